This design comes from an exercise in tuning for small area on the open sky130 flow, not from production work.
At most, simulation tests tie the RTL to the original design; equivalence was not proved.
The runs stand in the order in which they began. Some may have run side by side, so a run need not build on the results above it, and the first need not be the original design.
Some runs may be left out. An edit can pass the tests and still lose a function that they never use.
The RTL of runs 2 and 10 was laid out without a check of its function.

==> design.v <==
`timescale 1ns / 1ps
module reset_synchronization (
    input wire clk,
    input wire rst_n,
    output reg rst_n_sync
);
reg upsample_data_in;
reg upsample_data_mid;
always @(posedge clk or negedge rst_n) begin
    if (!rst_n) begin
        rst_n_sync <= 0;
        upsample_data_mid <= 0;
        upsample_data_in <= 0;
    end else begin
        rst_n_sync <= upsample_data_mid;
        upsample_data_mid <= upsample_data_in;
        upsample_data_in <= 1'b1;
    end
end
endmodule
`timescale 1ns / 1ps
module upsampler(
		 input wire	  clk,
		 input wire	  rst_n,
		 input wire       new_symbol,
		 input wire [3:0] input_data,
		 input wire [3:0] sample_rate,
		 output reg [3:0] output_data
		 );
   reg [3:0] output_data_next;
   reg [3:0] sample_count_next;
   reg	     state_next;
   reg [3:0] sample_count_current;
   reg	     state_current;
   reg [3:0] sample_rate_q;
   parameter S0_IDLE = 1'b0;
   parameter S1_SAMPLING = 1'b1;
   parameter ZERO_PAD = 4'b0000;
   always @(posedge clk or negedge rst_n)
     begin
	if(rst_n == 1'b0)begin
	   output_data <= 4'd0;
	   sample_count_current <= 4'd0;
	   state_current <= S0_IDLE;
	end else begin
	   sample_rate_q <= sample_rate;
	   output_data <= output_data_next;
	   sample_count_current <= sample_count_next;
	   state_current <= state_next;
	end
     end
   always @(*)
     begin
	output_data_next = output_data;
	state_next = state_current;
	sample_count_next = sample_count_current;
	case(state_current)
	  S0_IDLE: begin
	     if(new_symbol == 1'b1)begin
		state_next = S1_SAMPLING;
	     end
	  end
	  S1_SAMPLING: begin
	     sample_count_next = sample_count_current + 1'b1;
	     if(sample_count_current == sample_rate_q-1)begin
		state_next = S0_IDLE;
		sample_count_next = 4'd0;		
	     end else if(sample_count_current == 4'd0)begin
		output_data_next = input_data;
	     end else begin
		output_data_next = ZERO_PAD;
	     end
	  end  
	endcase  
     end  
endmodule  
`timescale 1ns /1ps
module dsp_slice(
		 input wire clk,
		 input wire signed [3:0] sample_in,
		 input wire signed [11:0] accum_in,
		 input wire signed [7:0] coeff_in,
		 output wire signed [3:0] sample_out,
		 output wire signed [11:0] accum_out
		 );
   reg signed [3:0] 			   sample_delay0;
   reg signed [3:0] 			   sample_delay1;
   reg signed [11:0] 			   mult_out;
   reg signed [11:0]                       accum;
   assign sample_out = sample_delay1;
   assign accum_out  = accum;
    always @(posedge clk)
      begin
	 sample_delay0 <= sample_in;
	 sample_delay1 <= sample_delay0;
	 mult_out      <= sample_delay1 * coeff_in;
	 accum         <= accum_in + mult_out;         
    end
endmodule
`timescale 1ns /1ps
module coeff_memory(
		 input wire 		  clk,
		 input wire signed [7:0]  coeff_in,
		 input wire [6:0] 	  coeff_addr,
		 input wire 		  coeff_write,
		 output wire signed [7:0] coeff_out0,
		 output wire signed [7:0] coeff_out1,
		 output wire signed [7:0] coeff_out2,
		 output wire signed [7:0] coeff_out3,
		 output wire signed [7:0] coeff_out4,
		 output wire signed [7:0] coeff_out5,
		 output wire signed [7:0] coeff_out6,
		 output wire signed [7:0] coeff_out7,
		 output wire signed [7:0] coeff_out8,
		 output wire signed [7:0] coeff_out9,
		 output wire signed [7:0] coeff_out10,
		 output wire signed [7:0] coeff_out11,
		 output wire signed [7:0] coeff_out12,
		 output wire signed [7:0] coeff_out13,
		 output wire signed [7:0] coeff_out14,
		 output wire signed [7:0] coeff_out15,
		 output wire signed [7:0] coeff_out16,
		 output wire signed [7:0] coeff_out17,
		 output wire signed [7:0] coeff_out18,
		 output wire signed [7:0] coeff_out19,
		 output wire signed [7:0] coeff_out20,
		 output wire signed [7:0] coeff_out21,
		 output wire signed [7:0] coeff_out22,
		 output wire signed [7:0] coeff_out23,
		 output wire signed [7:0] coeff_out24,
		 output wire signed [7:0] coeff_out25,
		 output wire signed [7:0] coeff_out26,
		 output wire signed [7:0] coeff_out27,
		 output wire signed [7:0] coeff_out28,
		 output wire signed [7:0] coeff_out29,
                 output wire signed [7:0] coeff_out30,
		 output wire signed [7:0] coeff_out31,
		 output wire signed [7:0] coeff_out32,
		 output wire signed [7:0] coeff_out33,
		 output wire signed [7:0] coeff_out34,
		 output wire signed [7:0] coeff_out35,
		 output wire signed [7:0] coeff_out36,
		 output wire signed [7:0] coeff_out37,
		 output wire signed [7:0] coeff_out38,
		 output wire signed [7:0] coeff_out39,
		 output wire signed [7:0] coeff_out40,
		 output wire signed [7:0] coeff_out41,
		 output wire signed [7:0] coeff_out42,
		 output wire signed [7:0] coeff_out43,
		 output wire signed [7:0] coeff_out44,
		 output wire signed [7:0] coeff_out45,
		 output wire signed [7:0] coeff_out46,
		 output wire signed [7:0] coeff_out47,
		 output wire signed [7:0] coeff_out48,
		 output wire signed [7:0] coeff_out49,
		 output wire signed [7:0] coeff_out50,
		 output wire signed [7:0] coeff_out51,
		 output wire signed [7:0] coeff_out52,
		 output wire signed [7:0] coeff_out53,
		 output wire signed [7:0] coeff_out54,
		 output wire signed [7:0] coeff_out55,
		 output wire signed [7:0] coeff_out56,
		 output wire signed [7:0] coeff_out57,
		 output wire signed [7:0] coeff_out58,
		 output wire signed [7:0] coeff_out59,
		 output wire signed [7:0] coeff_out60,
		 output wire signed [7:0] coeff_out61,
		 output wire signed [7:0] coeff_out62,
		 output wire signed [7:0] coeff_out63,
		 output wire signed [7:0] coeff_out64,
		 output wire signed [7:0] coeff_out65,
		 output wire signed [7:0] coeff_out66,
		 output wire signed [7:0] coeff_out67,
		 output wire signed [7:0] coeff_out68,
		 output wire signed [7:0] coeff_out69,
		 output wire signed [7:0] coeff_out70
		 );
   reg signed [7:0] coeff_internal[0:70];
   always @(posedge clk)
     begin
	if (coeff_write == 1'b1) begin
	   coeff_internal[coeff_addr] <= coeff_in;
	end
     end
   assign coeff_out0 = coeff_internal[0];
   assign coeff_out1 = coeff_internal[1];
   assign coeff_out2 = coeff_internal[2];
   assign coeff_out3 = coeff_internal[3];
   assign coeff_out4 = coeff_internal[4];
   assign coeff_out5 = coeff_internal[5];
   assign coeff_out6 = coeff_internal[6];
   assign coeff_out7 = coeff_internal[7];
   assign coeff_out8 = coeff_internal[8];
   assign coeff_out9 = coeff_internal[9];
   assign coeff_out10 = coeff_internal[10];
   assign coeff_out11 = coeff_internal[11];
   assign coeff_out12 = coeff_internal[12];
   assign coeff_out13 = coeff_internal[13];
   assign coeff_out14 = coeff_internal[14];
   assign coeff_out15 = coeff_internal[15];
   assign coeff_out16 = coeff_internal[16];
   assign coeff_out17 = coeff_internal[17];
   assign coeff_out18 = coeff_internal[18];
   assign coeff_out19 = coeff_internal[19];
   assign coeff_out20 = coeff_internal[20];
   assign coeff_out21 = coeff_internal[21];
   assign coeff_out22 = coeff_internal[22];
   assign coeff_out23 = coeff_internal[23];
   assign coeff_out24 = coeff_internal[24];
   assign coeff_out25 = coeff_internal[25];
   assign coeff_out26 = coeff_internal[26];
   assign coeff_out27 = coeff_internal[27];
   assign coeff_out28 = coeff_internal[28];
   assign coeff_out29 = coeff_internal[29];
   assign coeff_out30 = coeff_internal[30];
   assign coeff_out31 = coeff_internal[31];
   assign coeff_out32 = coeff_internal[32];
   assign coeff_out33 = coeff_internal[33];
   assign coeff_out34 = coeff_internal[34];
   assign coeff_out35 = coeff_internal[35];
   assign coeff_out36 = coeff_internal[36];
   assign coeff_out37 = coeff_internal[37];
   assign coeff_out38 = coeff_internal[38];
   assign coeff_out39 = coeff_internal[39];
   assign coeff_out40 = coeff_internal[40];
   assign coeff_out41 = coeff_internal[41];
   assign coeff_out42 = coeff_internal[42];
   assign coeff_out43 = coeff_internal[43];
   assign coeff_out44 = coeff_internal[44];
   assign coeff_out45 = coeff_internal[45];
   assign coeff_out46 = coeff_internal[46];
   assign coeff_out47 = coeff_internal[47];
   assign coeff_out48 = coeff_internal[48];
   assign coeff_out49 = coeff_internal[49];
   assign coeff_out50 = coeff_internal[50];
   assign coeff_out51 = coeff_internal[51];
   assign coeff_out52 = coeff_internal[52];
   assign coeff_out53 = coeff_internal[53];
   assign coeff_out54 = coeff_internal[54];
   assign coeff_out55 = coeff_internal[55];
   assign coeff_out56 = coeff_internal[56];
   assign coeff_out57 = coeff_internal[57];
   assign coeff_out58 = coeff_internal[58];
   assign coeff_out59 = coeff_internal[59];
   assign coeff_out60 = coeff_internal[60];
   assign coeff_out61 = coeff_internal[61];
   assign coeff_out62 = coeff_internal[62];
   assign coeff_out63 = coeff_internal[63];
   assign coeff_out64 = coeff_internal[64];
   assign coeff_out65 = coeff_internal[65];
   assign coeff_out66 = coeff_internal[66];
   assign coeff_out67 = coeff_internal[67];
   assign coeff_out68 = coeff_internal[68];
   assign coeff_out69 = coeff_internal[69];
   assign coeff_out70 = coeff_internal[70];
endmodule
`timescale 1ns /1ps
module fir_filter(
		  input wire 		    clk,
		  input wire signed [3:0]   sample_in,
		  input wire 		    coeff_write,
		  input wire signed [7:0]   coeff_in,
		  input wire [6:0] 	    coeff_addr,
		  output wire signed [11:0] fir_out
		  );
   wire signed [3:0] 				    sample_internal [0:71];
   wire signed [11:0] 				    accum_internal [0:71];
   wire signed [7:0] 				    coeff [0:70];
   genvar 				    i;
   assign sample_internal[0] = sample_in;
   assign accum_internal[0] = 12'h000;
   assign fir_out = accum_internal[71];
   generate for (i = 0; i < 71; i = i + 1)
     begin: GEN_SLICE
	dsp_slice u_fir_slice(
			      .clk(clk),
			      .sample_in(sample_internal[i]),
			      .accum_in(accum_internal[i]),
			      .coeff_in(coeff[i]),
			      .sample_out(sample_internal[i+1]),
			      .accum_out(accum_internal[i+1])
			      );
     end
   endgenerate
   coeff_memory u_coeff_memory(
			       .clk(clk),
			       .coeff_in(coeff_in),
			       .coeff_addr(coeff_addr),
			       .coeff_write(coeff_write),
			       .coeff_out0(coeff[0]),
			       .coeff_out1(coeff[1]),
			       .coeff_out2(coeff[2]),
			       .coeff_out3(coeff[3]),
			       .coeff_out4(coeff[4]),
			       .coeff_out5(coeff[5]),
			       .coeff_out6(coeff[6]),
			       .coeff_out7(coeff[7]),
			       .coeff_out8(coeff[8]),
			       .coeff_out9(coeff[9]),
			       .coeff_out10(coeff[10]),
			       .coeff_out11(coeff[11]),
			       .coeff_out12(coeff[12]),
			       .coeff_out13(coeff[13]),
			       .coeff_out14(coeff[14]),
			       .coeff_out15(coeff[15]),
			       .coeff_out16(coeff[16]),
			       .coeff_out17(coeff[17]),
			       .coeff_out18(coeff[18]),
			       .coeff_out19(coeff[19]),
			       .coeff_out20(coeff[20]),
			       .coeff_out21(coeff[21]),
			       .coeff_out22(coeff[22]),
			       .coeff_out23(coeff[23]),
			       .coeff_out24(coeff[24]),
			       .coeff_out25(coeff[25]),
			       .coeff_out26(coeff[26]),
			       .coeff_out27(coeff[27]),
			       .coeff_out28(coeff[28]),
			       .coeff_out29(coeff[29]),
			       .coeff_out30(coeff[30]),
			       .coeff_out31(coeff[31]),
			       .coeff_out32(coeff[32]),
			       .coeff_out33(coeff[33]),
			       .coeff_out34(coeff[34]),
			       .coeff_out35(coeff[35]),
			       .coeff_out36(coeff[36]),
			       .coeff_out37(coeff[37]),
			       .coeff_out38(coeff[38]),
			       .coeff_out39(coeff[39]),
			       .coeff_out40(coeff[40]),
			       .coeff_out41(coeff[41]),
			       .coeff_out42(coeff[42]),
			       .coeff_out43(coeff[43]),
			       .coeff_out44(coeff[44]),
			       .coeff_out45(coeff[45]),
			       .coeff_out46(coeff[46]),
			       .coeff_out47(coeff[47]),
			       .coeff_out48(coeff[48]),
			       .coeff_out49(coeff[49]),
			       .coeff_out50(coeff[50]),
			       .coeff_out51(coeff[51]),
			       .coeff_out52(coeff[52]),
			       .coeff_out53(coeff[53]),
			       .coeff_out54(coeff[54]),
			       .coeff_out55(coeff[55]),
			       .coeff_out56(coeff[56]),
			       .coeff_out57(coeff[57]),
			       .coeff_out58(coeff[58]),
			       .coeff_out59(coeff[59]),
			       .coeff_out60(coeff[60]),
			       .coeff_out61(coeff[61]),
			       .coeff_out62(coeff[62]),
			       .coeff_out63(coeff[63]),
			       .coeff_out64(coeff[64]),
			       .coeff_out65(coeff[65]),
			       .coeff_out66(coeff[66]),
			       .coeff_out67(coeff[67]),
			       .coeff_out68(coeff[68]),
			       .coeff_out69(coeff[69]),
			       .coeff_out70(coeff[70])
			       );
endmodule			       
`timescale 1ns / 1ps
module TopModule(
    input clk,
    input rst_n,				
    input wire [3:0] sample_rate,
    input [3:0] data_in,     	 
    input coeff_write,
    input [7:0] coeff_in, 		 
    input [6:0] coeff_addr,
    input wire new_symbol, 		
    output wire [11:0] data_out,   
    output reg data_out_valid     
);
    wire [3:0] upsampler_out;
	wire [11:0] filter_out;
    wire rst_n_sync_wire;
    parameter LATENCY = 144;
    reg [7:0] counter;
    reg [7:0] counter_next;
    reg data_out_valid_next;
    reset_synchronization rst(.clk(clk),
                            .rst_n(rst_n),
                            .rst_n_sync(rst_n_sync_wire)
    );
	upsampler u_upsampler(
		.clk(clk),
		.rst_n(rst_n_sync_wire),
		.sample_rate(sample_rate),
		.new_symbol(new_symbol),
		.input_data(data_in),
		.output_data(upsampler_out)
	);
    fir_filter u_fir_filter(
        .clk(clk),
		.sample_in(upsampler_out),
        .coeff_write(coeff_write),
        .coeff_in(coeff_in),
        .coeff_addr(coeff_addr),
        .fir_out(filter_out)
    );
  always @(posedge clk or negedge rst_n_sync_wire) begin
    if (!rst_n_sync_wire) begin
        counter <= 0;
        data_out_valid <= 0;
    end else begin
        counter <= counter_next;
        data_out_valid <= data_out_valid_next;
    end
end
	always @(*) begin
		data_out_valid_next = data_out_valid;
		counter_next = counter;
		if(data_in) begin
			counter_next = counter + 1'b1;
		end
		if (counter < LATENCY) begin
			data_out_valid_next = 0;
		end
		else begin
			data_out_valid_next = 1'b1;
		end
	end
    assign data_out = filter_out;
endmodule
==> run.sh <==
#!/bin/bash
# synth_recipe.tcl (not shown) runs the flow's synth.tcl, then flattens the netlist and writes it again
# the make line also repeats each setting of config.mk as NAME=value (left out here)
make -C /OpenROAD-flow-scripts/flow DESIGN_CONFIG=/design/flow/config.mk WORK_HOME=/design/flow/orfs CLKGATE_MAP_FILE= SYNTH_SCRIPT=/design/flow/synth_recipe.tcl finish
==> config.mk <==
export PLATFORM = sky130hd
export DESIGN_NAME = TopModule
export DESIGN_NICKNAME = TopModule
export VERILOG_FILES = /design/flow/design.v
export SDC_FILE = /design/flow/constraint.sdc
export NUM_CORES = 4
export LEC_CHECK = 0
export CAP_MARGIN = 20
export CORE_MARGIN = 2
export CORE_UTILIZATION = 40
export SLEW_MARGIN = 20
==> constraint.sdc <==
create_clock -name core_clock -period 6.0 [get_ports {clk}]
set_input_delay 1.2000 -clock core_clock [delete_from_list [all_inputs] [get_ports {clk}]]
set_output_delay 1.2000 -clock core_clock [all_outputs]
set_load 0.01 [all_outputs]
==> results of run 1 <==
-- path summary, 6_finish.rpt --
kind | end | slack, ns | depth (start not counted)
min | register | 0.31 | 0
min reg2reg | register | 0.31 | 0
max reg2reg | u_fir_filter.GEN_SLICE[4].u_fir_slice.mult_out[11] | 2.16 | 11
max in group asynchronous | counter[1] | 5.09 | 0
max | u_fir_filter.GEN_SLICE[4].u_fir_slice.mult_out[11] | 2.16 | 11
min in group asynchronous | u_upsampler.sample_count_current[3] | 0.37 | 0
-- final cells by class --
class	instances	area, um^2
Antenna cell	5	12.51
Multi-Input combinational cell	11480	105900
Clock buffer	432	9264
Clock inverter	164	1843
Fill cell	40110	239100
Timing Repair Buffer	64	588.1
Inverter	1178	4422
Sequential cell	2865	63190
Tap cell	5710	7144
-- per-layer routing --
| metal | part of all wire (%) | track usage [%] | routed length (um) |
|---|---|---|---|
| met2 | 46 | 25.65 | 155300 |
| met1 | 49 | 21.48 | 165300 |
| met4 | 2.5 | 3.924 | 8548 |
| met3 | 3.0 | 1.592 | 10320 |
| met5 | 0 | 0 | 0 |
-- flip-flops by register name, indices dropped and copies added, names as in the netlist --
register	cells
u_upsampler.output_data	4
data_out_valid	1
counter	8
u_fir_filter.u_coeff_memory.coeff_internal	568
u_fir_filter.GEN_SLICE.u_fir_slice.sample_delay1	284
u_upsampler.sample_rate_q	4
u_fir_filter.GEN_SLICE.u_fir_slice.sample_delay0	284
rst.upsample_data_mid	1
rst.upsample_data_in	1
u_upsampler.sample_count_current	4
rst.rst_n_sync	1
u_fir_filter.GEN_SLICE.u_fir_slice.accum	852
u_upsampler.state_current	1
u_fir_filter.GEN_SLICE.u_fir_slice.mult_out	852
-- worst max-delay path, stage by stage, from the launching register on --
cell and delay [ns]:
dfxtp_1 0.55, nand2b_1 0.14, fa_1 0.48, fa_1 0.50, inv_1 0.05, fa_1 0.44, ha_1 0.25, fa_1 0.48
a211oi_1 0.32, o21ai_0 0.16, a31oi_1 0.24, xnor2_1 0.10
-- per-stage QoR --
| stage | hold slack [ns] | util [%] | cell area (um^2) | std cells |
|---|---|---|---|---|
| 2_1_floorplan | 0.2770 | - | 173500 | 15530 |
| 3_3_place_gp | 0.3098 | 42.00 | 181200 | 21290 |
| 3_5_place_dp | 0.3121 | 42.00 | 181200 | 21290 |
| 4_1_cts | 0.3162 | 44.58 | 192300 | 21890 |
| 5_1_grt | 0.3206 | 44.58 | 192400 | 21890 |
| 6_report | 0.3128 | 44.58 | 192400 | 21890 |
-- cells in the final DEF (no fill, tap or decap), types with 130 or more instances in the layout --
cell type and instances:
dfxtp_1 2272, ha_1 2194, and2_1 1352, fa_1 1277, inv_1 1174, xnor2_1 950
edfxtp_1 572, nand2_1 547, a21oi_1 509, nor2b_1 477, nor2_1 454, o21ai_0 432
xor2_1 402, clkbuf_16 348, nor3_1 319, a21o_1 301, nand2b_1 280, a211oi_1 226
a31oi_1 159, o211ai_1 137, o21bai_1 133, o21a_1 130
-- logic make-up (layout without fill, tap and decap cells) --
group,count (synthesis),count (layout),synth area share [%]
and+or+nand+nor,3938,3938,12.54
muxes,113,113,0.6930
adders and majority gates,3471,3471,30.55
AOI/OAI and AO/OA,2601,2601,10.41
other,1,6,0.002161
xor gates and xnor gates,1352,1352,6.824
DFF,2865,2865,36.41
buffers and inverters,1188,1838,2.570
==> summary.txt, run 1 <==
- Clock Skew: 0.03188 ns
- CTS tree: built
- Synth Cell Area: 173500 um^2
- Slew @ Worst Pin: 1.080 ns
- Wire per inst: 15.50 um
- First-pass GRT wire length: 566400 um
- Post-synth EDFFs: 572
- Drt pass-1 iters: 5
- FMAX: 260.4 MHz
- Rel. slew slack: 27.75%
- Final worst-path cycle share: 64.00%
- Synth warn: 6
- Maximum root-to-sink buffer count: 4
- Area share of the largest cell type after synthesis: 26.21%
- Most common cell in the netlist: dfxtp_1
- Remaining Overflow, GRT: 0
- Port buffer count: 39
- Synth area leaders: dfxtp_1, ha_1, fa_1, edfxtp_1, and2_1
- Pins Over Slew Limit: 0
- Cell taking the most area after synthesis: dfxtp_1
- Worst setup SP type: register
- Clock transition at path regs: 0.06 ns
- Async SR Flop Fraction: 0.7330%
- Setup TNS: 0 ns
- Clock root buffer: clkbuf_16
- Vias per inst: 4.908
- Via count: 107400
- CP Capture Type: register
- Initial antenna violation count: 25
- Core Rows: 241
- RSZ-0062 raised after global routing: no
- Unique masters post-synth: 73
- Critical path type: register to register
- Arr. time, crit path: 4.64 ns
- Post CTS Setup Buffer Count: 0
- Post-Synthesis Cells: 15530
- Syn-to-layout area delta: 10.87%
- Final WL: 339400 um
- Endpoints failing setup: 0
- WP data required: 6.80 ns
- Iteration-0 DRC Markers: 4878
- Routed Antenna Nets: 0
- Post-synth top cells: dfxtp_1, ha_1, and2_1
- Synthesized flop and latch total: 2865
- Die ar.: 439100 um^2
- Clock Sinks: 2865
- Starting Density: 40.21%
- Worst Hold Class: register to register
- Layout cells sized above 1: 4.722%
- Largest net degree at the start of global routing: 45
- Worst-path maximum fanout: 10
- Core area: 431500 um^2
- Worst skew pair latency: 0.92 ns
- Register area share after synthesis: 36.41%
- H-tree levels: 5
- Post-DP HPWL: 254500 um
- Worst setup margin: 2.160 ns
- Post-CTS sizing: 0
- Status: timing/DRC/antenna clean
- Inserted Clock Buffers: 321
- Mean Syn Cell Area: 11.17 um^2
- DRC: 0
- Fin. Hold Viols: 0
- Hold Buf Count CTS: 0
- Max Cap Violations: 0
- Die height: 662.6 um
- Post-Syn Nets: 19030
- Post-layout nets: 19400
- Die width: 662.6 um
- Total GRT Usage: 15.43%
- RePlAce Congestion: 0.7981
- Pre-CTS WS: 1.733 ns
- Number of global-route vias before repair: 109600
- Crit path time final: 3.840 ns
- Top_reg_cell synth: dfxtp_1
- IO Pins: 40
Power of run 1 is not shown: the default activity estimate is doubtful for this run.
--- run 2: outline of the changes from run 1 ---
design.v: 426 -> 6754 lines; modules unchanged: 1
  upsampler: edited, 55 -> 31 lines
  csa_fa: new, 10 lines
  coeff_memory: edited, 156 -> 15 lines
  fir_filter: edited, 105 -> 6629 lines, shown in part
  TopModule: edited, 63 -> 44 lines
  removed: dsp_slice
==> module upsampler as of run 2 <==
module upsampler(
		 input wire	  clk,
		 input wire	  rst_n,
		 input wire       new_symbol,
		 input wire [3:0] input_data,
		 input wire [3:0] sample_rate,
		 output reg [3:0] output_data
		 );
   reg [3:0] sample_count;
   reg	     sampling;
   reg [3:0] sample_rate_q;
   wire last = (sample_rate_q != 4'd0) && (sample_count == sample_rate_q - 4'd1);
   always @(posedge clk)
     sample_rate_q <= sample_rate;
   always @(posedge clk or negedge rst_n)
     begin
	if (!rst_n) begin
	   output_data <= 4'd0;
	   sample_count <= 4'd0;
	   sampling <= 1'b0;
	end else if (!sampling) begin
	   sampling <= new_symbol;
	end else if (last) begin
	   sampling <= 1'b0;
	   sample_count <= 4'd0;
	end else begin
	   sample_count <= sample_count + 4'd1;
	   output_data <= (sample_count == 4'd0) ? input_data : 4'd0;
	end
     end
endmodule
==> module csa_fa as of run 2 <==
module csa_fa(
	      input wire  a,
	      input wire  b,
	      input wire  c,
	      output wire s,
	      output wire co
	      );
   assign s  = a ^ b ^ c;
   assign co = (a & b) | (a & c) | (b & c);
endmodule
==> module coeff_memory as of run 2 <==
module coeff_memory(
		    input wire 	       clk,
		    input wire [7:0]   coeff_in,
		    input wire [6:0]   coeff_addr,
		    input wire 	       coeff_write,
		    output reg [567:0] coeff_out
		    );
   genvar i;
   generate for (i = 0; i < 71; i = i + 1) begin: GEN_COEFF
      always @(posedge clk)
	if (coeff_write && coeff_addr == i)
	  coeff_out[8*i +: 8] <= coeff_in;
   end
   endgenerate
endmodule
==> module fir_filter, changes in run 2, first 53 of 6719 lines <==
@@ -4,102 +4,6626 @@
 		  input wire 		    coeff_write,
 		  input wire signed [7:0]   coeff_in,
 		  input wire [6:0] 	    coeff_addr,
-		  output wire signed [11:0] fir_out
+		  output reg signed [11:0]  fir_out
 		  );
-   wire signed [3:0] 				    sample_internal [0:71];
-   wire signed [11:0] 				    accum_internal [0:71];
-   wire signed [7:0] 				    coeff [0:70];
-   genvar 				    i;
-   assign sample_internal[0] = sample_in;
-   assign accum_internal[0] = 12'h000;
-   assign fir_out = accum_internal[71];
-   generate for (i = 0; i < 71; i = i + 1)
-     begin: GEN_SLICE
-	dsp_slice u_fir_slice(
-			      .clk(clk),
-			      .sample_in(sample_internal[i]),
-			      .accum_in(accum_internal[i]),
-			      .coeff_in(coeff[i]),
-			      .sample_out(sample_internal[i+1]),
-			      .accum_out(accum_internal[i+1])
-			      );
-     end
-   endgenerate
+   reg [567:0] dl;
+   always @(posedge clk)
+     dl <= {dl[563:0], sample_in};
+   wire [567:0] coef;
    coeff_memory u_coeff_memory(
 			       .clk(clk),
 			       .coeff_in(coeff_in),
 			       .coeff_addr(coeff_addr),
 			       .coeff_write(coeff_write),
-			       .coeff_out0(coeff[0]),
-			       .coeff_out1(coeff[1]),
-			       .coeff_out2(coeff[2]),
-			       .coeff_out3(coeff[3]),
-			       .coeff_out4(coeff[4]),
-			       .coeff_out5(coeff[5]),
-			       .coeff_out6(coeff[6]),
-			       .coeff_out7(coeff[7]),
-			       .coeff_out8(coeff[8]),
-			       .coeff_out9(coeff[9]),
-			       .coeff_out10(coeff[10]),
-			       .coeff_out11(coeff[11]),
-			       .coeff_out12(coeff[12]),
-			       .coeff_out13(coeff[13]),
-			       .coeff_out14(coeff[14]),
-			       .coeff_out15(coeff[15]),
-			       .coeff_out16(coeff[16]),
-			       .coeff_out17(coeff[17]),
==> module TopModule as of run 2 <==
module TopModule(
    input clk,
    input rst_n,
    input wire [3:0] sample_rate,
    input [3:0] data_in,
    input coeff_write,
    input [7:0] coeff_in,
    input [6:0] coeff_addr,
    input wire new_symbol,
    output wire [11:0] data_out,
    output reg data_out_valid
);
    parameter LATENCY = 144;
    wire [3:0] upsampler_out;
    wire rst_n_sync_wire;
    reg [7:0] counter;
    reset_synchronization rst(.clk(clk),
                              .rst_n(rst_n),
                              .rst_n_sync(rst_n_sync_wire));
    upsampler u_upsampler(
        .clk(clk),
        .rst_n(rst_n_sync_wire),
        .sample_rate(sample_rate),
        .new_symbol(new_symbol),
        .input_data(data_in),
        .output_data(upsampler_out));
    fir_filter u_fir_filter(
        .clk(clk),
        .sample_in(upsampler_out),
        .coeff_write(coeff_write),
        .coeff_in(coeff_in),
        .coeff_addr(coeff_addr),
        .fir_out(data_out));
    always @(posedge clk or negedge rst_n_sync_wire) begin
        if (!rst_n_sync_wire) begin
            counter <= 0;
            data_out_valid <= 0;
        end else begin
            if (data_in != 4'd0)
                counter <= counter + 8'd1;
            data_out_valid <= (counter >= LATENCY);
        end
    end
endmodule
--- a/config.mk
+++ b/config.mk
@@ -9,3 +9,4 @@
 export CORE_MARGIN = 2
 export CORE_UTILIZATION = 40
 export SLEW_MARGIN = 20
+export SYNTH_HIERARCHICAL = 1
==> run 2 against run 1 <==
  * Now fails the layout checks on negative setup slack
  * Synthesized area decreased by 51%
  * Sequential share of layout area down 0.50 points
  * Core utilization grew 0.42 points
  * Critical path depth up 3
  * Synthesized cell count shrank 59%
  * First-iteration DRC count rose by 60%
  * Cell count shrank 57%
  * Hold slack lost 0.017 ns
  * Fmax shrank 36%
  * Via count decreased by 50%
  * Design area down 50%
  * Critical endpoint is now u_fir_filter.st[24]
==> summary.txt, run 2 <==
- Die height: 467.0 um
- Iteration-0 DRC Markers: 7812
- Most frequent cells in the layout: nand2_1, fa_1, dfxtp_1, edfxtp_1, buf_4
- RSZ-0062 raised after global routing: no
- Clock Sinks: 1256
- CP Capture Type: register
- H-tree levels: 4
- Synth Cell Area: 85740 um^2
- Port buffer count: 39
- Cell taking the most area after synthesis: fa_1
- Worst skew pair latency: 0.87 ns
- Synth warn: 11
- Worst Hold Class: register to async pin
- Endpoints failing setup: 1
- Placed insts: 9092
- Post CTS Setup Buffer Count: 0
- Drt pass-1 iters: 5
- Pins Over Slew Limit: 0
- CTS tree: built
- Wire per inst: 43.70 um
- Worst setup SP type: register
- Rel. slew slack: 18.96%
- Die width: 467.0 um
- Arr. time, crit path: 6.75 ns
- Failed Checks: negative setup slack
- Vias per inst: 5.757
- Die ar.: 218100 um^2
- WP data required: 6.72 ns
- Clock root buffer: clkbuf_16
- Final WL: 409400 um
- Clock transition at path regs: 0.07 ns
- Routed Antenna Nets: 0
- Post-DP HPWL: 356200 um
- Number of global-route vias before repair: 56750
- Synthesized flop and latch total: 1256
- Biggest regs: u_fir_filter.dl: 568 flops, u_fir_filter.u_coeff_memory.coeff_out: 568 flops, u_fir_filter.st: 83 flops
- IO Pins: 40
- Initial antenna violation count: 20
- Post-Syn Nets: 8477
- Total GRT Usage: 38.30%
- Crit path time final: 6.034 ns
- Most common cell in the netlist: nand2_1
- First-pass GRT wire length: 538800 um
- Slew @ Worst Pin: 1.216 ns
- Mean Syn Cell Area: 13.59 um^2
- Post-synth top cells: nand2_1, fa_1, dfxtp_1
- Post-layout nets: 8588
- Worst-path maximum fanout: 8
- Starting Density: 40.35%
- Top_reg_cell synth: dfxtp_1
- Register area share after synthesis: 36.08%
- Post-Synthesis Cells: 6308
- Post-CTS sizing: 0
- Unique masters post-synth: 40
- Worst setup margin: -0.03402 ns
- Async SR Flop Fraction: 1.672%
- RePlAce Congestion: 1.108
- Remaining Overflow, GRT: 0
- Synth area leaders: fa_1, edfxtp_1, dfxtp_1, nand2_1, clkbuf_1
- Maximum root-to-sink buffer count: 3
- Commonest non-fill, non-tap cell in the layout: nand2_1
- FMAX: 165.7 MHz
- Final worst-path cycle share: 100.6%
- Fin. Hold Viols: 0
- Area share of the largest cell type after synthesis: 49.64%
- Inserted Clock Buffers: 146
- Critical path type: register to register
- Core area: 212500 um^2
- Syn-to-layout area delta: 11.55%
- Fill count: 19080
- Final Non-Filler Cells: 9369
- Via count: 53940
- Largest net degree at the start of global routing: 42
- Core Rows: 169
- Layout cells sized above 1: 7.656%
- Post-synth EDFFs: 568
- DRC: 0
- Max Cap Violations: 0
- Clock Skew: 0.06097 ns
- Hold Buf Count CTS: 0
- Status: finished with violations
-- run 2: modules after synthesis, one instance, submodules excluded --
module	cell area (um^2)	copies in the design	cells inside	flops+latches
TopModule	406.6	1	36	9
coeff_memory	17670	1	678	568
csa_fa	20.02	2125	1	0
fir_filter	24410	1	3410	663
reset_synchronization	78.83	1	4	3
upsampler	636.9	1	55	13
-- run 2: cells by family (layout without fill, tap and decap cells) --
family          after synthesis  after routing  synth area share [%]
compound gates               23             23                0.2072
simple gates               2393           2393                 10.77
fa+ha+maj                  2142           2142                 49.87
mux                           1              1               0.01167
other cells                   1              5              0.004374
flops                      1256           1256                 36.08
xor+xnor                    150            150                 1.550
buf+inv                     342            578                 1.510
-- run 2: final cells by class --
type                       count  area [um^2]  share of cell area (%)
tap                         2821         3530                   3.690
clock buffer                 186         4049                   4.233
timing repair buffer         264         2230                   2.331
sequential                  1256        30930                   32.34
inverter                      41        153.9                  0.1609
antenna                        4        10.01                 0.01047
multi-input combinational   4710        53570                   56.02
clock inverter                87         1161                   1.214
-- run 2: path summary, 6_finish.rpt --
kind,cells after the start,from,slack [ns],to
min reg2reg,0,rst.rst_n_sync,0.30,u_upsampler.sample_count[3]
min,0,rst.rst_n_sync,0.30,u_upsampler.sample_count[3]
max reg2reg,14,u_fir_filter.dl[287],-0.03,u_fir_filter.st[24]
min in group core_clock,0,u_fir_filter.dl[254],0.32,u_fir_filter.dl[258]
max in group asynchronous,0,rst.rst_n_sync,5.24,counter[1]
max,14,u_fir_filter.dl[287],-0.03,u_fir_filter.st[24]
-- run 2: layer usage --
layer  track usage (%)  share of wire [%]  wire, um
met2             55.26                 43    175600
met5                 0              0.042       170
met4             22.18                7.3     30020
met3             11.09                 11     43500
met1             51.69                 39    160100
-- run 2: metrics by stage --
| stage | setup TNS (ns) | hold slack [ns] | cell area (um^2) | util [%] | setup WS, ns |
|---|---|---|---|---|---|
| 2_1_floorplan | 0 | 0.2266 | 85740 | - | 0.9842 |
| 3_3_place_gp | 0 | 0.3107 | 90420 | 42.55 | 0.1296 |
| 3_5_place_dp | 0 | 0.3121 | 90420 | 42.55 | 0.1368 |
| 4_1_cts | 0 | 0.3157 | 95630 | 45.00 | 0.1220 |
| 5_1_grt | 0 | 0.3249 | 95630 | 45.00 | 0.01530 |
| 6_report | -0.03402 | 0.2963 | 95640 | 45.01 | -0.03402 |
-- run 2: critical path, cell delays in order, from the launching register on --
cell and delay, ns:
dfxtp_1 0.34, buf_4 0.31, nand2_1 0.32, fa_1 0.58, fa_1 0.59, fa_1 0.65
fa_1 0.53, fa_1 0.54, fa_1 0.42, fa_1 0.42, xnor2_1 0.15, xnor2_1 0.40
xnor2_1 0.17, xnor2_1 0.36, xnor2_1 0.11
Power of run 2 is not shown: the default activity estimate is doubtful for this run.
--- run 3: outline of the changes from run 2 ---
design.v: 6754 -> 6757 lines; modules unchanged: 5
  fir_filter: edited, 6629 -> 6632 lines, shown in part
==> module fir_filter as of run 3, first 54 of 6632 lines <==
module fir_filter(
		  input wire 		    clk,
		  input wire signed [3:0]   sample_in,
		  input wire 		    coeff_write,
		  input wire signed [7:0]   coeff_in,
		  input wire [6:0] 	    coeff_addr,
		  output reg signed [11:0]  fir_out
		  );
   reg [563:0] dl;
   always @(posedge clk)
     dl <= {dl[559:0], sample_in};
   wire [567:0] coef;
   coeff_memory u_coeff_memory(
			       .clk(clk),
			       .coeff_in(coeff_in),
			       .coeff_addr(coeff_addr),
			       .coeff_write(coeff_write),
			       .coeff_out(coef)
			       );
   wire p1 = ~(coef[0] & dl[280]);
   wire p2 = ~(coef[0] & dl[281]);
   wire p3 = ~(coef[0] & dl[282]);
   wire p4 = ~(coef[0] & dl[283]);
   wire p5 = ~(coef[1] & dl[280]);
   wire p6 = ~(coef[1] & dl[281]);
   wire p7 = ~(coef[1] & dl[282]);
   wire p8 = ~(coef[1] & dl[283]);
   wire p9 = ~(coef[2] & dl[280]);
   wire p10 = ~(coef[2] & dl[281]);
   wire p11 = ~(coef[2] & dl[282]);
   wire p12 = ~(coef[2] & dl[283]);
   wire p13 = ~(coef[3] & dl[280]);
   wire p14 = ~(coef[3] & dl[281]);
   wire p15 = ~(coef[3] & dl[282]);
   wire p16 = ~(coef[3] & dl[283]);
   wire p17 = ~(coef[4] & dl[280]);
   wire p18 = ~(coef[4] & dl[281]);
   wire p19 = ~(coef[4] & dl[282]);
   wire p20 = ~(coef[4] & dl[283]);
   wire p21 = ~(coef[5] & dl[280]);
   wire p22 = ~(coef[5] & dl[281]);
   wire p23 = ~(coef[5] & dl[282]);
   wire p24 = ~(coef[5] & dl[283]);
   wire p25 = ~(coef[6] & dl[280]);
   wire p26 = ~(coef[6] & dl[281]);
   wire p27 = ~(coef[6] & dl[282]);
   wire p28 = ~(coef[6] & dl[283]);
   wire p29 = ~(coef[7] & dl[280]);
   wire p30 = ~(coef[7] & dl[281]);
   wire p31 = ~(coef[7] & dl[282]);
   wire p32 = ~(coef[7] & dl[283]);
   wire p33 = ~(coef[8] & dl[284]);
   wire p34 = ~(coef[8] & dl[285]);
   wire p35 = ~(coef[8] & dl[286]);
==> run 3 against run 2 <==
  * Core utilization down 0.14 points
  * Largest cell class unchanged
  * Critical endpoint is now u_fir_filter.st0[100]
  * Register-to-register slack better by 0.23 ns
  * Now clean on timing, DRC and antenna
  * Cell count up 0.85%
  * Synthesized area up 0.86%
  * Global-route usage up 0.25 points
  * Hold slack worse by 0.018 ns
  * First-iteration DRC count down 1.9%
  * Sequential share of layout area up 0.50 points
  * Non-clock buffer count down 8
  * Synthesized cell count up 0.63%
  * Highest routed layer unchanged
  * Fmax up 4.1%
  * Die area up 0.85%
==> summary.txt, run 3 <==
- WP data required: 6.74 ns
- Post-synth top cells: nand2_1, fa_1, dfxtp_1
- Final worst-path cycle share: 96.65%
- First-pass GRT wire length: 542100 um
- Largest net degree at the start of global routing: 52
- Register area share after synthesis: 36.61%
- IO Pins: 40
- Iteration-0 DRC Markers: 7667
- Via count: 53860
- Post-DP HPWL: 359900 um
- Layout cells sized above 1: 7.455%
- Max reg flops: 568
- Cell taking the most area after synthesis: fa_1
- Total GRT Usage: 38.55%
- Synth Cell Area: 86480 um^2
- Post-synth EDFFs: 568
- Most common cell in the netlist: nand2_1
- Number of global-route vias before repair: 57020
- CP Capture Type: register
- Critical path type: register to register
- Core Rows: 170
- Async SR Flop Fraction: 1.625%
- Synthesized flop and latch total: 1292
- Die ar.: 219900 um^2
- Clock transition at path regs: 0.06 ns
- Post-layout nets: 8625
- Drt pass-1 iters: 9
- Fin. Hold Viols: 0
- Arr. time, crit path: 6.54 ns
- Hold Buf Count CTS: 0
- Remaining Overflow, GRT: 0
- Pins Over Slew Limit: 0
- H-tree levels: 4
- Main combinational cell family by area after synthesis: adder cells
- Die height: 469.0 um
- Commonest non-fill, non-tap cell in the layout: nand2_1
- Mux cell area share after synthesis: 0.01157%
- Top_reg_cell synth: dfxtp_1
- Clock Skew: 0.08846 ns
- Area share of the largest cell type after synthesis: 49.22%
- Final Non-Filler Cells: 9449
- Setup TNS: 0 ns
- Unique masters post-synth: 40
- Initial antenna violation count: 34
- Post CTS Setup Buffer Count: 0
- Starting Density: 40.25%
- Placed insts: 9141
- Vias per inst: 5.700
- Slew @ Worst Pin: 1.395 ns
- Routed Antenna Nets: 0
- Wire per inst: 43.79 um
- Worst Hold Class: register to async pin
- Mean Syn Cell Area: 13.62 um^2
- Biggest regs: u_fir_filter.u_coeff_memory.coeff_out: 568 flops, u_fir_filter.dl: 564 flops, u_fir_filter.st0: 102 flops
- RePlAce Congestion: 1.125
- R2R setup slack: 0.20 ns
- Synth area leaders: fa_1, edfxtp_1, dfxtp_1, nand2_1, clkbuf_1
- RSZ-0062 raised after global routing: no
- Worst setup SP type: register
- R2R Path End: u_fir_filter.st0[100]
- Most frequent cells in the layout: nand2_1, fa_1, dfxtp_1, edfxtp_1, buf_4
- Post-Synthesis Cells: 6348
- Max Cap Violations: 0
- Syn-to-layout area delta: 11.46%
- Simple-Gate Fraction of Synth Area: 10.67%
- Worst-path maximum fanout: 9
- Fin area: 96380 um^2
- Largest Register: u_fir_filter.u_coeff_memory.coeff_out
- Worst skew pair latency: 0.90 ns
- Synth warn: 11
- R2r startpoint: u_fir_filter.dl[288]
- Worst R2R Path Depth: 14
- DRC: 0
- Clock Sinks: 1292
- Final WL: 413800 um
- Core area: 214800 um^2
- Placed Area: 91030 um^2
- Inserted Clock Buffers: 151
- Endpoints failing setup: 0
- Xor and xnor area share after synthesis: 1.537%
- Post-CTS sizing: 0
- Status: timing/DRC/antenna clean
- Maximum root-to-sink buffer count: 3
- CTS tree: built
- Clock root buffer: clkbuf_16
- Post-Synth Adder-Cell Area: 49.45%
- Port buffer count: 39
- Compound-cell area share of the yosys netlist: 0.2055%
- Post-Syn Nets: 8517
- FMAX: 172.4 MHz
- Die width: 469.0 um
- Rel. slew slack: 6.353%
- Crit path time final: 5.799 ns
-- run 3: stage by stage --
stage               hold WS, ns  util, %  worst slack (ns)
floorplan                0.2266        -             1.208
global placement         0.3096    42.37            0.2017
global route             0.3025    44.84            0.1066
finish                   0.2783    44.87            0.2010
detailed placement       0.3121    42.37            0.2661
CTS                      0.3022    44.84            0.1876
-- run 3: how the worst max path moves through the flow --
| stage | from | endpoint | slack, ns | cells past startpoint |
|---|---|---|---|---|
| floorplan | u_fir_filter.dl[492] | u_fir_filter.st0[100] | 1.21 | 15 |
| global placement | u_fir_filter.u_coeff_memory.coeff_out[3] | u_fir_filter.st0[100] | 0.20 | 14 |
| detailed placement | u_fir_filter.u_coeff_memory.coeff_out[3] | u_fir_filter.st0[100] | 0.27 | 14 |
| global route | u_fir_filter.dl[288] | u_fir_filter.st0[100] | 0.11 | 14 |
| CTS | u_fir_filter.u_coeff_memory.coeff_out[3] | u_fir_filter.st0[100] | 0.19 | 14 |
| finish | u_fir_filter.dl[288] | u_fir_filter.st0[100] | 0.20 | 14 |
-- run 3: kinds of logic (layout without fill, tap and decap cells) --
kind of cell,count (synthesis),count (layout)
simple gates,2393,2393
compound gates,23,23
mux,1,1
fa+ha+maj,2142,2142
xor+xnor,150,150
buf+inv,346,584
other cells,1,26
flops,1292,1292
-- run 3: metal layers --
| metal | vias to the layer above | wire, um | track usage (%) |
|---|---|---|---|
| li1 | 19860 | - | - |
| met2 | 3718 | 177500 | 55.41 |
| met4 | 30 | 29310 | 21.71 |
| met3 | 769 | 47270 | 13.27 |
| met5 | - | 219 | 0.1948 |
| met1 | 29490 | 159500 | 51.06 |
-- run 3: critical path, cell delays in order (launching register included) --
cell and delay (ns):
dfxtp_1 0.82, nand2_1 0.15, fa_1 0.53, fa_1 0.44
fa_1 0.64, fa_1 0.58, fa_1 0.43, fa_1 0.44
fa_1 0.42, xnor2_1 0.30, xnor2_1 0.14, xnor2_1 0.19
xnor2_1 0.27, xnor2_1 0.12, xnor2_1 0.20
-- run 3: layout make-up --
type                       count  area (um^2)
fill                       19460       118400
inverter                      45        168.9
multi-input combinational   4710        53590
clock buffer                 198         4159
tap                         2838         3551
antenna                       25        62.56
sequential                  1292        31660
clock inverter                85         1127
timing repair buffer         256         2067
-- run 3: modules after synthesis (local to each module, per instance) --
module / flops+latches / cell area (um^2) / times used
TopModule: 9 / 406.6 / 1
coeff_memory: 568 / 17670 / 1
fir_filter: 699 / 25140 / 1
upsampler: 13 / 636.9 / 1
reset_synchronization: 3 / 78.83 / 1
csa_fa: 0 / 20.02 / 2125
Power of run 3 is not shown: the default activity estimate is doubtful for this run.
==> run 4: changes to the inputs <==
--- a/config.mk
+++ b/config.mk
@@ -7,6 +7,9 @@
 export LEC_CHECK = 0
 export CAP_MARGIN = 20
 export CORE_MARGIN = 2
-export CORE_UTILIZATION = 40
+export CORE_UTILIZATION = 65
+export CTS_BUF_LIST = sky130_fd_sc_hd__clkbuf_8 sky130_fd_sc_hd__clkbuf_16
+export CTS_CLUSTER_DIAMETER = 60
+export CTS_CLUSTER_SIZE = 20
 export SLEW_MARGIN = 20
 export SYNTH_HIERARCHICAL = 1
==> run 4 against run 3 <==
  * Register-to-register slack better by 0.09 ns
  * Sequential cell count is the same
  * Worst setup slack improved by 0.087 ns
  * Synthesized area did not move
  * Clock-buffer cell count fell by 84
  * Wire length is 13% lower
  * Cell count shrank 14%
  * Critical path type unchanged
  * First-iteration DRC count increased by 32%
  * Fmax up 1.5%
  * Hold slack better by 0.0075 ns
  * Non-clock buffer count decreased by 116
==> summary.txt, run 4 <==
- Status: timing/DRC/antenna clean
- Routed Antenna Nets: 0
- Crit path time final: 5.712 ns
- Clock Sinks: 1292
- Endpoints failing setup: 0
- Fill count: 8905
- WP data required: 6.66 ns
- Port buffer count: 39
- Worst setup SP type: register
- IO Pins: 40
- Post-layout nets: 8468
- Final WL: 359400 um
- DRC: 0
- Post-synth EDFFs: 568
- Starting Density: 65.61%
- Initial antenna violation count: 23
- Top_reg_cell synth: dfxtp_1
- R2R Path End: u_fir_filter.st0[100]
- Crit path from: u_fir_filter.u_coeff_memory.coeff_out[3]
- Core area: 131800 um^2
- Slowest CP cell: fa_1
- GRT Max-Usage Layer: met2
- Mux cell area share after synthesis: 0.01157%
- Synth warn: 11
- RePlAce Congestion: 1.251
- Die ar.: 136000 um^2
- Pins Over Slew Limit: 0
- R2r startpoint: u_fir_filter.u_coeff_memory.coeff_out[3]
- Largest stage delay on the critical path: 0.72 ns
- Clock transition at path regs: 0.08 ns
- Fin. Hold Viols: 0
- Post-DP HPWL: 303900 um
- Inserted Clock Buffers: 110
- Worst-path maximum fanout: 4
- Die height: 368.7 um
- Critical path type: register to register
- Post-Syn Nets: 8517
- Post-CTS sizing: 0
- GR Util met1: 66.88%
- Vias per inst: 6.887
- Mean Syn Cell Area: 13.62 um^2
- Synth area leaders: fa_1, edfxtp_1, dfxtp_1, nand2_1, clkbuf_1
- Storage cell area: 31660 um^2
- Setup TNS: 0 ns
- Commonest non-fill, non-tap cell in the layout: nand2_1
- Synthesized flop and latch total: 1292
- Via count: 56260
- FMAX: 175.1 MHz
- R2R setup slack: 0.29 ns
- Cell taking the most area after synthesis: fa_1
- Remaining Overflow, GRT: 0
- Unique masters post-synth: 40
- Met2 Track Usage GR: 71.68%
- CP Capture Type: register
- Post-Synth Adder-Cell Area: 49.45%
- Slew @ Worst Pin: 1.250 ns
- Max reg flops: 568
- Die width: 368.7 um
- Arr. time, crit path: 6.37 ns
- Largest net degree at the start of global routing: 40
- Hold Buf Count CTS: 0
- Worst Setup EP: u_fir_filter.st0[100]
- Compound-cell area share of the yosys netlist: 0.2055%
- Max Cap Violations: 0
- Clock Skew: 0.05994 ns
- Drt pass-1 iters: 8
- CTS tree: built
- Synth Cell Area: 86480 um^2
- Worst R2R Path Depth: 14
- Simple-Gate Fraction of Synth Area: 10.67%
- Area of the multi-input gates: 53560 um^2
- Most common cell in the netlist: nand2_1
- Xor and xnor area share after synthesis: 1.537%
- Most frequent cells in the layout: nand2_1, fa_1, dfxtp_1, edfxtp_1, xnor2_1
- Post-Synthesis Cells: 6348
- Number of global-route vias before repair: 58200
- Layout cells sized above 1: 4.943%
- Worst skew pair latency: 0.82 ns
- Area share of the largest cell type after synthesis: 49.22%
- Iteration-0 DRC Markers: 10120
- Main combinational cell family by area after synthesis: adder cells
- Async SR Flop Fraction: 1.625%
- Biggest regs: u_fir_filter.u_coeff_memory.coeff_out: 568 flops, u_fir_filter.dl: 564 flops, u_fir_filter.st0: 102 flops
- Largest Register: u_fir_filter.u_coeff_memory.coeff_out
- Post CTS Setup Buffer Count: 0
- Wire per inst: 44.00 um
- Clock root buffer: clkbuf_16
- Core Rows: 133
- Rel. slew slack: 16.04%
- Register area share after synthesis: 36.61%
- First-pass GRT wire length: 483500 um
- H-tree levels: 3
- Final worst-path cycle share: 95.20%
- Post-synth top cells: nand2_1, fa_1, dfxtp_1
- Worst Hold Class: register to async pin
- CP most frequent cell: fa_1
- Syn-to-layout area delta: 7.226%
- Crit-path cells: nand2_1, fa_1, fa_1, fa_1, fa_1, fa_1, fa_1, fa_1, xnor2_1, xnor2_1, xnor2_1, xnor2_1, xnor2_1, xnor2_1
- GR Util met3: 31.82%
- RSZ-0062 raised after global routing: no
- Total GRT Usage: 54.88%
- Maximum root-to-sink buffer count: 3
run 4: cell count changes in the layout (fill, tap and decap cells not counted), moves of 12 or more:
cell / delta
buf_4: -108
clkbuf_1: -30
clkbuf_16: -42
clkbuf_8: -12
clkinv_1: -14
clkinv_2: -24
inv_1: +23
inv_12: +20
run 4: critical path: cells and delay by family, from the launching register on:
kind,cells,cell delay (ns)
XOR/XNOR,6,1.03
adder cells (fa/ha/maj),7,3.71
flip-flops,1,0.60
AND/OR/NAND/NOR,1,0.24
run 4: per-layer routing:
layer,part of all wire [%],vias up
met1,31,28810
met3,19,1605
met4,11,28
met5,0.21,-
li1,-,19500
met2,39,6314
run 4: logic make-up after synthesis:
kind of cell / count (synthesis)
and+or+nand+nor: 2393
xor gates and xnor gates: 150
buffers and inverters: 346
adders and majority gates: 2142
AOI/OAI and AO/OA: 23
DFF: 1292
muxes: 1
other: 1
run 4: how the worst min path moves through the flow:
stage                    startpoint                    to  slack (ns)  cells past startpoint
2_1_floorplan        rst.rst_n_sync            counter[0]        0.23                      0
3_3_place_gp         rst.rst_n_sync            counter[5]        0.31                      0
3_5_place_dp         rst.rst_n_sync            counter[3]        0.31                      0
4_1_cts        u_fir_filter.dl[198]  u_fir_filter.dl[202]        0.31                      0
5_1_grt        u_fir_filter.dl[198]  u_fir_filter.dl[202]        0.31                      0
6_report             rst.rst_n_sync            counter[5]        0.29                      0
run 4: Yosys stat by module (local to each module, per instance):
module,cells,area [um^2],flops+latches,times used
fir_filter,3450,25140,699,1
coeff_memory,678,17670,568,1
upsampler,55,636.9,13,1
TopModule,36,406.6,9,1
reset_synchronization,4,78.83,3,1
csa_fa,1,20.02,0,2125
run 4: layout make-up:
cell class              count  area share [%]
repair buffers            140           1.231
clock buffers             114           3.052
well taps                1755           2.368
clock inverters            92           1.209
inverters                  45          0.1822
flip-flops and latches   1292           34.14
multi-input cells        4710           57.76
diodes                     20         0.05397
run 4: metrics by stage:
step	utilization, %	hold slack, ns	setup slack [ns]	instance area [um^2]	std cells
after floorplan	-	0.2266	1.208	86480	6348
after global placement	67.32	0.3073	0.3288	88720	7942
after detailed placement	67.32	0.3121	0.4751	88720	7942
after CTS	70.32	0.3120	0.4719	92680	8148
after global routing	70.32	0.3137	0.3290	92690	8152
final	70.35	0.2858	0.2880	92730	8168
Power of run 4 is not shown: the default activity estimate is doubtful for this run.
==> run 5: changes to the inputs <==
--- a/config.mk
+++ b/config.mk
@@ -8,8 +8,8 @@
 export CAP_MARGIN = 20
 export CORE_MARGIN = 2
 export CORE_UTILIZATION = 65
-export CTS_BUF_LIST = sky130_fd_sc_hd__clkbuf_8 sky130_fd_sc_hd__clkbuf_16
-export CTS_CLUSTER_DIAMETER = 60
-export CTS_CLUSTER_SIZE = 20
+export CTS_BUF_LIST = sky130_fd_sc_hd__clkbuf_8
+export CTS_CLUSTER_DIAMETER = 50
+export CTS_CLUSTER_SIZE = 16
 export SLEW_MARGIN = 20
 export SYNTH_HIERARCHICAL = 1
==> run 5 against run 4 <==
  * Design area shrank 0.85%
  * Sequential share of layout area is 0.29 points higher
  * Wire length down 1.0%
  * Still clean on timing, DRC and antenna
  * Register-to-register slack barely moved
  * Worst setup slack lost 0.0036 ns
  * Core utilization shrank 0.60 points
  * Via count shrank 0.46%
  * Critical path depth is the same
  * Clock-buffer cell count grew 38
  * Highest routed layer unchanged
  * Critical path type unchanged
==> summary.txt, run 5 <==
- Register area share after synthesis: 36.61%
- Status: timing/DRC/antenna clean
- Commonest non-fill, non-tap cell in the layout: nand2_1
- Die width: 368.7 um
- Top_reg_cell synth: dfxtp_1
- Remaining Overflow, GRT: 0
- Iteration-0 DRC Markers: 10220
- Layout cells sized above 1: 5.643%
- Post-synth EDFFs: 568
- Total GRT Usage: 54.47%
- Routed Antenna Nets: 0
- Port buffer count: 39
- Initial antenna violation count: 19
- Synth warn: 11
- Synthesized flop and latch total: 1292
- Post CTS Setup Buffer Count: 0
- Slew @ Worst Pin: 1.244 ns
- Cell taking the most area after synthesis: fa_1
- First-pass GRT wire length: 479200 um
- H-tree levels: 4
- Arr. time, crit path: 6.48 ns
- Clock Sinks: 1292
- IO Pins: 40
- Placed Area: 88720 um^2
- RSZ-0062 raised after global routing: no
- Biggest regs: u_fir_filter.u_coeff_memory.coeff_out: 568 flops, u_fir_filter.dl: 564 flops, u_fir_filter.st0: 102 flops
- Largest stage delay on the critical path: 0.72 ns
- Wire per inst: 43.29 um
- Via count: 56000
- Critical path type: register to register
- Area share of the largest cell type after synthesis: 49.22%
- DRC: 0
- Post-Synthesis Cells: 6348
- FMAX: 175.0 MHz
- Syn-to-layout area delta: 6.311%
- CP most frequent cell: fa_1
- Rel. slew slack: 16.45%
- Crit path time final: 5.716 ns
- Slowest CP cell: fa_1
- Fin area: 91930 um^2
- Synth area leaders: fa_1, edfxtp_1, dfxtp_1, nand2_1, clkbuf_1
- Most common cell in the netlist: nand2_1
- Final WL: 355800 um
- Crit-path cells: nand2_1, fa_1, fa_1, fa_1, fa_1, fa_1, fa_1, fa_1, xnor2_1, xnor2_1, xnor2_1, xnor2_1, xnor2_1, xnor2_1
- Maximum root-to-sink buffer count: 3
- Core area: 131800 um^2
- Endpoints failing setup: 0
- WP data required: 6.77 ns
- Die height: 368.7 um
- CTS tree: built
- Vias per inst: 6.812
- Clock root buffer: clkbuf_8
- Post-synth top cells: nand2_1, fa_1, dfxtp_1
- Async SR Flop Fraction: 1.625%
- Final worst-path cycle share: 95.26%
- Post-Syn Nets: 8517
- Max reg flops: 568
- Worst skew pair latency: 0.95 ns
- Largest Register: u_fir_filter.u_coeff_memory.coeff_out
- Synth Cell Area: 86480 um^2
- Hold Buf Count CTS: 0
- Post-DP HPWL: 303900 um
- Post-CTS sizing: 0
- Pins Over Slew Limit: 0
- Post-layout nets: 8502
- Number of global-route vias before repair: 57990
- Worst Hold Class: register to async pin
- Worst setup SP type: register
- Setup TNS: 0 ns
- Inserted Clock Buffers: 144
- Starting Density: 65.61%
- Fin. Hold Viols: 0
- Core Rows: 133
- Clock Skew: 0.08750 ns
- Worst hold slack: 0.3019 ns
- RePlAce Congestion: 1.251
- Most frequent cells in the layout: nand2_1, fa_1, dfxtp_1, edfxtp_1, clkbuf_8
- Mean Syn Cell Area: 13.62 um^2
- Unique masters post-synth: 40
- Worst-path maximum fanout: 4
- Largest net degree at the start of global routing: 40
- Max Cap Violations: 0
- Die ar.: 136000 um^2
- Clock transition at path regs: 0.10 ns
- CP Capture Type: register
- Drt pass-1 iters: 7
run 5: worst paths after layout:
path                       slack [ns]                     endpoint                                      from  cells past startpoint
setup / recovery                 0.28        u_fir_filter.st0[100]  u_fir_filter.u_coeff_memory.coeff_out[3]                     14
hold / removal                   0.30  u_upsampler.sample_count[3]                            rst.rst_n_sync                      0
setup reg to reg                 0.28        u_fir_filter.st0[100]  u_fir_filter.u_coeff_memory.coeff_out[3]                     14
hold reg to reg                  0.30  u_upsampler.sample_count[3]                            rst.rst_n_sync                      0
max in group asynchronous        5.24   u_upsampler.output_data[2]                            rst.rst_n_sync                      0
min in group core_clock          0.31          u_fir_filter.dl[83]                       u_fir_filter.dl[79]                      0
run 5: logic make-up after synthesis:
| logic type | count (synthesis) | share of synthesized area (%) |
|---|---|---|
| AOI/OAI and AO/OA | 23 | 0.2054 |
| xor gates and xnor gates | 150 | 1.537 |
| adders and majority gates | 2142 | 49.45 |
| buffers and inverters | 346 | 1.515 |
| DFF | 1292 | 36.61 |
| muxes | 1 | 0.01158 |
| other | 1 | 0.004336 |
| and+or+nand+nor | 2393 | 10.67 |
run 5: stage by stage:
step | setup slack (ns) | utilization (%) | instances
final | 0.2844 | 69.75 | 8220
after CTS | 0.4554 | 69.73 | 8206
after floorplan | 1.208 | - | 6348
after detailed placement | 0.4751 | 67.32 | 7942
after global routing | 0.2674 | 69.73 | 8208
after global placement | 0.3288 | 67.32 | 7942
run 5: worst max-delay path, delay by kind of cell, from the launching register on:
family / cells / cell delay (ns)
xor gates and xnor gates: 6 / 1.02
adders and majority gates: 7 / 3.70
DFF: 1 / 0.59
and+or+nand+nor: 1 / 0.24
run 5: per-module statistics from Yosys (local to each module, per instance):
| module | copies in the design | flip-flops and latches | cells | area (um^2) |
|---|---|---|---|---|
| TopModule | 1 | 9 | 36 | 406.6 |
| reset_synchronization | 1 | 3 | 4 | 78.83 |
| csa_fa | 2125 | 0 | 1 | 20.02 |
| coeff_memory | 1 | 568 | 678 | 17670 |
| fir_filter | 1 | 699 | 3450 | 25140 |
| upsampler | 1 | 13 | 55 | 636.9 |
run 5: area by class of cell:
class	count	area, um^2
Multi-Input combinational cell	4710	53560
Fill cell	9111	39860
Sequential cell	1292	31660
Tap cell	1755	2196
Clock buffer	152	2092
Timing Repair Buffer	140	1141
Clock inverter	112	1084
Inverter	45	168.9
Antenna cell	14	35.03
run 5: metal layers:
layer	wire [um]	share of wire [%]	GRT usage (%)	vias up
li1	-	-	-	19580
met1	111900	31	66.80	28760
met2	140900	40	71.82	6220
met3	66750	19	30.89	1416
met4	35920	10	39.82	18
met5	285	0.080	1.781	-
Power of run 5 is not shown: the default activity estimate is doubtful for this run.
==> run 6: changes to the inputs <==
--- a/config.mk
+++ b/config.mk
@@ -7,9 +7,9 @@
 export LEC_CHECK = 0
 export CAP_MARGIN = 20
 export CORE_MARGIN = 2
-export CORE_UTILIZATION = 65
-export CTS_BUF_LIST = sky130_fd_sc_hd__clkbuf_8
-export CTS_CLUSTER_DIAMETER = 50
-export CTS_CLUSTER_SIZE = 16
+export CORE_UTILIZATION = 60
+export CTS_BUF_LIST = sky130_fd_sc_hd__clkbuf_16
+export CTS_CLUSTER_DIAMETER = 80
+export CTS_CLUSTER_SIZE = 26
 export SLEW_MARGIN = 20
 export SYNTH_HIERARCHICAL = 1
==> run 6 against run 5 <==
  * Hold slack worse by 0.018 ns
  * First-iteration DRC count down 9.1%
  * Non-clock buffer count down 4
  * Worst setup slack better by 0.078 ns
  * Clock skew down 0.028 ns
  * Sequential share of layout area about the same
  * Design area about the same
  * Highest routed layer unchanged
  * Critical path depth unchanged
==> summary.txt, run 6 <==
- Pins Over Slew Limit: 0
- Crit path time final: 5.637 ns
- Die height: 383.6 um
- R2R Path End: u_fir_filter.st0[29]
- IO Pins: 40
- Largest Register: u_fir_filter.u_coeff_memory.coeff_out
- Clock root buffer: clkbuf_16
- Post-synth EDFFs: 568
- Top_reg_cell synth: dfxtp_1
- Clock Skew: 0.05916 ns
- Vias per inst: 6.674
- First-pass GRT wire length: 494900 um
- Wire per inst: 44.81 um
- Clock Sinks: 1292
- Max Cap Violations: 0
- Port buffer count: 39
- Area share of the largest cell type after synthesis: 49.22%
- R2R setup slack: 0.36 ns
- Post-layout nets: 8436
- Rel. slew slack: 16.84%
- Synth Cell Area: 86480 um^2
- Syn-to-layout area delta: 6.384%
- RSZ-0062 raised after global routing: no
- H-tree levels: 3
- Post CTS Setup Buffer Count: 0
- WP data required: 6.69 ns
- Status: timing/DRC/antenna clean
- FMAX: 177.4 MHz
- Most frequent cells in the layout: nand2_1, fa_1, dfxtp_1, edfxtp_1, xnor2_1
- Post-Synthesis Cells: 6348
- Hold Buf Count CTS: 0
- Commonest non-fill, non-tap cell in the layout: nand2_1
- Inserted Clock Buffers: 82
- Drt pass-1 iters: 7
- Mean Syn Cell Area: 13.62 um^2
- Slew @ Worst Pin: 1.247 ns
- Unique masters post-synth: 40
- Worst Hold Class: register to async pin
- Worst skew pair latency: 0.79 ns
- Critical path type: register to register
- Largest net degree at the start of global routing: 40
- Via count: 55110
- Post-synth top cells: nand2_1, fa_1, dfxtp_1
- Fill count: 10650
- Arr. time, crit path: 6.33 ns
- Synth warn: 11
- DRC: 0
- Final worst-path cycle share: 93.96%
- Worst setup SP type: register
- Die ar.: 147200 um^2
- Fin. Hold Viols: 0
- Post-CTS sizing: 0
- RePlAce Congestion: 1.189
- Number of global-route vias before repair: 56670
- Cell taking the most area after synthesis: fa_1
- Clock transition at path regs: 0.10 ns
- R2r startpoint: u_fir_filter.dl[283]
- Worst-path maximum fanout: 9
- Layout cells sized above 1: 4.121%
- Synth area leaders: fa_1, edfxtp_1, dfxtp_1, nand2_1, clkbuf_1
- Die width: 383.6 um
- Core Rows: 139
- CTS tree: built
- Routed Antenna Nets: 0
- Worst R2R Path Depth: 14
- Biggest regs: u_fir_filter.u_coeff_memory.coeff_out: 568 flops, u_fir_filter.dl: 564 flops, u_fir_filter.st0: 102 flops
- Core Util, Final: 64.20%
- Maximum root-to-sink buffer count: 3
- Async SR Flop Fraction: 1.625%
- Core area: 143300 um^2
- Endpoints failing setup: 0
- Iteration-0 DRC Markers: 9293
- CP Capture Type: register
- Post-Syn Nets: 8517
- Max reg flops: 568
- Initial antenna violation count: 19
- Setup TNS: 0 ns
- Final WL: 370100 um
- Starting Density: 60.34%
- Synthesized flop and latch total: 1292
- Post-DP HPWL: 318500 um
- Most common cell in the netlist: nand2_1
- Remaining Overflow, GRT: 0
- Total GRT Usage: 52.14%
- Register area share after synthesis: 36.61%
==> run 6: kinds of logic after synthesis <==
| family | count (synthesis) | share of synthesized area [%] |
|---|---|---|
| simple gates | 2393 | 10.67 |
| fa+ha+maj | 2142 | 49.45 |
| flops | 1292 | 36.61 |
| buf+inv | 346 | 1.515 |
| xor+xnor | 150 | 1.537 |
| compound gates | 23 | 0.2054 |
| other cells | 1 | 0.004336 |
| mux | 1 | 0.01158 |
==> run 6: cell type report <==
class                   count  area [um^2]  share of cell area (%)
repair buffers            136         1099                   1.194
inverters                  45        168.9                  0.1836
clock buffers              82         2052                   2.230
flip-flops and latches   1292        31660                   34.41
multi-input cells        4710        53580                   58.24
well taps                1903         2381                   2.588
clock inverters            69         1010                   1.098
diodes                     21        52.55                 0.05712
==> run 6: per-module statistics from Yosys (local to each module, per instance) <==
| module | cells | area [um^2] | times used |
|---|---|---|---|
| reset_synchronization | 4 | 78.83 | 1 |
| coeff_memory | 678 | 17670 | 1 |
| upsampler | 55 | 636.9 | 1 |
| TopModule | 36 | 406.6 | 1 |
| csa_fa | 1 | 20.02 | 2125 |
| fir_filter | 3450 | 25140 | 1 |
==> run 6: worst max-delay path by stage <==
stage	from	end	slack [ns]
after floorplan	u_fir_filter.dl[492]	u_fir_filter.st0[100]	1.21
after global placement	u_fir_filter.u_coeff_memory.coeff_out[3]	u_fir_filter.st0[100]	0.45
after detailed placement	u_fir_filter.u_coeff_memory.coeff_out[3]	u_fir_filter.st0[100]	0.53
after CTS	u_fir_filter.u_coeff_memory.coeff_out[3]	u_fir_filter.st0[100]	0.53
after global routing	u_fir_filter.dl[283]	u_fir_filter.st0[29]	0.36
final	u_fir_filter.dl[283]	u_fir_filter.st0[29]	0.36
==> run 6: worst max-delay path: stages, from the launching register on <==
cell     delay, ns
dfxtp_1       0.33
buf_4         0.43
nand2_1       0.20
buf_4         0.19
fa_1          0.49
fa_1          0.61
fa_1          0.73
fa_1          0.55
fa_1          0.44
fa_1          0.48
fa_1          0.44
xnor2_1       0.20
xnor2_1       0.15
xnor2_1       0.15
xnor2_1       0.13
==> run 6: metal layers <==
layer / global-route usage (%) / wire length [um] / part of all wire, % / vias to the layer above
met5: 0.4873 / 175 / 0.047 / -
met3: 24.52 / 61320 / 17 / 1268
met2: 68.52 / 146200 / 40 / 5483
met1: 67.56 / 124800 / 34 / 28960
met4: 38.55 / 37590 / 10 / 16
li1: - / - / - / 19380
==> run 6: through the flow <==
stage          hold slack [ns]  std cells  area [um^2]  setup WS (ns)
6_report                0.2834       8258        92000         0.3625
5_1_grt                 0.3238       8246        91970         0.3572
4_1_cts                 0.3139       8237        91940         0.5344
3_5_place_dp            0.3044       8086        88880         0.5305
3_3_place_gp            0.3020       8086        88880         0.4475
2_1_floorplan           0.2266       6348        86480          1.208
Power of run 6 is not shown: the default activity estimate is doubtful for this run.
==> run 7: changes to the inputs <==
--- a/config.mk
+++ b/config.mk
@@ -5,11 +5,12 @@
 export SDC_FILE = /design/flow/constraint.sdc
 export NUM_CORES = 4
 export LEC_CHECK = 0
-export CAP_MARGIN = 20
+export CAP_MARGIN = 10
 export CORE_MARGIN = 2
 export CORE_UTILIZATION = 60
 export CTS_BUF_LIST = sky130_fd_sc_hd__clkbuf_16
 export CTS_CLUSTER_DIAMETER = 80
 export CTS_CLUSTER_SIZE = 26
-export SLEW_MARGIN = 20
+export GPL_TIMING_DRIVEN = 0
+export SLEW_MARGIN = 10
 export SYNTH_HIERARCHICAL = 1
==> run 7 against run 6 <==
  * Now fails the layout checks on negative setup slack
  * Cell count is 2.7% higher
  * Non-clock buffer count grew 226
  * Clock-buffer cell count grew 6
  * Clock skew is 0.017 ns higher
  * Via count is 1.2% lower
  * Die area did not move
  * First-iteration DRC count shrank 12%
  * Critical path depth increased by 1
  * Synthesized cell count did not move
  * Sequential share of layout area decreased by 0.31 points
  * Worst setup slack worse by 0.47 ns
  * Wire length fell by 4.3%
==> summary.txt, run 7 <==
- Drt pass-1 iters: 8
- Post-Syn Nets: 8517
- Pins Over Slew Limit: 0
- GR Util met3: 22.52%
- R2R setup slack: -0.11 ns
- Fin. Hold Viols: 0
- Crit path from: u_fir_filter.dl[294]
- Worst setup margin: -0.1066 ns
- Status: finished with violations
- Max Cap Violations: 0
- Final WL: 354300 um
- Post-Synthesis Cells: 6348
- Layout cells sized above 1: 3.473%
- CTS tree: built
- Final worst-path cycle share: 101.8%
- Die ar.: 147200 um^2
- Clock Sinks: 1292
- Biggest regs: u_fir_filter.u_coeff_memory.coeff_out: 568 flops, u_fir_filter.dl: 564 flops, u_fir_filter.st0: 102 flops
- Clock root buffer: clkbuf_16
- R2r startpoint: u_fir_filter.dl[294]
- Mean Syn Cell Area: 13.62 um^2
- Synth warn: 11
- Clock Skew: 0.07633 ns
- IO Pins: 40
- Crit path time final: 6.107 ns
- Setup TNS: -0.1066 ns
- Port buffer count: 38
- Rel. slew slack: 15.04%
- Number of global-route vias before repair: 57610
- GR Util met1: 64.25%
- Area share of the largest cell type after synthesis: 49.22%
- Worst R2R Path Depth: 15
- Worst skew pair latency: 0.79 ns
- Die height: 383.6 um
- Via count: 54450
- Clock transition at path regs: 0.10 ns
- Synth area leaders: fa_1, edfxtp_1, dfxtp_1, nand2_1, clkbuf_1
- R2R Path End: u_fir_filter.st0[100]
- H-tree levels: 3
- Wire per inst: 41.79 um
- WP data required: 6.60 ns
- Inserted Clock Buffers: 85
- Post-DP HPWL: 308300 um
- Remaining Overflow, GRT: 0
- GRT Max-Usage Layer: met2
- Initial antenna violation count: 21
- CP Capture Type: register
- DRC: 0
- Vias per inst: 6.422
- Failed Checks: negative setup slack
- Total GRT Usage: 50.04%
- Synth Cell Area: 86480 um^2
- Most frequent cells in the layout: nand2_1, fa_1, dfxtp_1, edfxtp_1, clkbuf_1
- Starting Density: 60.34%
- Post-synth top cells: nand2_1, fa_1, dfxtp_1
- Cell taking the most area after synthesis: fa_1
- Core Rows: 139
- Unique masters post-synth: 40
- Iteration-0 DRC Markers: 8202
- RePlAce Congestion: 1.183
- Worst-path maximum fanout: 8
- First-pass GRT wire length: 477700 um
- Post-synth EDFFs: 568
- Largest net degree at the start of global routing: 42
- Worst Hold Class: register to async pin
- Largest Register: u_fir_filter.u_coeff_memory.coeff_out
- Max reg flops: 568
- Slew @ Worst Pin: 1.267 ns
- Die width: 383.6 um
- Register area share after synthesis: 36.61%
- Core Util, Final: 64.79%
- Critical path type: register to register
- Syn-to-layout area delta: 7.369%
- Async SR Flop Fraction: 1.625%
- Worst setup SP type: register
- Post-layout nets: 8665
- Routed Antenna Nets: 0
- Most common cell in the netlist: nand2_1
- Commonest non-fill, non-tap cell in the layout: nand2_1
- Met2 Track Usage GR: 68.42%
- RSZ-0062 raised after global routing: yes
- Top_reg_cell synth: dfxtp_1
- Maximum root-to-sink buffer count: 3
- Core area: 143300 um^2
- Arr. time, crit path: 6.71 ns
- Endpoints failing setup: 1
- Synthesized flop and latch total: 1292
- FMAX: 163.8 MHz
## run 7: final cells by class
cell class | count | area (um^2)
antenna | 11 | 27.53
buffer | 301 | 1192
clock buffer | 88 | 2202
clock inverter | 68 | 938.4
fill | 10660 | 50460
inverter | 45 | 168.9
multi-input combinational | 4710 | 53570
sequential | 1292 | 31660
tap | 1903 | 2381
timing repair buffer | 61 | 714.4
## run 7: per-module statistics from Yosys, one instance, submodules excluded
module	times used	flops+latches	area [um^2]	cells inside
TopModule	1	9	406.6	36
reset_synchronization	1	3	78.83	4
coeff_memory	1	568	17670	678
csa_fa	2125	0	20.02	1
upsampler	1	13	636.9	55
fir_filter	1	699	25140	3450
## run 7: worst max-delay path by stage
| stage | slack [ns] | cells past startpoint | to |
|---|---|---|---|
| CTS | 0.006 | 15 | u_fir_filter.st0[100] |
| finish | -0.11 | 15 | u_fir_filter.st0[100] |
| global placement | -1.00 | 15 | u_fir_filter.st0[100] |
| detailed placement | -0.29 | 15 | u_fir_filter.st0[100] |
| global route | -0.04 | 15 | u_fir_filter.st0[100] |
| floorplan | 1.21 | 15 | u_fir_filter.st0[100] |
## run 7: metal layers
metal / wire length, um / up-vias / part of all wire [%]
li1: - / 19870 / -
met3: 55390 / 1039 / 16
met4: 33020 / 20 / 9.3
met2: 145000 / 4518 / 41
met5: 132 / - / 0.037
met1: 120800 / 29000 / 34
## run 7: logic make-up after synthesis
logic type	count (synthesis)	share of synthesized area (%)
DFF	1292	36.61
muxes	1	0.01158
AOI/OAI and AO/OA	23	0.2054
xor gates and xnor gates	150	1.537
other	1	0.004336
and+or+nand+nor	2393	10.67
buffers and inverters	346	1.515
adders and majority gates	2142	49.45
## run 7: repair_timing
| item | CTS | global route |
|---|---|---|
| pin swaps | 0 | 0 |
| gates resized for setup | 18 | 15 |
| endpoints found under the setup margin | 1 | 2 |
| hold buffers | 0 | 0 |
| setup buffers | 0 | 0 |
## run 7: critical path, cell delays in order (launching register included)
cell	delay [ns]
dfxtp_1	0.59
clkbuf_4	0.36
nand2_1	0.11
fa_1	0.51
fa_1	0.50
fa_1	0.68
fa_1	0.65
fa_1	0.46
fa_1	0.49
fa_1	0.39
xnor2_1	0.25
xnor2_1	0.14
xnor2_1	0.16
xnor2_1	0.34
xnor2_1	0.14
xnor2_1	0.14
## run 7: stage by stage
stage	cells	hold slack, ns	worst slack [ns]	area, um^2
4_1_cts	8468	0.3163	0.006235	92810
3_5_place_dp	8312	0.3121	-0.2925	89640
2_1_floorplan	6348	0.2266	1.208	86480
6_report	8479	0.2832	-0.1066	92850
5_1_grt	8472	0.3181	-0.03969	92830
3_3_place_gp	8289	0.3048	-1.003	89240
Power of run 7 is not shown: the default activity estimate is doubtful for this run.
==> run 8: changes to the inputs <==
==> config.mk (replaced) <==
export PLATFORM = sky130hd
export DESIGN_NAME = TopModule
export DESIGN_NICKNAME = TopModule
export VERILOG_FILES = /design/flow/design.v
export SDC_FILE = /design/flow/constraint.sdc
export NUM_CORES = 4
export LEC_CHECK = 0
export CAP_MARGIN = 20
export CORE_MARGIN = 2
export CORE_UTILIZATION = 60
export CTS_BUF_LIST = sky130_fd_sc_hd__clkbuf_16
export CTS_CLUSTER_DIAMETER = 70
export CTS_CLUSTER_SIZE = 30
export SLEW_MARGIN = 20
export SYNTH_HIERARCHICAL = 1
==> run 8 against run 7 <==
  * Critical path type unchanged
  * Clock skew down 0.030 ns
  * Die area unchanged
  * Design area fell by 0.32%
  * Core utilization fell by 0.21 points
  * Non-clock buffer count fell by 226
  * Clock-buffer cell count grew 5
  * Highest routed layer unchanged
  * Wire length grew 4.8%
  * The run now finishes clean
  * Global-route usage grew 2.2 points
==> summary.txt, run 8 <==
- Port buffer count: 39
- Slew @ Worst Pin: 1.287 ns
- Routed Antenna Nets: 0
- Pre-CTS WS: 0.5305 ns
- Clock Skew: 0.04673 ns
- Core area: 143300 um^2
- Post-Synthesis Cells: 6348
- Biggest regs: u_fir_filter.u_coeff_memory.coeff_out: 568 flops, u_fir_filter.dl: 564 flops, u_fir_filter.st0: 102 flops
- Syn-to-layout area delta: 7.022%
- Fin. Hold Viols: 0
- Post CTS Setup Buffer Count: 0
- Synthesized flop and latch total: 1292
- Setup TNS: 0 ns
- Worst R2R Path Depth: 14
- Compound-cell area share of the yosys netlist: 0.2055%
- Die ar.: 147200 um^2
- Final WL: 371400 um
- Most common cell in the netlist: nand2_1
- Post-Syn Nets: 8517
- Post-synth top cells: nand2_1, fa_1, dfxtp_1
- Hold Buf Count CTS: 0
- Xor and xnor area share after synthesis: 1.537%
- Simple-Gate Fraction of Synth Area: 10.67%
- Starting Density: 60.34%
- Mux cell area share after synthesis: 0.01157%
- Area share of the largest cell type after synthesis: 49.22%
- Total GRT Usage: 52.28%
- Worst Setup EP: u_fir_filter.st0[100]
- IO Pins: 40
- Most frequent cells in the layout: nand2_1, fa_1, dfxtp_1, edfxtp_1, xnor2_1
- R2r startpoint: u_fir_filter.dl[290]
- Die height: 383.6 um
- Post-Synth Adder-Cell Area: 49.45%
- Worst-path maximum fanout: 9
- Storage cell area: 31660 um^2
- Drt pass-1 iters: 6
- DRC: 0
- Initial antenna violation count: 14
- Vias per inst: 6.659
- Commonest non-fill, non-tap cell in the layout: nand2_1
- Remaining Overflow, GRT: 0
- Status: timing/DRC/antenna clean
- Main combinational cell family by area after synthesis: adder cells
- H-tree levels: 3
- Worst setup SP type: register
- Final worst-path cycle share: 94.80%
- Arr. time, crit path: 6.36 ns
- Layout cells sized above 1: 4.626%
- R2R Path End: u_fir_filter.st0[100]
- Clock transition at path regs: 0.10 ns
- Number of global-route vias before repair: 56800
- CP Capture Type: register
- Die width: 383.6 um
- First-pass GRT wire length: 496400 um
- Top_reg_cell synth: dfxtp_1
- Largest net degree at the start of global routing: 40
- CTS tree: built
- Core Util, Final: 64.58%
- Synth area leaders: fa_1, edfxtp_1, dfxtp_1, nand2_1, clkbuf_1
- Post-synth EDFFs: 568
- Inserted Clock Buffers: 93
- Post-CTS sizing: 0
- Largest Register: u_fir_filter.u_coeff_memory.coeff_out
- Area of the multi-input gates: 53570 um^2
- Critical path type: register to register
- RePlAce Congestion: 1.189
- Synth Cell Area: 86480 um^2
- RSZ-0062 raised after global routing: no
- R2R setup slack: 0.31 ns
- Crit path time final: 5.688 ns
- Worst skew pair latency: 0.78 ns
- Maximum root-to-sink buffer count: 3
- Synth warn: 11
- Post-DP HPWL: 318500 um
- Unique masters post-synth: 40
- FMAX: 175.8 MHz
- Crit path from: u_fir_filter.dl[290]
- Cell taking the most area after synthesis: fa_1
- Worst setup margin: 0.3122 ns
- Worst Hold Class: register to async pin
- Async SR Flop Fraction: 1.625%
- Max reg flops: 568
- Mean Syn Cell Area: 13.62 um^2
- Register area share after synthesis: 36.61%
- Post-layout nets: 8447
- Iteration-0 DRC Markers: 9321
- Core Rows: 139
- WP data required: 6.67 ns
- Via count: 55130
- Wire per inst: 44.86 um
- Pins Over Slew Limit: 0
- Clock root buffer: clkbuf_16
- Clock Sinks: 1292
- Endpoints failing setup: 0
- Rel. slew slack: 13.59%
- Max Cap Violations: 0
- Fill count: 10520
==> run 8: area by class of cell <==
type,instances,share of cell area (%)
Clock inverter,80,1.401
Timing Repair Buffer,136,1.187
Sequential cell,1292,34.20
Multi-Input combinational cell,4710,57.88
Inverter,45,0.1825
Antenna cell,20,0.05408
Clock buffer,93,2.515
Tap cell,1903,2.573
==> run 8: how the worst min path moves through the flow <==
stage / cells past startpoint / end / startpoint / slack (ns)
2_1_floorplan: 0 / counter[0] / rst.rst_n_sync / 0.23
3_3_place_gp: 0 / counter[5] / rst.rst_n_sync / 0.30
3_5_place_dp: 0 / data_out_valid / rst.rst_n_sync / 0.30
4_1_cts: 0 / counter[5] / rst.rst_n_sync / 0.31
5_1_grt: 0 / u_fir_filter.dl[41] / u_fir_filter.dl[37] / 0.33
6_report: 0 / counter[5] / rst.rst_n_sync / 0.29
==> run 8: critical path, cell delays in order (launching register included) <==
cell,delay (ns)
dfxtp_1,0.65
nand2_1,0.16
fa_1,0.53
fa_1,0.55
fa_1,0.68
fa_1,0.61
fa_1,0.45
fa_1,0.43
fa_1,0.42
xnor2_1,0.25
xnor2_1,0.14
xnor2_1,0.17
xnor2_1,0.23
xnor2_1,0.16
xnor2_1,0.15
==> run 8: cell families after synthesis <==
kind of cell | count (synthesis)
AO/OA/AOI/OAI | 23
multiplexers | 1
adder cells (fa/ha/maj) | 2142
XOR/XNOR | 150
AND/OR/NAND/NOR | 2393
flip-flops | 1292
other | 1
buffers and inverters | 346
==> run 8: routing by layer <==
metal | vias to the layer above | wire (um) | global-route usage [%] | share of wire [%]
met5 | - | 94 | 0.2599 | 0.025
met4 | 8 | 37480 | 39.11 | 10
met3 | 1202 | 61640 | 24.33 | 17
met2 | 5554 | 147700 | 68.92 | 40
met1 | 28940 | 124500 | 67.53 | 34
li1 | 19420 | - | - | -
==> run 8: per-module statistics from Yosys, one instance, submodules excluded <==
| module | flops+latches | cell area, um^2 |
|---|---|---|
| upsampler | 13 | 636.9 |
| reset_synchronization | 3 | 78.83 |
| csa_fa | 0 | 20.02 |
| TopModule | 9 | 406.6 |
| fir_filter | 699 | 25140 |
| coeff_memory | 568 | 17670 |
==> run 8: metrics by stage <==
step                      hold slack (ns)  instance area [um^2]  std cells
after global routing               0.3295                 92530       8270
after global placement             0.3020                 88880       8086
final                              0.2912                 92550       8279
after floorplan                    0.2266                 86480       6348
after CTS                          0.3125                 92500       8259
after detailed placement           0.3044                 88880       8086
Power of run 8 is not shown: the default activity estimate is doubtful for this run.
==> run 9: changes to the inputs <==
--- a/config.mk
+++ b/config.mk
@@ -7,9 +7,9 @@
 export LEC_CHECK = 0
 export CAP_MARGIN = 20
 export CORE_MARGIN = 2
-export CORE_UTILIZATION = 60
+export CORE_UTILIZATION = 70
 export CTS_BUF_LIST = sky130_fd_sc_hd__clkbuf_16
-export CTS_CLUSTER_DIAMETER = 70
-export CTS_CLUSTER_SIZE = 30
+export CTS_CLUSTER_DIAMETER = 80
+export CTS_CLUSTER_SIZE = 26
 export SLEW_MARGIN = 20
 export SYNTH_HIERARCHICAL = 1
==> run 9 against run 8 <==
  * Still clean
  * Design area decreased by 1.5%
  * Synthesized area unchanged
  * Clock skew increased by 0.015 ns
  * Clock-buffer cell count decreased by 18
  * Via count increased by 4.0%
  * Fmax increased by 1.8%
  * Cell count decreased by 4.0%
  * Register-to-register slack improved by 0.098 ns
  * Worst setup slack improved by 0.098 ns
  * Sequential cell count unchanged
  * Largest cell class unchanged
==> summary.txt, run 9 <==
- Core area: 122200 um^2
- Crit-path leading delay family: adder cells
- Die ar.: 126400 um^2
- Worst Path Buf+Inv: 1
- CP Capture Type: register
- Endpoints failing setup: 0
- Worst skew pair latency: 0.78 ns
- Status: timing/DRC/antenna clean
- R2R Path End: u_fir_filter.st0[100]
- DR WL met3: 73190 um
- Clock transition at path regs: 0.11 ns
- Maximum root-to-sink buffer count: 3
- Post-Synthesis Cells: 6348
- Clock Skew: 0.06195 ns
- Syn-to-layout area delta: 5.437%
- Crit-path cells: buf_4, nand2_1, fa_1, fa_1, fa_1, fa_1, fa_1, fa_1, fa_1, xnor2_1, xnor2_1, xnor2_1, xnor2_1, xnor2_1, xnor2_1
- Post-synth EDFFs: 568
- R2r startpoint: u_fir_filter.dl[398]
- Largest stage delay on the critical path: 0.68 ns
- Crit path time final: 5.589 ns
- Fin. Hold Viols: 0
- Xor and xnor area share after synthesis: 1.537%
- Initial antenna violation count: 17
- Simple-Gate Fraction of Synth Area: 10.67%
- Setup TNS: 0 ns
- Mux cell area share after synthesis: 0.01157%
- Rel. slew slack: 16.20%
- Post-Synth Adder-Cell Area: 49.45%
- Commonest non-fill, non-tap cell in the layout: nand2_1
- Worst Hold Class: register to async pin
- Layout cells sized above 1: 3.646%
- Main combinational cell family by area after synthesis: adder cells
- Register area share after synthesis: 36.61%
- IO Pins: 40
- Slowest CP cell: fa_1
- CP most frequent cell: fa_1
- Via count: 57340
- Routed Antenna Nets: 0
- Biggest regs: u_fir_filter.u_coeff_memory.coeff_out: 568 flops, u_fir_filter.dl: 564 flops, u_fir_filter.st0: 102 flops
- Post-DP HPWL: 304900 um
- RSZ-0062 raised after global routing: no
- Worst-path maximum fanout: 8
- Core Rows: 128
- First-pass GRT wire length: 487600 um
- Post-CTS sizing: 0
- Iteration-0 DRC Markers: 11430
- Inserted Clock Buffers: 75
- Largest Register: u_fir_filter.u_coeff_memory.coeff_out
- Mean Syn Cell Area: 13.62 um^2
- Number of global-route vias before repair: 59370
- WP data required: 6.63 ns
- Final WL: 363100 um
- WP depth: 15
- Area share of the largest cell type after synthesis: 49.22%
- CTS tree: built
- Post-layout nets: 8417
- Die width: 355.5 um
- Clock Sinks: 1292
- Worst R2R Path Depth: 15
- Met2 routed WL: 141300 um
- Post-Syn Nets: 8517
- Top_reg_cell synth: dfxtp_1
- Synth warn: 11
- Synth Cell Area: 86480 um^2
- Max Cap Violations: 0
- Pins Over Slew Limit: 0
- Die height: 355.5 um
- Compound-cell area share of the yosys netlist: 0.2055%
- Starting Density: 70.77%
- Arr. time, crit path: 6.22 ns
- Cell taking the most area after synthesis: fa_1
- H-tree levels: 3
- Fill count: 7371
- Most frequent cells in the layout: nand2_1, fa_1, dfxtp_1, edfxtp_1, xnor2_1
- Synthesized flop and latch total: 1292
- FMAX: 178.9 MHz
- Top layer in use: met5
- Post CTS Setup Buffer Count: 0
- Hold Buf Count CTS: 0
- Clock root buffer: clkbuf_16
- Async SR Flop Fraction: 1.625%
- DRC: 0
- Slew @ Worst Pin: 1.257 ns
- Largest net degree at the start of global routing: 40
- Synth area leaders: fa_1, edfxtp_1, dfxtp_1, nand2_1, clkbuf_1
- Drt pass-1 iters: 9
- Unique masters post-synth: 40
- Port buffer count: 39
- Remaining Overflow, GRT: 0
- Post-synth top cells: nand2_1, fa_1, dfxtp_1
- Wire per inst: 45.67 um
- Most common cell in the netlist: nand2_1
- Final worst-path cycle share: 93.16%
- Critical path type: register to register
- RePlAce Congestion: 1.262
- M1 WL: 107000 um
- Worst setup SP type: register
- Vias per inst: 7.212
- Max reg flops: 568
- Total GRT Usage: 59.65%
- R2R setup slack: 0.41 ns
==> run 9: cell counts after synthesis <==
No cell type changed its count.
==> run 9: cell families after synthesis <==
| logic type | count (synthesis) |
|---|---|
| other | 1 |
| AND/OR/NAND/NOR | 2393 |
| buffers and inverters | 346 |
| XOR/XNOR | 150 |
| AO/OA/AOI/OAI | 23 |
| adder cells (fa/ha/maj) | 2142 |
| flip-flops | 1292 |
| multiplexers | 1 |
==> run 9: through the flow <==
step	instance area [um^2]	setup slack (ns)	std cells	utilization (%)	hold WS (ns)
2_1_floorplan	86480	1.208	6348	-	0.2266
3_3_place_gp	88410	0.6088	7793	72.35	0.3047
3_5_place_dp	88450	0.5569	7795	72.38	0.3121
4_1_cts	91110	0.5767	7933	74.56	0.3220
5_1_grt	91150	0.3201	7940	74.59	0.3374
6_report	91180	0.4105	7951	74.62	0.3251
==> run 9: worst max path at each step <==
stage / to / start / slack [ns]
floorplan: u_fir_filter.st0[100] / u_fir_filter.dl[492] / 1.21
global placement: u_fir_filter.st0[100] / u_fir_filter.dl[302] / 0.61
detailed placement: u_fir_filter.st0[100] / u_fir_filter.dl[302] / 0.56
CTS: u_fir_filter.st0[100] / u_fir_filter.dl[302] / 0.58
global route: u_fir_filter.st0[100] / u_fir_filter.dl[525] / 0.32
finish: u_fir_filter.st0[100] / u_fir_filter.dl[398] / 0.41
==> run 9: cell type report <==
class	count	area, um^2	area share (%)
Clock buffer	75	1877	2.058
Clock inverter	63	787.0	0.8631
Sequential cell	1292	31660	34.72
Tap cell	1625	2033	2.230
Timing Repair Buffer	124	1044	1.144
Antenna cell	17	42.54	0.04666
Inverter	45	168.9	0.1853
Multi-Input combinational cell	4710	53570	58.75
==> run 9: modules after synthesis (local to each module, per instance) <==
module                 copies in the design  cells inside  cell area [um^2]  flip-flops and latches
csa_fa                                 2125             1             20.02                       0
coeff_memory                              1           678             17670                     568
fir_filter                                1          3450             25140                     699
TopModule                                 1            36             406.6                       9
upsampler                                 1            55             636.9                      13
reset_synchronization                     1             4             78.83                       3
==> run 9: per-layer routing <==
| layer | global-route usage (%) | vias up |
|---|---|---|
| met5 | 6.528 | - |
| met4 | 45.99 | 34 |
| met3 | 36.51 | 1889 |
| met2 | 77.67 | 7161 |
| met1 | 70.82 | 28910 |
| li1 | - | 19350 |
Power of run 9 is not shown: the default activity estimate is doubtful for this run.
--- run 10: outline of the changes from run 9 ---
design.v: 6757 -> 6821 lines; modules unchanged: 5
  fir_filter: edited, 6632 -> 6696 lines, shown in part
==> module fir_filter, changes in run 10, first 33 of 5855 lines <==
@@ -2836,3797 +2836,3861 @@
    wire s272, c272;
    csa_fa u_fa272 (.a(s268), .b(s269), .c(c123), .s(s272), .co(c272));
    wire s273, c273;
-   csa_fa u_fa273 (.a(p10), .b(p1002), .c(p1005), .s(s273), .co(c273));
+   csa_fa u_fa273 (.a(s270), .b(s271), .c(s272), .s(s273), .co(c273));
+   wire n2275 = ~s273;
    wire s274, c274;
-   csa_fa u_fa274 (.a(p103), .b(p1031), .c(p1034), .s(s274), .co(c274));
+   csa_fa u_fa274 (.a(p10), .b(p1002), .c(p1005), .s(s274), .co(c274));
    wire s275, c275;
-   csa_fa u_fa275 (.a(p1037), .b(p106), .c(p1063), .s(s275), .co(c275));
+   csa_fa u_fa275 (.a(p103), .b(p1031), .c(p1034), .s(s275), .co(c275));
    wire s276, c276;
-   csa_fa u_fa276 (.a(p1066), .b(p1069), .c(p109), .s(s276), .co(c276));
+   csa_fa u_fa276 (.a(p1037), .b(p106), .c(p1063), .s(s276), .co(c276));
    wire s277, c277;
-   csa_fa u_fa277 (.a(p1095), .b(p1098), .c(p1101), .s(s277), .co(c277));
+   csa_fa u_fa277 (.a(p1066), .b(p1069), .c(p109), .s(s277), .co(c277));
    wire s278, c278;
-   csa_fa u_fa278 (.a(p1127), .b(p1130), .c(p1133), .s(s278), .co(c278));
+   csa_fa u_fa278 (.a(p1095), .b(p1098), .c(p1101), .s(s278), .co(c278));
    wire s279, c279;
-   csa_fa u_fa279 (.a(p1159), .b(p1162), .c(p1165), .s(s279), .co(c279));
+   csa_fa u_fa279 (.a(p1127), .b(p1130), .c(p1133), .s(s279), .co(c279));
    wire s280, c280;
-   csa_fa u_fa280 (.a(p1191), .b(p1194), .c(p1197), .s(s280), .co(c280));
+   csa_fa u_fa280 (.a(p1159), .b(p1162), .c(p1165), .s(s280), .co(c280));
    wire s281, c281;
-   csa_fa u_fa281 (.a(p1223), .b(p1226), .c(p1229), .s(s281), .co(c281));
+   csa_fa u_fa281 (.a(p1191), .b(p1194), .c(p1197), .s(s281), .co(c281));
    wire s282, c282;
-   csa_fa u_fa282 (.a(p1255), .b(p1258), .c(p1261), .s(s282), .co(c282));
--- a/config.mk
+++ b/config.mk
@@ -7,7 +7,7 @@
 export LEC_CHECK = 0
 export CAP_MARGIN = 20
 export CORE_MARGIN = 2
-export CORE_UTILIZATION = 70
+export CORE_UTILIZATION = 60
 export CTS_BUF_LIST = sky130_fd_sc_hd__clkbuf_16
 export CTS_CLUSTER_DIAMETER = 80
 export CTS_CLUSTER_SIZE = 26
==> run 10 against run 9 <==
  * The layout now fails its checks (negative setup slack)
  * Critical endpoint is now u_fir_filter.st0[29]
  * Fmax down 8.1%
  * Highest routed layer unchanged
  * Via count decreased by 1.9%
  * Global-route usage down 6.2 points
  * Sequential share of layout area shrank 0.78 points
==> summary.txt, run 10 <==
- Arr. time, crit path: 6.69 ns
- Vias per inst: 6.741
- Clock transition at path regs: 0.10 ns
- Max reg flops: 568
- H-tree levels: 3
- Synthesized flop and latch total: 1277
- Top_reg_cell synth: dfxtp_1
- Die height: 383.0 um
- FMAX: 164.4 MHz
- Drt pass-1 iters: 10
- IO Pins: 40
- Worst-path maximum fanout: 5
- Most common cell in the netlist: nand2_1
- Post-synth EDFFs: 568
- Clock Sinks: 1277
- Starting Density: 60.21%
- Max Cap Violations: 0
- Via count: 56280
- Total GRT Usage: 53.48%
- Die width: 383.0 um
- Area share of the largest cell type after synthesis: 49.38%
- CP Capture Type: register
- Post-layout nets: 8524
- Crit path time final: 6.083 ns
- Synth Cell Area: 86190 um^2
- Worst hold slack: 0.3238 ns
- Register area share after synthesis: 36.38%
- Worst skew pair latency: 0.78 ns
- Post-Syn Nets: 8504
- Placed insts: 8175
- Critical path type: register to register
- Wire per inst: 45.43 um
- Core area: 143100 um^2
- First-pass GRT wire length: 505800 um
- Commonest non-fill, non-tap cell in the layout: nand2_1
- Clock Skew: 0.07094 ns
- Pins Over Slew Limit: 0
- Synth area leaders: fa_1, edfxtp_1, dfxtp_1, nand2_1, clkbuf_1
- Endpoints failing setup: 1
- RSZ-0062 raised after global routing: no
- Cell taking the most area after synthesis: fa_1
- Async SR Flop Fraction: 1.644%
- Inserted Clock Buffers: 81
- Slew @ Worst Pin: 1.298 ns
- Fin. Hold Viols: 0
- CTS tree: built
- Unique masters post-synth: 41
- Die ar.: 146700 um^2
- Largest net degree at the start of global routing: 42
- Post-synth top cells: nand2_1, fa_1, dfxtp_1
- Final worst-path cycle share: 101.4%
- Layout cells sized above 1: 5.651%
- Post-Synthesis Cells: 6335
- Storage cell area: 31360 um^2
- Number of global-route vias before repair: 58110
- Crit-path cells: nand2_1, fa_1, fa_1, fa_1, fa_1, fa_1, fa_1, fa_1, xor2_1, xnor2_1, xnor2_1
- Port buffer count: 39
- Status: finished with violations
- Initial antenna violation count: 23
- Area of the multi-input gates: 53580 um^2
- Final Non-Filler Cells: 8348
- Final WL: 379300 um
- Rel. slew slack: 13.44%
- Worst setup margin: -0.08303 ns
- Synth warn: 11
- Syn-to-layout area delta: 7.215%
- Largest stage delay on the critical path: 0.83 ns
- Slowest CP cell: fa_1
- Mean Syn Cell Area: 13.60 um^2
- RePlAce Congestion: 1.183
- Worst Path Buf+Inv: 0
- Iteration-0 DRC Markers: 9464
- Largest Register: u_fir_filter.u_coeff_memory.coeff_out
- Core Rows: 139
- Failed Checks: negative setup slack
- DRC: 0
- CP most frequent cell: fa_1
- Clock root buffer: clkbuf_16
- Maximum root-to-sink buffer count: 3
- WP data required: 6.61 ns
- Biggest regs: u_fir_filter.u_coeff_memory.coeff_out: 568 flops, u_fir_filter.dl: 564 flops, u_fir_filter.st0: 90 flops
- Most frequent cells in the layout: nand2_1, fa_1, dfxtp_1, edfxtp_1, buf_4
- Fill count: 10240
- Routed Antenna Nets: 0
- Remaining Overflow, GRT: 0
- Worst setup SP type: register
- Crit-path leading delay family: adder cells
- Worst Hold Class: register to async pin
- Post-DP HPWL: 326400 um
run 10: cell count changes in the layout (fill, tap and decap cells not counted), sizes merged, moves of 4 or more:
cell,delta
xor2,-6
buf,+114
diode,+4
clkbuf,+7
dfxtp,-15
xnor2,+5
inv,+7
run 10: final timing paths:
check,depth (start not counted),startpoint,slack [ns],endpoint
hold / removal,0,rst.rst_n_sync,0.32,u_upsampler.output_data[0]
hold reg to reg,0,rst.rst_n_sync,0.32,u_upsampler.output_data[0]
setup / recovery,11,u_fir_filter.dl[297],-0.08,u_fir_filter.st0[29]
min in group core_clock,0,u_fir_filter.dl[271],0.33,u_fir_filter.dl[275]
max in group asynchronous,0,rst.rst_n_sync,5.18,data_out_valid
setup reg to reg,11,u_fir_filter.dl[297],-0.08,u_fir_filter.st0[29]
run 10: stage by stage:
step / worst slack, ns / area [um^2] / setup TNS [ns] / utilization, %
after floorplan: 1.081 / 86190 / 0 / -
after global placement: -0.3716 / 89360 / -5.497 / 62.43
after detailed placement: -0.04429 / 89360 / -0.04429 / 62.43
after CTS: 0.02045 / 92350 / 0 / 64.52
after global routing: 0.03015 / 92360 / 0 / 64.53
final: -0.08303 / 92410 / -0.08303 / 64.56
run 10: metal layers:
layer	vias to the layer above	wire (um)	global-route usage (%)
met5	-	366	0
met4	24	39000	39.30
met3	1433	61380	24.03
met2	5906	151600	71.65
met1	29360	126900	68.91
li1	19560	-	-
run 10: area by class of cell:
cell class / instances / share of cell area, %
Multi-Input combinational cell: 4713 / 57.99
Sequential cell: 1277 / 33.94
Tap cell: 1903 / 2.577
Clock buffer: 82 / 2.221
Timing Repair Buffer: 238 / 2.031
Clock inverter: 70 / 1.010
Inverter: 44 / 0.1787
Antenna cell: 21 / 0.05687
run 10: cell families (layout without fill, tap and decap cells):
kind of cell    Yosys count  after routing  synth area share (%)
mux                       1              1               0.01161
simple gates           2396           2396                 10.73
buf+inv                 345            434                 1.516
fa+ha+maj              2142           2142                 49.61
compound gates           24             24                0.2105
flops                  1277           1277                 36.38
other cells               1             22              0.004351
xor+xnor                149            149                 1.532
run 10: repair_timing:
action | 4_1_cts | 5_1_grt
cloned | 0 | 0
buffers inserted | 0 | 0
endpoints found under the hold margin | 0 | 0
setup endpoints to repair | 1 | 5
pin swaps | 0 | 0
hold buffers | 0 | 0
resized for setup | 1 | 2
run 10: per-module statistics from Yosys, one instance, submodules excluded:
module                 flops+latches  cell area (um^2)  copies in the design
fir_filter                       684             24850                     1
TopModule                          9             406.6                     1
csa_fa                             0             20.02                  2125
reset_synchronization              3             78.83                     1
upsampler                         13             636.9                     1
coeff_memory                     568             17670                     1
run 10: worst reg2reg max path, stage by stage, from the launching register on:
cell and delay (ns):
dfxtp_1 0.72, nand2_1 0.21, fa_1 0.59, fa_1 0.83, fa_1 0.67, fa_1 0.63
fa_1 0.47, fa_1 0.46, fa_1 0.46, xor2_1 0.18, xnor2_1 0.55, xnor2_1 0.17
Power of run 10 is not shown: the default activity estimate is doubtful for this run.
==> run 11: changes to the inputs <==
==> design.v: back to that of run 3 <==
--- a/config.mk
+++ b/config.mk
@@ -7,9 +7,10 @@
 export LEC_CHECK = 0
 export CAP_MARGIN = 20
 export CORE_MARGIN = 2
-export CORE_UTILIZATION = 60
+export CORE_UTILIZATION = 70
 export CTS_BUF_LIST = sky130_fd_sc_hd__clkbuf_16
 export CTS_CLUSTER_DIAMETER = 80
 export CTS_CLUSTER_SIZE = 26
+export PLACE_DENSITY = 0.75
 export SLEW_MARGIN = 20
 export SYNTH_HIERARCHICAL = 1
==> run 11 against run 10 <==
  * The run now finishes clean
  * Sequential share of layout area is 0.88 points higher
  * Clock-buffer cell count is 7 lower
  * Worst setup slack better by 0.20 ns
  * Sequential cell count is 15 higher
  * Global-route usage is 7.2 points higher
  * Via count is 2.9% higher
  * Clock skew is 0.029 ns lower
  * Fmax is 3.4% higher
  * Wire length is 3.0% lower
==> summary.txt, run 11 <==
- Status: timing/DRC/antenna clean
- Max reg flops: 568
- Mean Syn Cell Area: 13.62 um^2
- Largest Register: u_fir_filter.u_coeff_memory.coeff_out
- Vias per inst: 7.303
- Worst hold slack: 0.3141 ns
- CP most frequent cell: fa_1
- Crit path time final: 5.882 ns
- Post CTS Setup Buffer Count: 0
- Maximum root-to-sink buffer count: 3
- DRC: 0
- Commonest non-fill, non-tap cell in the layout: nand2_1
- Fill count: 7426
- Most common cell in the netlist: nand2_1
- Routed Antenna Nets: 0
- Biggest regs: u_fir_filter.u_coeff_memory.coeff_out: 568 flops, u_fir_filter.dl: 564 flops, u_fir_filter.st0: 102 flops
- Worst-path maximum fanout: 6
- Drt pass-1 iters: 9
- Total GRT Usage: 60.67%
- Synthesized flop and latch total: 1292
- Post-DP HPWL: 306300 um
- RSZ-0062 raised after global routing: no
- Cell taking the most area after synthesis: fa_1
- Clock transition at path regs: 0.10 ns
- Post-Synthesis Cells: 6348
- Largest stage delay on the critical path: 1.06 ns
- Remaining Overflow, GRT: 0
- Crit-path cells: buf_4, nand2_1, fa_1, fa_1, fa_1, fa_1, fa_1, fa_1, fa_1, xnor2_1, xnor2_1, xnor2_1, xnor2_1
- Synth area leaders: fa_1, edfxtp_1, dfxtp_1, nand2_1, clkbuf_1
- Slew @ Worst Pin: 1.278 ns
- Worst skew pair latency: 0.76 ns
- Top layer in use: met5
- Layout cells sized above 1: 3.340%
- Post-layout nets: 8397
- Via count: 57920
- WP data required: 6.68 ns
- IO Pins: 40
- Core Rows: 128
- Post-synth EDFFs: 568
- Synth Cell Area: 86480 um^2
- Most frequent cells in the layout: nand2_1, fa_1, dfxtp_1, edfxtp_1, xnor2_1
- Largest net degree at the start of global routing: 41
- Number of global-route vias before repair: 59950
- Slowest CP cell: dfxtp_1
- Die height: 355.5 um
- Register area share after synthesis: 36.61%
- Unique masters post-synth: 40
- Die width: 355.5 um
- Iteration-0 DRC Markers: 11680
- Area share of the largest cell type after synthesis: 49.22%
- Synth warn: 11
- CP Capture Type: register
- Final worst-path cycle share: 98.03%
- Met2 routed WL: 142600 um
- Post-Syn Nets: 8517
- M1 WL: 107000 um
- CTS tree: built
- DR WL met3: 75420 um
- Clock Sinks: 1292
- Die ar.: 126400 um^2
- Final WL: 368000 um
- First-pass GRT wire length: 496700 um
- Post-synth top cells: nand2_1, fa_1, dfxtp_1
- Syn-to-layout area delta: 5.136%
- Setup TNS: 0 ns
- Worst Hold Class: register to register
- Initial antenna violation count: 15
- Inserted Clock Buffers: 74
- Fin. Hold Viols: 0
- Wire per inst: 46.40 um
- FMAX: 170.0 MHz
- Max Cap Violations: 0
- Critical path type: register to register
- Starting Density: 70.77%
- H-tree levels: 3
- Hold Buf Count CTS: 0
- Clock root buffer: clkbuf_16
- RePlAce Congestion: 1.246
- Top_reg_cell synth: dfxtp_1
- Pins Over Slew Limit: 0
- Endpoints failing setup: 0
- Arr. time, crit path: 6.56 ns
- Clock Skew: 0.04215 ns
- Async SR Flop Fraction: 1.625%
- Port buffer count: 39
- Post-CTS sizing: 0
- Rel. slew slack: 14.16%
- Core area: 122200 um^2
- Worst setup SP type: register
run 11: Yosys stat by module, one instance, submodules excluded:
module | flops+latches | cell area [um^2]
reset_synchronization | 3 | 78.83
upsampler | 13 | 636.9
fir_filter | 699 | 25140
TopModule | 9 | 406.6
csa_fa | 0 | 20.02
coeff_memory | 568 | 17670
run 11: metrics by stage:
| stage | worst slack [ns] | util (%) | instance area [um^2] | instances |
|---|---|---|---|---|
| after floorplan | 1.208 | - | 86480 | 6348 |
| after global routing | 0.1569 | 74.37 | 90880 | 7915 |
| after global placement | 0.4214 | 72.27 | 88310 | 7777 |
| final | 0.1185 | 74.40 | 90920 | 7931 |
| after CTS | 0.3688 | 74.36 | 90870 | 7913 |
| after detailed placement | 0.3849 | 72.28 | 88320 | 7777 |
run 11: area by class of cell:
type / instances / area (um^2) / area share, %
Clock buffer: 75 / 1877 / 2.064
Inverter: 45 / 168.9 / 0.1858
Timing Repair Buffer: 105 / 888.4 / 0.9771
Multi-Input combinational cell: 4710 / 53580 / 58.93
Tap cell: 1625 / 2033 / 2.236
Sequential cell: 1292 / 31660 / 34.82
Antenna cell: 18 / 45.04 / 0.04954
Clock inverter: 61 / 671.9 / 0.7390
run 11: critical path: cells and delay by family, from the launching register on:
kind / cells / cell delay (ns)
adder cells (fa/ha/maj): 7 / 3.61
buffers and inverters: 1 / 0.27
XOR/XNOR: 4 / 0.71
AND/OR/NAND/NOR: 1 / 0.18
flip-flops: 1 / 1.06
run 11: final timing paths:
kind | start | to | slack (ns) | depth (start not counted)
max in group asynchronous | rst_n | rst.upsample_data_in | 5.17 | 1
setup / recovery | u_fir_filter.dl[280] | u_fir_filter.st0[29] | 0.12 | 13
hold / removal | u_fir_filter.dl[73] | u_fir_filter.dl[77] | 0.31 | 0
min in group asynchronous | rst.rst_n_sync | counter[4] | 0.32 | 0
setup reg to reg | u_fir_filter.dl[280] | u_fir_filter.st0[29] | 0.12 | 13
hold reg to reg | u_fir_filter.dl[73] | u_fir_filter.dl[77] | 0.31 | 0
run 11: logic make-up (layout without fill, tap and decap cells):
group	count (synthesis)	count (layout)	synth area share (%)
flip-flops	1292	1292	36.61
adder cells (fa/ha/maj)	2142	2142	49.45
other	1	19	0.004336
XOR/XNOR	150	150	1.537
AND/OR/NAND/NOR	2393	2393	10.67
AO/OA/AOI/OAI	23	23	0.2054
buffers and inverters	346	286	1.515
multiplexers	1	1	0.01158
run 11: per-layer routing:
metal / track usage (%) / up-vias
met5: 3.698 / -
met4: 47.97 / 24
met3: 38.24 / 2044
met2: 78.51 / 7470
met1: 71.46 / 29080
li1: - / 19300
Power of run 11 is not shown: the default activity estimate is doubtful for this run.
==> run 12: changes to the inputs <==
--- a/config.mk
+++ b/config.mk
@@ -9,8 +9,8 @@
 export CORE_MARGIN = 2
 export CORE_UTILIZATION = 70
 export CTS_BUF_LIST = sky130_fd_sc_hd__clkbuf_16
-export CTS_CLUSTER_DIAMETER = 80
-export CTS_CLUSTER_SIZE = 26
+export CTS_CLUSTER_DIAMETER = 90
+export CTS_CLUSTER_SIZE = 28
 export PLACE_DENSITY = 0.75
 export SLEW_MARGIN = 20
 export SYNTH_HIERARCHICAL = 1
==> run 12 against run 11 <==
  * Worst setup slack improved by 0.060 ns
  * Wire length fell by 0.42%
  * Die area did not move
  * Register-to-register slack improved by 0.06 ns
  * Still clean on timing, DRC and antenna
  * First-iteration DRC count fell by 5.3%
  * Synthesized area did not move
  * Critical endpoint unchanged
  * Clock skew fell by 0.0025 ns
==> summary.txt, run 12 <==
- Worst-path maximum fanout: 6
- Core area: 122200 um^2
- Post-synth top cells: nand2_1, fa_1, dfxtp_1
- Remaining Overflow, GRT: 0
- Final worst-path cycle share: 97.02%
- Area share of the largest cell type after synthesis: 49.22%
- Endpoints failing setup: 0
- CTS tree: built
- Vias per inst: 7.297
- Arr. time, crit path: 6.51 ns
- Largest stage delay on the critical path: 1.04 ns
- Async SR Flop Fraction: 1.625%
- Fin. Hold Viols: 0
- Post CTS Setup Buffer Count: 0
- Wire per inst: 46.29 um
- Critical path type: register to register
- Inserted Clock Buffers: 60
- Largest net degree at the start of global routing: 41
- Post-synth EDFFs: 568
- Crit-path leading delay family: adder cells
- WP data required: 6.69 ns
- Routed Antenna Nets: 0
- Worst R2R Path Depth: 13
- Maximum root-to-sink buffer count: 3
- Final WL: 366400 um
- Hold Buf Count CTS: 0
- Rel. slew slack: 14.77%
- Via count: 57760
- Register area share after synthesis: 36.61%
- Syn-to-layout area delta: 4.516%
- Initial antenna violation count: 20
- Clock transition at path regs: 0.12 ns
- Clock root buffer: clkbuf_16
- Commonest non-fill, non-tap cell in the layout: nand2_1
- Worst setup SP type: register
- Crit-path cells: buf_4, nand2_1, fa_1, fa_1, fa_1, fa_1, fa_1, fa_1, fa_1, xnor2_1, xnor2_1, xnor2_1, xnor2_1
- Die width: 355.5 um
- Crit path time final: 5.821 ns
- Max reg flops: 568
- Total GRT Usage: 60.42%
- Drt pass-1 iters: 14
- CP Capture Type: register
- IO Pins: 40
- Slowest CP cell: dfxtp_1
- Cell taking the most area after synthesis: fa_1
- Unique masters post-synth: 40
- Worst skew pair latency: 0.77 ns
- Mean Syn Cell Area: 13.62 um^2
- Most common cell in the netlist: nand2_1
- RePlAce Congestion: 1.246
- Post-DP HPWL: 306300 um
- Placed Area: 88320 um^2
- RSZ-0062 raised after global routing: no
- Die height: 355.5 um
- Setup TNS: 0 ns
- Port buffer count: 39
- Layout cells sized above 1: 2.905%
- Synthesized flop and latch total: 1292
- Post-CTS sizing: 0
- Most frequent cells in the layout: nand2_1, fa_1, dfxtp_1, edfxtp_1, xnor2_1
- Iteration-0 DRC Markers: 11060
- DRC: 0
- WP depth: 13
- Worst Path Buf+Inv: 1
- CP most frequent cell: fa_1
- Max Cap Violations: 0
- Biggest regs: u_fir_filter.u_coeff_memory.coeff_out: 568 flops, u_fir_filter.dl: 564 flops, u_fir_filter.st0: 102 flops
- Worst Hold Class: register to async pin
- Largest Register: u_fir_filter.u_coeff_memory.coeff_out
- Synth Cell Area: 86480 um^2
- H-tree levels: 2
- FMAX: 171.8 MHz
- Clock Skew: 0.03970 ns
- Post-Synthesis Cells: 6348
- Synth area leaders: fa_1, edfxtp_1, dfxtp_1, nand2_1, clkbuf_1
- Die ar.: 126400 um^2
- Synth warn: 11
- Number of global-route vias before repair: 59510
- Status: timing/DRC/antenna clean
- Post-layout nets: 8383
- First-pass GRT wire length: 494200 um
- Post-Syn Nets: 8517
- Core Rows: 128
- Starting Density: 70.77%
- Slew @ Worst Pin: 1.279 ns
- Fin area: 90380 um^2
- Clock Sinks: 1292
- Top_reg_cell synth: dfxtp_1
- Pins Over Slew Limit: 0
run 12: modules after synthesis (local to each module, per instance):
module                 copies in the design  cell area [um^2]  flops+latches
TopModule                                 1             406.6              9
coeff_memory                              1             17670            568
csa_fa                                 2125             20.02              0
fir_filter                                1             25140            699
reset_synchronization                     1             78.83              3
upsampler                                 1             636.9             13
run 12: per-stage QoR:
stage	hold WS [ns]	util, %	worst slack, ns	cells
2_1_floorplan	0.2266	-	1.208	6348
3_3_place_gp	0.3043	72.27	0.4214	7777
3_5_place_dp	0.3055	72.28	0.3849	7777
4_1_cts	0.3015	73.90	0.3431	7890
5_1_grt	0.3215	73.92	0.1932	7893
6_report	0.3005	73.96	0.1786	7916
run 12: area by class of cell:
cell class / count / area [um^2]
antenna: 26 / 65.06
inverter: 45 / 168.9
timing repair buffer: 105 / 890.9
sequential: 1292 / 31660
fill: 7498 / 31820
tap: 1625 / 2033
clock inverter: 52 / 455.4
clock buffer: 61 / 1526
multi-input combinational: 4710 / 53590
run 12: worst paths after layout:
check	from	to	slack (ns)
max	u_fir_filter.dl[280]	u_fir_filter.st0[29]	0.18
min reg2reg	rst.rst_n_sync	counter[4]	0.30
max in group asynchronous	rst.rst_n_sync	u_upsampler.sample_count[3]	5.24
max reg2reg	u_fir_filter.dl[280]	u_fir_filter.st0[29]	0.18
min	rst.rst_n_sync	counter[4]	0.30
min in group core_clock	u_fir_filter.dl[39]	u_fir_filter.dl[43]	0.33
run 12: cell families after synthesis:
group / Yosys count / share of synthesized area [%]
adders and majority gates: 2142 / 49.45
AOI/OAI and AO/OA: 23 / 0.2054
DFF: 1292 / 36.61
xor gates and xnor gates: 150 / 1.537
buffers and inverters: 346 / 1.515
other: 1 / 0.004336
and+or+nand+nor: 2393 / 10.67
muxes: 1 / 0.01158
run 12: routing by layer:
| layer | vias to the layer above | wire [um] | global-route usage, % |
|---|---|---|---|
| met5 | - | 581 | 2.717 |
| met4 | 26 | 41820 | 46.89 |
| met3 | 1951 | 73570 | 37.22 |
| met2 | 7290 | 141800 | 78.37 |
| met1 | 29210 | 108600 | 72.16 |
| li1 | 19280 | - | - |
Power of run 12 is not shown: the default activity estimate is doubtful for this run.
==> run 13: changes to the inputs <==
--- a/config.mk
+++ b/config.mk
@@ -10,7 +10,7 @@
 export CORE_UTILIZATION = 70
 export CTS_BUF_LIST = sky130_fd_sc_hd__clkbuf_16
 export CTS_CLUSTER_DIAMETER = 90
-export CTS_CLUSTER_SIZE = 28
-export PLACE_DENSITY = 0.75
+export CTS_CLUSTER_SIZE = 30
+export PLACE_DENSITY = 0.8
 export SLEW_MARGIN = 20
 export SYNTH_HIERARCHICAL = 1
==> run 13 against run 12 <==
  * Clock-buffer cell count unchanged
  * Design area about the same
  * Hold slack better by 0.014 ns
  * Fmax up 2.3%
  * Wire length down 2.1%
  * Sequential share of layout area about the same
  * Clock skew up 0.039 ns
  * Register-to-register slack better by 0.13 ns
  * Core utilization about the same
  * Global-route usage down 1.5 points
==> summary.txt, run 13 <==
- Met2 routed WL: 138400 um
- Synth Cell Area: 86480 um^2
- Syn-to-layout area delta: 4.517%
- IO Pins: 40
- WP data required: 6.63 ns
- Commonest non-fill, non-tap cell in the layout: nand2_1
- Worst skew pair latency: 0.80 ns
- Most common cell in the netlist: nand2_1
- Largest net degree at the start of global routing: 42
- Worst hold slack: 0.3144 ns
- Fill count: 7518
- Post-synth EDFFs: 568
- FMAX: 175.7 MHz
- Routed Antenna Nets: 0
- Worst-path maximum fanout: 9
- Area of the multi-input gates: 53590 um^2
- Clock Sinks: 1292
- Top layer in use: met5
- Synth area leaders: fa_1, edfxtp_1, dfxtp_1, nand2_1, clkbuf_1
- Rel. slew slack: 12.43%
- Slew @ Worst Pin: 1.304 ns
- Inserted Clock Buffers: 59
- Crit path time final: 5.691 ns
- Setup TNS: 0 ns
- Max reg flops: 568
- M1 WL: 106800 um
- Total GRT Usage: 58.95%
- Clock transition at path regs: 0.12 ns
- Number of global-route vias before repair: 58550
- Post-DP HPWL: 299800 um
- Die width: 355.5 um
- Iteration-0 DRC Markers: 11110
- Unique masters post-synth: 40
- Most frequent cells in the layout: nand2_1, fa_1, dfxtp_1, edfxtp_1, xnor2_1
- RePlAce Congestion: 1.255
- Status: timing/DRC/antenna clean
- Register area share after synthesis: 36.61%
- Vias per inst: 7.251
- Cell taking the most area after synthesis: fa_1
- CP Capture Type: register
- Pins Over Slew Limit: 0
- Layout cells sized above 1: 2.800%
- RSZ-0062 raised after global routing: no
- Initial antenna violation count: 19
- First-pass GRT wire length: 482800 um
- Fin. Hold Viols: 0
- Endpoints failing setup: 0
- Die ar.: 126400 um^2
- CTS tree: built
- DR WL met3: 72170 um
- Via count: 57280
- Synth warn: 11
- Post-Syn Nets: 8517
- Area share of the largest cell type after synthesis: 49.22%
- Post-layout nets: 8371
- Post-Synthesis Cells: 6348
- Storage cell area: 31660 um^2
- Maximum root-to-sink buffer count: 3
- Wire per inst: 45.40 um
- Max Cap Violations: 0
- Async SR Flop Fraction: 1.625%
- Worst setup SP type: register
- Synthesized flop and latch total: 1292
- Starting Density: 70.77%
- Clock Skew: 0.07852 ns
- Placed Area: 88200 um^2
- Drt pass-1 iters: 10
- Post-synth top cells: nand2_1, fa_1, dfxtp_1
- Final WL: 358600 um
- Remaining Overflow, GRT: 0
- Mean Syn Cell Area: 13.62 um^2
- Biggest regs: u_fir_filter.u_coeff_memory.coeff_out: 568 flops, u_fir_filter.dl: 564 flops, u_fir_filter.st0: 102 flops
- Arr. time, crit path: 6.32 ns
- Clock root buffer: clkbuf_16
- Critical path type: register to register
- H-tree levels: 2
- Hold Buf Count CTS: 0
- Die height: 355.5 um
- Fin area: 90380 um^2
- DRC: 0
- Core Rows: 128
- Top_reg_cell synth: dfxtp_1
- Port buffer count: 39
- Core area: 122200 um^2
- Worst Hold Class: register to register
- Final worst-path cycle share: 94.84%
- Largest Register: u_fir_filter.u_coeff_memory.coeff_out
==> run 13: path summary, 6_finish.rpt <==
path	from	end	slack, ns	depth (start not counted)
worst max-delay path	u_fir_filter.dl[511]	u_fir_filter.st0[25]	0.31	9
worst min-delay path	u_fir_filter.dl[45]	u_fir_filter.dl[49]	0.31	0
worst max register to register	u_fir_filter.dl[511]	u_fir_filter.st0[25]	0.31	9
worst min register to register	u_fir_filter.dl[45]	u_fir_filter.dl[49]	0.31	0
max in group asynchronous	rst.rst_n_sync	u_upsampler.output_data[2]	5.18	0
min in group asynchronous	rst.rst_n_sync	counter[5]	0.32	0
==> run 13: cells by family (layout without fill, tap and decap cells) <==
| logic type | after synthesis | after routing | share of synthesized area, % |
|---|---|---|---|
| buf+inv | 346 | 248 | 1.515 |
| fa+ha+maj | 2142 | 2142 | 49.45 |
| compound gates | 23 | 23 | 0.2054 |
| flops | 1292 | 1292 | 36.61 |
| other cells | 1 | 25 | 0.004336 |
| simple gates | 2393 | 2393 | 10.67 |
| mux | 1 | 1 | 0.01158 |
| xor+xnor | 150 | 150 | 1.537 |
==> run 13: layout make-up <==
type	count	area share, %
multi-input combinational	4710	59.30
sequential	1292	35.02
tap	1625	2.250
clock buffer	61	1.689
timing repair buffer	94	0.8444
clock inverter	48	0.6423
inverter	45	0.1869
antenna	24	0.06645
==> run 13: worst max-delay path, cell delays in order (launching register included) <==
cell and delay (ns):
dfxtp_1 0.60, nand2_1 0.14, fa_1 0.48, fa_1 0.59
fa_1 0.88, fa_1 0.76, fa_1 0.56, fa_1 0.46
fa_1 0.57, fa_1 0.47
==> run 13: routing by layer <==
| metal | vias up | global-route usage [%] |
|---|---|---|
| met5 | - | 3.434 |
| met4 | 20 | 46.16 |
| met3 | 1829 | 35.52 |
| met2 | 7271 | 76.00 |
| met1 | 28910 | 71.19 |
| li1 | 19250 | - |
==> run 13: modules after synthesis (local to each module, per instance) <==
module	flip-flops and latches	cell area, um^2	cells inside
fir_filter	699	25140	3450
coeff_memory	568	17670	678
upsampler	13	636.9	55
TopModule	9	406.6	36
reset_synchronization	3	78.83	4
csa_fa	0	20.02	1
==> run 13: per-stage QoR <==
step	util [%]	setup slack, ns	cells
3_5_place_dp	72.18	0.3105	7766
2_1_floorplan	-	1.208	6348
4_1_cts	73.91	0.2616	7875
5_1_grt	73.93	0.2729	7882
6_report	73.96	0.3093	7899
3_3_place_gp	72.18	0.2931	7766
==> run 13: timing repair <==
action	in CTS	in global routing
setup buffers	0	0
gates resized for setup	0	1
setup endpoints to repair	0	1
endpoints found under the hold margin	0	0
Power of run 13 is not shown: the default activity estimate is doubtful for this run.
==> run 14: changes to the inputs <==
--- a/config.mk
+++ b/config.mk
@@ -7,10 +7,10 @@
 export LEC_CHECK = 0
 export CAP_MARGIN = 20
 export CORE_MARGIN = 2
-export CORE_UTILIZATION = 70
+export CORE_UTILIZATION = 75
 export CTS_BUF_LIST = sky130_fd_sc_hd__clkbuf_16
 export CTS_CLUSTER_DIAMETER = 90
-export CTS_CLUSTER_SIZE = 30
-export PLACE_DENSITY = 0.8
+export CTS_CLUSTER_SIZE = 28
+export PLACE_DENSITY = 0.75
 export SLEW_MARGIN = 20
 export SYNTH_HIERARCHICAL = 1
==> run 14 against run 13 <==
  * Sequential share of layout area rose by 0.097 points
  * Clock-buffer cell count stayed put
  * Register-to-register slack improved by 0.06 ns
  * First-iteration DRC count is 3.3% higher
  * Via count is 2.4% higher
  * Critical path type unchanged
  * Critical path depth did not move
  * Cell count shrank 1.4%
  * Hold slack better by 0.0026 ns
  * Clock skew is 0.043 ns lower
  * Non-clock buffer count fell by 11
==> summary.txt, run 14 <==
- Status: timing/DRC/antenna clean
- FMAX: 177.7 MHz
- Clock Sinks: 1292
- Number of global-route vias before repair: 60320
- Rel. slew slack: 9.447%
- WP data required: 6.67 ns
- Die width: 343.6 um
- Worst setup SP type: register
- Largest net degree at the start of global routing: 39
- Crit path time final: 5.628 ns
- Placed insts: 7640
- Post-synth top cells: nand2_1, fa_1, dfxtp_1
- Remaining Overflow, GRT: 0
- Pins Over Slew Limit: 0
- CP Capture Type: register
- Port buffer count: 39
- Area share of the largest cell type after synthesis: 49.22%
- Synth area leaders: fa_1, edfxtp_1, dfxtp_1, nand2_1, clkbuf_1
- Post-layout nets: 8362
- Die height: 343.6 um
- Post CTS Setup Buffer Count: 0
- Via count: 58670
- Clock root buffer: clkbuf_16
- Biggest regs: u_fir_filter.u_coeff_memory.coeff_out: 568 flops, u_fir_filter.dl: 564 flops, u_fir_filter.st0: 102 flops
- Fill count: 6204
- Post-CTS sizing: 0
- Synth Cell Area: 86480 um^2
- Critical path type: register to register
- Max reg flops: 568
- Register area share after synthesis: 36.61%
- RSZ-0062 raised after global routing: no
- Worst-path maximum fanout: 9
- Synthesized flop and latch total: 1292
- Mean Syn Cell Area: 13.62 um^2
- Arr. time, crit path: 6.29 ns
- Worst skew pair latency: 0.80 ns
- Storage cell area: 31660 um^2
- Die ar.: 118000 um^2
- GR Util met1: 72.65%
- Top_reg_cell synth: dfxtp_1
- First-pass GRT wire length: 482900 um
- Wire per inst: 45.81 um
- H-tree levels: 2
- Worst R2R Path Depth: 9
- Routed Antenna Nets: 0
- Hold Buf Count CTS: 0
- Post-synth EDFFs: 568
- Most frequent cells in the layout: nand2_1, fa_1, dfxtp_1, edfxtp_1, xnor2_1
- Post-Syn Nets: 8517
- Maximum root-to-sink buffer count: 3
- GRT Max-Usage Layer: met2
- Initial antenna violation count: 22
- Async SR Flop Fraction: 1.625%
- Drt pass-1 iters: 10
- Final WL: 356700 um
- Layout cells sized above 1: 2.659%
- Core Rows: 124
- Unique masters post-synth: 40
- GR Util met3: 41.77%
- Syn-to-layout area delta: 4.225%
- Slew @ Worst Pin: 1.349 ns
- IO Pins: 40
- DRC: 0
- Area of the multi-input gates: 53580 um^2
- RePlAce Congestion: 1.270
- Commonest non-fill, non-tap cell in the layout: nand2_1
- Clock transition at path regs: 0.11 ns
- Inserted Clock Buffers: 61
- Largest Register: u_fir_filter.u_coeff_memory.coeff_out
- Starting Density: 75.63%
- Vias per inst: 7.535
- CTS tree: built
- Setup TNS: 0 ns
- Met2 Track Usage GR: 81.35%
- Iteration-0 DRC Markers: 11470
- Synth warn: 11
- Final worst-path cycle share: 93.80%
- Post-DP HPWL: 294400 um
- R2R setup slack: 0.37 ns
- Max Cap Violations: 0
- Total GRT Usage: 63.31%
- Worst Hold Class: register to async pin
- Fin. Hold Viols: 0
- Cell taking the most area after synthesis: fa_1
- Most common cell in the netlist: nand2_1
- Endpoints failing setup: 0
- Core area: 114300 um^2
- Clock Skew: 0.03567 ns
- Final Non-Filler Cells: 7787
- Post-Synthesis Cells: 6348
==> run 14: cell count changes in the layout (fill, tap and decap cells not counted), moves of 2 or more <==
cell and delta:
bufinv_16 -2, inv_1 +2, inv_12 +2, diode_2 +9, inv_16 -3, clkinv_4 +6
buf_4 -10, inv_8 -3, buf_2 -3, buf_6 +2
==> run 14: worst max-delay path, cell delays in order (launching register included) <==
cell and delay, ns:
dfxtp_1 0.80, nand2_1 0.23, fa_1 0.54, fa_1 0.49, fa_1 0.71, fa_1 0.76, fa_1 0.50, fa_1 0.54
fa_1 0.44, fa_1 0.46
==> run 14: routing by layer <==
metal / vias up / part of all wire (%)
met2: 8122 / 38
li1: 19230 / -
met5: - / 0.23
met1: 28810 / 28
met4: 24 / 13
met3: 2494 / 21
==> run 14: per-stage QoR <==
stage	hold WS, ns	util (%)	setup slack [ns]	instance area (um^2)
4_1_cts	0.3327	78.71	0.5724	90000
3_3_place_gp	0.3043	76.91	0.6575	87940
5_1_grt	0.3348	78.75	0.3400	90050
6_report	0.3170	78.82	0.3719	90130
2_1_floorplan	0.2266	-	1.208	86480
3_5_place_dp	0.3121	76.91	0.5913	87950
==> run 14: cell type report <==
class / instances / area share [%]
Multi-Input combinational cell: 4710 / 59.45
Sequential cell: 1292 / 35.12
Tap cell: 1512 / 2.099
Clock buffer: 61 / 1.694
Timing Repair Buffer: 83 / 0.7718
Clock inverter: 51 / 0.5858
Inverter: 45 / 0.1874
Antenna cell: 33 / 0.09162
==> run 14: kinds of logic after synthesis <==
logic type               after synthesis  synth area share [%]
flip-flops                          1292                 36.61
buffers and inverters                346                 1.515
XOR/XNOR                             150                 1.537
multiplexers                           1               0.01158
other                                  1              0.004336
AND/OR/NAND/NOR                     2393                 10.67
AO/OA/AOI/OAI                         23                0.2054
adder cells (fa/ha/maj)             2142                 49.45
==> run 14: final timing paths <==
check,from,end
max in group asynchronous,rst.rst_n_sync,counter[4]
worst max register to register,u_fir_filter.dl[306],u_fir_filter.st0[50]
worst min-delay path,rst.rst_n_sync,counter[1]
min in group core_clock,u_fir_filter.st1[0],u_fir_filter.fir_out[0]
worst max-delay path,u_fir_filter.dl[306],u_fir_filter.st0[50]
worst min register to register,rst.rst_n_sync,counter[1]
==> run 14: Yosys stat by module, one instance, submodules excluded <==
module | times used | cell area, um^2 | flops+latches
TopModule | 1 | 406.6 | 9
coeff_memory | 1 | 17670 | 568
csa_fa | 2125 | 20.02 | 0
fir_filter | 1 | 25140 | 699
reset_synchronization | 1 | 78.83 | 3
upsampler | 1 | 636.9 | 13
Power of run 14 is not shown: the default activity estimate is doubtful for this run.

-- static timing again, ports no longer ideal --
The results above use ideal ports. As a check the final layouts listed here were re-extracted and re-timed, cells and wires unchanged.
Step 1: set_driving_cell puts a clkbuf_16 on clk and a buf_2 on each other input, an assumption about the parent block.
Step 2 times the ports against the registers' clock, not the clock port: input delays grow and output delays shrink by t, the midpoint of the rising clock arrivals with the driver on.
Slacks: no drivers / after step 1 / after step 2; pairs: no drivers / after step 1.
run	shift t [ns]	setup WS [ns]	worst register clock-pin slew, ns	worst slew at a driven data input, ns
run 1	1.001	2.160 / 2.160 / 1.696	0.07 / 0.07	0.14
run 2	0.940	-0.034 / -0.034 / -0.034	0.07 / 0.07	0.03
run 3	0.950	0.201 / 0.201 / 0.201	0.08 / 0.08	0.04
run 4	0.875	0.288 / 0.288 / 0.288	0.09 / 0.09	0.05
run 5	0.996	0.284 / 0.284 / 0.284	0.10 / 0.10	0.04
run 6	0.847	0.363 / 0.363 / 0.363	0.11 / 0.11	0.04
run 7	0.840	-0.107 / -0.107 / -0.107	0.11 / 0.11	0.04
run 8	0.845	0.312 / 0.312 / 0.312	0.12 / 0.12	0.05
run 9	0.839	0.411 / 0.411 / 0.411	0.11 / 0.11	0.06
run 10	0.827	-0.083 / -0.083 / -0.083	0.10 / 0.10	0.04
run 11	0.825	0.118 / 0.118 / 0.118	0.11 / 0.11	0.06
run 12	0.835	0.179 / 0.179 / 0.179	0.12 / 0.12	0.06
run 13	0.844	0.309 / 0.309 / 0.309	0.12 / 0.12	0.06
run 14	0.873	0.372 / 0.372 / 0.372	0.12 / 0.12	0.04
For run 1, which loses most, drivers alone change the setup slack by 0.000 ns; drivers and shift together by -0.464 ns.
